This design comes from an exercise in tuning for small area on the open sky130 flow, not from production work. The RTL was checked by simulation tests, not by an equivalence proof against the original design. Order is by start time. A run may have started before the one above it ended, and the first run may already hold edits. Not every run is shown, and edits may drop behaviour that the tests do not exercise.

==> flow/design.v <==
/*verilator lint_off UNOPTFLAT*/
module cic_rca #(parameter W = 8) (
    input  wire [W-1:0] a,
    input  wire [W-1:0] b,
    input  wire         ci,
    output wire [W-1:0] s,
    output wire         co
    );
    wire [W:0] c;
    assign c[0] = ci;
    genvar i;
    generate
        for (i = 0; i < W; i = i + 1) begin : bit_
            assign s[i]   = a[i] ^ b[i] ^ c[i];
            assign c[i+1] = (a[i] & b[i]) | (c[i] & (a[i] ^ b[i]));
        end
    endgenerate
    assign co = c[W];
endmodule
/*verilator lint_on UNOPTFLAT*/
module cic_count #(parameter R = 100) (
    input  wire       i_clk,
    input  wire       i_reset,
    input  wire       i_step,
    output wire       o_first,
    output wire       o_last
    );
    reg [6:0] cnt;
    assign o_first = (cnt == 7'd0);
    assign o_last  = (cnt == R - 1);
    always @(posedge i_clk) begin
        if (i_reset)
            cnt <= 7'd0;
        else if (i_step)
            cnt <= o_last ? 7'd0 : cnt + 7'd1;
    end
endmodule
module cic_comb_ring #(parameter D = 14, P = 5) (
    input  wire         i_clk,
    input  wire         i_proc,     
    input  wire         i_first,    
    input  wire [D-1:0] i_data,     
    output wire [D-1:0] o_data      
    );
    reg [D*P-1:0] ring;
    reg           cy;
    wire [D-1:0]  head = ring[D-1:0];
    wire          co;
    cic_rca #(.W(D)) sub (.a(i_data), .b(~head), .ci(cy | i_first), .s(o_data), .co(co));
    always @(posedge i_clk) begin
        ring <= {(i_proc ? i_data : head), ring[D*P-1:D]};
        cy   <= co;
    end
endmodule
module cic (
    i_clk,
    i_reset,
    i_data,
    i_ready,
    o_data,
    o_ready
    );
    parameter IW = 2, OW = 128, R = 100, M = 10;
    localparam W  = 69;             
    localparam L  = 36;             
    localparam H  = W - L;          
    localparam D  = 14, P = 5;      
    localparam WR = D * P;          
    input  wire i_clk, i_reset;
    input  wire signed [(IW-1):0] i_data;
    input  wire i_ready;
    output wire signed [(OW-1):0] o_data;
    output reg  o_ready;
    wire g = i_ready & ~i_reset;
    wire first, last;
    cic_count #(.R(R)) counter (.i_clk(i_clk), .i_reset(i_reset), .i_step(g),
                                .o_first(first), .o_last(last));
    reg gd, rd, fd, ld, xsd;
    always @(posedge i_clk) begin
        gd  <= g;
        rd  <= i_reset;
        fd  <= g & first;
        ld  <= g & last;
        xsd <= i_data[IW-1];
    end
    reg  [L-1:0] lo [1:M];
    reg  [H-1:0] hi [1:M];
    reg  [M:1]   cy;
    wire [L-1:0] nlo [0:M];
    wire [H-1:0] nhi [0:M];
    wire [M:1]   co;
    assign nlo[0] = {{(L-IW){i_data[IW-1]}}, i_data};
    assign nhi[0] = {H{xsd}};
    genvar k;
    generate
        for (k = 1; k <= M; k = k + 1) begin : integ
            wire clr_lo = (k == M) ? (g & first) : i_reset;
            wire clr_hi = (k == M) ? fd : rd;
            wire [L-1:0] a_lo = lo[k] & {L{~clr_lo}};
            wire [L-1:0] b_lo = nlo[k-1] & {L{g}};
            wire [H-1:0] a_hi = hi[k] & {H{~clr_hi}};
            wire [H-1:0] b_hi = nhi[k-1] & {H{gd}};
            cic_rca #(.W(L)) add_lo (.a(a_lo), .b(b_lo), .ci(1'b0),  .s(nlo[k]), .co(co[k]));
            cic_rca #(.W(H)) add_hi (.a(a_hi), .b(b_hi), .ci(cy[k]), .s(nhi[k]), .co());
            always @(posedge i_clk) begin
                lo[k] <= nlo[k];
                hi[k] <= nhi[k];
                cy[k] <= co[k];
            end
        end
    endgenerate
    reg  [2:0] ph;         
    reg        run;        
    reg        pp;         
    reg  [3:0] cp;         
    wire clr   = (cp != 4'd0);
    wire start = (pp | clr) & (ph == 3'd0);
    wire proc  = start | run;
    always @(posedge i_clk) begin
        if (i_reset) begin
            ph  <= 3'd0;
            run <= 1'b0;
            pp  <= 1'b0;
            cp  <= 4'd9;
        end else begin
            ph  <= (ph == P - 1) ? 3'd0 : ph + 3'd1;
            run <= proc & (ph != P - 1);
            if (ld)
                pp <= 1'b1;
            else if (start & ~clr)
                pp <= 1'b0;
            if (proc & (ph == P - 1) & clr)
                cp <= cp - 4'd1;
        end
    end
    reg  [WR-1:0] O;
    wire [D-1:0] cd [1:M];
    assign cd[1] = O[D-1:0] & {D{~clr}};
    generate
        for (k = 2; k <= M; k = k + 1) begin : comb_
            cic_comb_ring #(.D(D), .P(P)) stage (
                .i_clk(i_clk), .i_proc(proc), .i_first(ph == 3'd0),
                .i_data(cd[k-1]), .o_data(cd[k]));
        end
    endgenerate
    always @(posedge i_clk) begin
        if (g & last)
            O[L-1:0] <= nlo[M];
        else if (proc)
            O[L-1:0] <= {O[L+D-1:D]};
        if (ld)
            O[W-1:L] <= nhi[M];
        else if (proc)
            O[WR-1:L] <= {cd[M], O[WR-1:L+D]};
    end
    reg [3:0] tm;
    always @(posedge i_clk) begin
        if (i_reset) begin
            tm      <= 4'd0;
            o_ready <= 1'b0;
        end else begin
            o_ready <= (tm == 4'd10);
            if (g & last)
                tm <= 4'd1;
            else if (tm == 4'd10)
                tm <= 4'd0;
            else if (tm != 4'd0)
                tm <= tm + 4'd1;
        end
    end
    assign o_data = {{(OW-W){O[W-1]}}, O[W-1:0]};
endmodule
==> flow/run.sh <==
#!/bin/bash
# synth_recipe.tcl (not shown) runs the flow's synth.tcl, then flattens the netlist and writes it again
# the make line also repeats each setting of config.mk as NAME=value (left out here)
make -C /OpenROAD-flow-scripts/flow DESIGN_CONFIG=/design/flow/config.mk WORK_HOME=/design/flow/orfs CLKGATE_MAP_FILE= SYNTH_SCRIPT=/design/flow/synth_recipe.tcl finish
==> flow/config.mk <==
export PLATFORM = sky130hd
export DESIGN_NAME = cic
export DESIGN_NICKNAME = cic
export VERILOG_FILES = /design/flow/design.v
export SDC_FILE = /design/flow/constraint.sdc
export NUM_CORES = 4
export LEC_CHECK = 0
export CAP_MARGIN = 20
export CORE_MARGIN = 2
export CORE_UTILIZATION = 40
export SLEW_MARGIN = 20
==> flow/constraint.sdc <==
create_clock -name core_clock -period 36.0 [get_ports {i_clk}]
set_input_delay 7.2000 -clock core_clock [delete_from_list [all_inputs] [get_ports {i_clk}]]
set_output_delay 7.2000 -clock core_clock [all_outputs]
set_load 0.01 [all_outputs]
==> summary.md, run 1 <==
| Metric | Value |
|---|---|
| Mapped Area | approximately 59000 um2 |
| Hold Buf Count CTS | 0 |
| Detailed Place HPWL | 66800 um |
| Largest delay share family, worst path | adder cells |
| Sinks on Clock Net | between 1000 and 1500 |
| Top-area cell type share of the netlist area | 0.459 |
| Core ar. | 148000 um2 |
| Relative slew margins | 0.360 |
| Number of synthesized flops with an enable pin | 70 |
| PostCTS Resize Cnt | 0 |
| Synthesized area per cell | about 12 um2 |
| Max Clk Rate | between 30 and 40 MHz |
| Least-Margin Pin Slew | a little under 1 ns |
| Cell with the most instances after synthesis | dfxtp_1 |
| Initial Utilization | 0.403 |
| CP dominant cell by count | fa_1 |
| Warning count from the yosys run | 7 |
| Chip Width | 390 um |
| Max Cap Viol | 0 |
| Hold Fails Final Rpt | 0 |
| Die area | 152000 um2 |
| Avg WL per Cell | 13.4 um |
| Total track usage | 0.136 |
| Postcts setup bufs | 0 |
| Ys flop type | dfxtp_1 |
| CP required | 36.49 ns |
| CTS Buf Count | 149 |
| Critical-path top delay cell | buf_4 |
| TritonRoute pass-1 iters | 5 |
| Layout cells sized above 1 | 0.0607 |
| Maximum clock path buffer count | 3 |
| Worst hold-check path type | reg -> reg |
| Clk pin slew, worst setup/hold paths | about 0.06 ns |
| Iter 0 DRT Violations | between 1000 and 1500 |
| Io pins | 134 |
| Slowest stage delay, CP | 0.63 ns |
| I/O Buffers | 133 |
| #FFs+latches synth | ~1400 |
| Pins Over Slew Limit | 0 |
| Final worst slack | 5.36 ns |
| Netlist cell types | 37 |
| Routed vias | 30300 |
| Synth-to-Final Area Change | 12.6% |
| Buf/Inv on CP | 8 |
| Fin Setup TNS | 0 ns |
| WL final | ~96000 um |
| CTS tree | built |
| Remaining Overflow, GRT | 0 |
| Vias per std cell | roughly 4.2 |
| Placer congestion estimate | 0.775 |
| Pre-CTS setup slack | between 4 and 5 ns |
| Commonest cells in the netlist | 1365 x dfxtp_1, 796 x fa_1, 701 x inv_1 |
| First-pass GRT wire length | ~170000 um |
| H-Tree Depth | 4 |
| Root Driver | clkbuf_16 |
| Status | no timing/DRC/antenna violations |
| Crit path kind | in -> reg |
| Hold Crit Start | comb_[8].stage.ring[58]$_DFF_P_ |
| Initial antenna violation count | 7 |
| Synth area leaders | dfxtp_1 46%, fa_1 27%, nand2b_1 5.8%, inv_1 4.4%, nand2_1 4.3% |
| Antenna Cells | 0 |
| Critical Path Source | i_ready |
| Area leader, netlist | dfxtp_1 |
| Post-route cell area | approximately 67000 um2 |
| Data arrival, critical path | around 31 ns |
| CP Max Fanout | about 90 |
| Worst-skew pair later-pin latency | 0.78 ns |
| Final Skew | just over 0.06 ns |
| Vias in the first global route | 33000 |
| Drt drc | 0 |
| Post-synthesis cell count | 5121 |
| Nets | 5935 |
| RSZ-0062 raised after global routing | no |
| Pin count of the biggest net entering global routing | 122 |
| Crit end category | register |
| Num rows | 141 |
| Sequential share of the synthesized area | 0.495 |
| Die height | about 390 um |
| Final number of setup-violating endpoints | 0 |
| Async S/R FF share, synth | 0 |
| R2R Path Start | gd$_DFF_P_ |
| Crit path time final | 30.64 ns |
| Tcrit/Tclk final | 0.851 |
| DRT antenna net count | 0 |
| CP Launch Type | primary input |
| Placed instance area | approximately 62000 um2 |
==> path summary, 6_finish.rpt <==
kind         slack [ns]  cells past startpoint                              end
max                5.36                     64                  O[35]$_DFFE_PP_
max reg2reg       12.88                     63                  O[68]$_DFFE_PP_
min                0.30                      0  comb_[8].stage.ring[44]$_DFF_P_
min reg2reg        0.30                      0  comb_[8].stage.ring[44]$_DFF_P_
==> routing by layer <==
| layer | GRT usage | up-vias | part of all wire |
|---|---|---|---|
| met3 | 0.0276 | 163 | 0.044 |
| met2 | 0.213 | 387 | 0.45 |
| met4 | 0.0456 | 4 | 0.025 |
| met1 | 0.188 | 14900 | 0.48 |
| li1 | - | 14800 | - |
| met5 | 0 | - | 0.00018 |
==> per-stage QoR <==
step / utilization / cells / hold WS, ns
6_report: 0.454 / 7169 / 0.303
5_1_grt: 0.454 / 7169 / 0.315
4_1_cts: 0.454 / 7169 / 0.311
3_5_place_dp: 0.419 / 6894 / 0.312
3_3_place_gp: 0.419 / 6894 / 0.310
2_1_floorplan: - / 5121 / 0.310
==> area by class of cell <==
class	count	area, um2
multi-input cells	2666	25800
repair buffers	161	1560
flip-flops and latches	1435	29400
clock inverters	61	862
clock buffers	214	4330
well taps	1930	2410
fillers	13400	80600
inverters	702	2640
==> state kept, by name, indices dropped and copies added (netlist names), 3 cells and up <==
register	cells
cp	4
hi	330
lo	360
comb_.stage.cy	9
tm	4
comb_.stage.ring	630
ph	3
O	70
cy	10
counter.cnt	7
==> logic make-up after synthesis <==
group / after synthesis / synth area share
and+or+nand+nor: 1629 / 0.135
DFF: 1435 / 0.495
buffers and inverters: 1020 / 0.0726
adders and majority gates: 815 / 0.272
AOI/OAI and AO/OA: 143 / 0.0122
xor gates and xnor gates: 42 / 0.00696
muxes: 37 / 0.00696
==> cell usage in the layout (no fill, tap or decap), drive strengths merged, types with 78 or more instances in the layout <==
cell / n
a21oi: 93
and2: 78
clkbuf: 215
clkdlybuf4s50: 132
dfxtp: 1365
fa: 796
inv: 706
nand2: 687
nand2b: 556
nor2: 180
nor2b: 106
Power of run 1 is not shown: default switching activity piles up to over one toggle a cycle in this logic, so the estimate is an artifact.
==> run 2: changes to the inputs <==
--- a/flow/config.mk
+++ b/flow/config.mk
@@ -5,6 +5,7 @@
 export SDC_FILE = /design/flow/constraint.sdc
 export NUM_CORES = 4
 export LEC_CHECK = 0
+export ABC_AREA = 1
 export CAP_MARGIN = 20
 export CORE_MARGIN = 2
 export CORE_UTILIZATION = 40
==> summary.md, run 2 <==
| Metric | Value |
|---|---|
| Final Skew | 0.0304 ns (-0.0302 ns) |
| WL final | 96600 um (+0.60%) |
| Layout cells sized above 1 | 0.0518 (-0.00892) |
| I/O Buffers | 133 (unchanged) |
| Nets | 6222 (+4.8%) |
| RSZ-0062 raised after global routing | no |
| CP required | 36.51 ns (+0.02 ns) |
| Synthesized area per cell | 10.8 um2 (-7.2%) |
| Least-Margin Pin Slew | 0.941 ns (-0.0193 ns) |
| Critical-path top delay cell | fa_1 |
| Data arrival, critical path | 30.40 ns (-0.74 ns) |
| Compound-Gate Fraction of Synth Area | 0.0128 (+0.000519) |
| Drt drc | 0 (unchanged) |
| Ys flop type | dfxtp_1 |
| Commonest non-fill, non-tap cell in the layout | nand2_1 |
| Post-synthesis cell count | 5403 (+5.5%) |
| H-Tree Depth | 4 (unchanged) |
| CTS tree | built |
| Adder-Cell Fraction of Synth Area | 0.278 (+0.00580) |
| Die height | 386 um (-1.0%) |
| Fin Setup TNS | 0 ns (unchanged) |
| Crit path time final | 29.89 ns (-0.750 ns) |
| Pins Over Slew Limit | 0 (unchanged) |
| Initial Utilization | 0.402 (-0.00128) |
| Remaining Overflow, GRT | 0 (unchanged) |
| Vias per std cell | 4.07 (-3.7%) |
| XOR/XNOR Fraction of Synth Area | 0.00165 (-0.00531) |
| Simple-gate share of the synthesized area | 0.115 (-0.0201) |
| Clk pin slew, worst setup/hold paths | 0.07 ns (about the same) |
| Die area | 149000 um2 (-2.1%) |
| DRT antenna net count | 0 (unchanged) |
| Buf/Inv on CP | 11 (+3) |
| Crit path kind | in -> reg |
| Hold Fails Final Rpt | 0 (unchanged) |
| Initial antenna violation count | 2 (-5) |
| Fill cell count | 13300 (-0.37%) |
| Crit end category | register |
| Worst-skew pair later-pin latency | 0.77 ns (about the same) |
| Largest delay share family, worst path | adder cells |
| PostCTS Resize Cnt | 0 (unchanged) |
| Netlist cell types | 26 (-30%) |
| Mux share of post-synthesis cell area | 0 (-0.00696) |
| Status | no timing/DRC/antenna violations |
| Io pins | 134 (unchanged) |
| First-pass GRT wire length | 163000 um (-1.8%) |
| Max Clk Rate | 33.5 MHz (+2.5%) |
| Avg WL per Cell | 13.0 um (-3.1%) |
| Chip Width | 386 um (-1.0%) |
| Mapped Area | 58300 um2 (-2.1%) |
| Max Cap Viol | 0 (unchanged) |
| CP Max Fanout | 6 (-93%) |
| Postcts setup bufs | 0 (unchanged) |
| Synth-to-Final Area Change | 12.6% (about the same) |
| Synth area leaders | dfxtp_1 47%, fa_1 27%, nand2_1 9.4%, inv_1 5.9%, edfxtp_1 3.6% |
| Num rows | 140 (-0.71%) |
| Largest regs | comb_.stage.ring: 630 flops, lo: 360 flops, hi: 330 flops |
| Commonest cells in the netlist | 1452 x nand2_1, 1365 x dfxtp_1, 917 x inv_1 |
| Worst hold-check path type | reg -> reg |
| Detailed Place HPWL | 68400 um (+2.3%) |
| Largest Register | comb_.stage.ring |
| Relative slew margins | 0.371 (+0.0114) |
| Final number of setup-violating endpoints | 0 (unchanged) |
| Sinks on Clock Net | 1435 (unchanged) |
| Async S/R FF share, synth | 0 (unchanged) |
| Most frequent cells in the layout | 1452 x nand2_1, 1364 x dfxtp_1, 915 x inv_1 |
| Cell with the most instances after synthesis | nand2_1 |
| TritonRoute pass-1 iters | 5 (unchanged) |
| Warning count from the yosys run | 7 (unchanged) |
| Maximum clock path buffer count | 3 (unchanged) |
| Largest family of logic cells by synthesized area | adder cells |
| Slowest stage delay, CP | 0.61 ns (-0.02 ns) |
| Pin count of the biggest net entering global routing | 182 (+49%) |
| Hold Buf Count CTS | 0 (unchanged) |
| Core ar. | 145000 um2 (-1.8%) |
| Area leader, netlist | dfxtp_1 |
| Max reg flops | 630 (unchanged) |
| Routed vias | 30300 (-0.076%) |
| R2R Setup Slk | 13.08 ns (+0.20 ns) |
| Tcrit/Tclk final | 0.830 (-0.0208) |
| Number of synthesized flops with an enable pin | 70 (unchanged) |
| Iter 0 DRT Violations | 1473 (+31%) |
| CTS Buf Count | 146 (-2.0%) |
| Sequential share of the synthesized area | 0.505 (+0.0105) |
| Placer congestion estimate | 0.759 (-2.1%) |
| #FFs+latches synth | 1435 (unchanged) |
| Total track usage | 0.136 (+0.000484) |
| CP dominant cell by count | fa_1 |
| Root Driver | clkbuf_16 |
| Vias in the first global route | 32500 (-1.4%) |
| CP Launch Type | primary input |
| Top-area cell type share of the netlist area | 0.469 (+0.00980) |
[run 2: cell types whose count changed after synthesis, moves of 4 or more]
cell,previous run,this run
a21oi_1,93,8
and2_1,78,0
buf_1,7,11
clkbuf_1,181,176
inv_1,701,917
mux2_2,35,0
nand2_1,686,1452
nand2_2,0,10
nand2b_1,556,0
nand3_1,4,19
nor2_1,180,260
nor2b_1,106,0
o21ai_0,45,139
xnor2_1,28,2
[run 2: layout make-up]
type                       count  area, um2  share of cell area
sequential                  1435      29400               0.449
multi-input combinational   2731      23700               0.362
clock buffer                 225       4410              0.0672
inverter                     919       3460              0.0528
tap                         1917       2400              0.0366
timing repair buffer         169       1620              0.0247
clock inverter                44        557             0.00849
antenna                        1       2.50           0.0000381
[run 2: path summary, 6_finish.rpt]
kind	from	to	cells past startpoint
min	comb_[2].stage.ring[14]$_DFF_P_	comb_[2].stage.ring[0]$_DFF_P_	0
min reg2reg	comb_[2].stage.ring[14]$_DFF_P_	comb_[2].stage.ring[0]$_DFF_P_	0
max	i_ready	O[35]$_DFFE_PP_	68
max reg2reg	lo[1][0]$_DFF_P_	O[35]$_DFFE_PP_	65
[run 2: stage by stage]
stage | hold slack [ns] | util | cells | instance area [um2] | setup slack, ns
finish | 0.315 | 0.452 | 7441 | 65600 | 6.11
global route | 0.315 | 0.452 | 7440 | 65600 | 4.96
detailed placement | 0.312 | 0.418 | 7171 | 60600 | 5.11
CTS | 0.310 | 0.452 | 7440 | 65600 | 5.92
global placement | 0.310 | 0.418 | 7171 | 60600 | 5.21
floorplan | 0.310 | - | 5403 | 58300 | 5.40
[run 2: logic make-up after synthesis]
kind of cell / Yosys count
AOI/OAI and AO/OA: 148
xor gates and xnor gates: 11
adders and majority gates: 815
buffers and inverters: 1237
DFF: 1435
and+or+nand+nor: 1757
[run 2: metal layers]
| metal | GRT usage | routed length, um |
|---|---|---|
| met5 | 0 | 0 |
| met4 | 0.0456 | 2390 |
| met3 | 0.0234 | 2970 |
| met2 | 0.218 | 43600 |
| met1 | 0.188 | 47600 |
Power of run 2 is left out for the same reason.
==> run 3: changes to the inputs <==
==> flow/design.v (replaced) <==
module cic_fa (
    input  wire a,
    input  wire b,
    input  wire c,
    output wire s,
    output wire co
    );
    assign s  = a ^ b ^ c;
    assign co = (a & b) | (c & (a ^ b));
endmodule
/*verilator lint_off UNOPTFLAT*/
module cic_rca #(parameter W = 8) (
    input  wire [W-1:0] a,
    input  wire [W-1:0] b,
    input  wire         ci,
    output wire [W-1:0] s,
    output wire         co
    );
    wire [W:0] c;
    assign c[0] = ci;
    genvar i;
    generate
        for (i = 0; i < W; i = i + 1) begin : bit_
            cic_fa fa (.a(a[i]), .b(b[i]), .c(c[i]), .s(s[i]), .co(c[i+1]));
        end
    endgenerate
    assign co = c[W];
endmodule
/*verilator lint_on UNOPTFLAT*/
module cic (
    i_clk,
    i_reset,
    i_data,
    i_ready,
    o_data,
    o_ready
    );
    parameter IW = 2, OW = 128, R = 100, M = 10;
    localparam W  = 69;             
    localparam L  = 36;             
    localparam H  = W - L;          
    localparam D  = 14, P = 5;      
    localparam WR = D * P;          
    input  wire i_clk, i_reset;
    input  wire signed [(IW-1):0] i_data;
    input  wire i_ready;
    output wire signed [(OW-1):0] o_data;
    output reg  o_ready;
    wire g = i_ready & ~i_reset;
    reg  [6:0] cnt;
    wire first = (cnt == 7'd0);
    wire last  = (cnt == R - 1);
    always @(posedge i_clk) begin
        if (i_reset)
            cnt <= 7'd0;
        else if (g)
            cnt <= last ? 7'd0 : cnt + 7'd1;
    end
    reg gd, fd, ld, xgd;
    always @(posedge i_clk) begin
        gd  <= g;
        fd  <= g & first;
        ld  <= g & last;
        xgd <= g & i_data[IW-1];
    end
    reg  [L-1:0] lo [1:M];
    reg  [H-1:0] hi [1:M];
    reg  [M:1]   cy;
    wire [L-1:0] nlo [1:M];
    wire [H-1:0] nhi [1:M];
    wire [M:1]   co;
    genvar k;
    generate
        for (k = 1; k <= M; k = k + 1) begin : integ
            localparam NEG = (k % 2 == 0);
            wire [L-1:0] a_lo, b_lo;
            wire [H-1:0] a_hi, b_hi;
            if (k == M) begin : dump           
                assign a_lo = lo[k] | {L{g & first}};
                assign a_hi = hi[k] | {H{fd}};
            end else begin : keep
                assign a_lo = lo[k];
                assign a_hi = hi[k];
            end
            if (k == 1) begin : in_
                assign b_lo = {{(L-1){g & i_data[IW-1]}}, g & i_data[0]};
                assign b_hi = {H{xgd}};
            end else if (NEG) begin : neg_
                assign b_lo = ~(nlo[k-1] & {L{g}});
                assign b_hi = ~(nhi[k-1] & {H{gd}});
            end else begin : pos_
                assign b_lo = ~(nlo[k-1] | {L{~g}});
                assign b_hi = ~(nhi[k-1] | {H{~gd}});
            end
            cic_rca #(.W(L)) add_lo (.a(a_lo), .b(b_lo), .ci(NEG ? 1'b1 : 1'b0),
                                     .s(nlo[k]), .co(co[k]));
            cic_rca #(.W(H)) add_hi (.a(a_hi), .b(b_hi), .ci(cy[k]),
                                     .s(nhi[k]), .co());
            always @(posedge i_clk)
                cy[k] <= co[k];
            if (k == M) begin : noreset
                always @(posedge i_clk) begin
                    lo[k] <= nlo[k];
                    hi[k] <= nhi[k];
                end
            end else begin : areset
                always @(posedge i_clk or posedge i_reset) begin
                    if (i_reset) begin
                        lo[k] <= {L{NEG ? 1'b1 : 1'b0}};
                        hi[k] <= {H{NEG ? 1'b1 : 1'b0}};
                    end else begin
                        lo[k] <= nlo[k];
                        hi[k] <= nhi[k];
                    end
                end
            end
        end
    endgenerate
    reg  [2:0] ph;         
    reg        run;        
    reg        pp;         
    reg  [3:0] cp;         
    wire clr   = (cp != 4'd0);
    wire start = (pp | clr) & (ph == 3'd0);
    wire proc  = start | run;
    always @(posedge i_clk) begin
        if (i_reset) begin
            ph  <= 3'd0;
            run <= 1'b0;
            pp  <= 1'b0;
            cp  <= 4'd9;
        end else begin
            ph  <= (ph == P - 1) ? 3'd0 : ph + 3'd1;
            run <= proc & (ph != P - 1);
            if (ld)
                pp <= 1'b1;
            else if (start & ~clr)
                pp <= 1'b0;
            if (proc & (ph == P - 1) & clr)
                cp <= cp - 4'd1;
        end
    end
    reg  [WR-1:0] O;
    wire [D-1:0] cq [1:M];
    assign cq[1] = O[D-1:0] | {D{clr}};    
    wire dig0 = (ph == 3'd0);
    generate
        for (k = 2; k <= M; k = k + 1) begin : comb_
            reg  [WR-1:0] ring;
            reg           ccy;
            wire [D-1:0]  head = ring[D-1:0];
            wire          cco;
            cic_rca #(.W(D)) add (.a(cq[k-1]), .b(head), .ci(ccy & ~dig0),
                                  .s(cq[k]), .co(cco));
            always @(posedge i_clk) begin
                ring <= {(proc ? ~cq[k-1] : head), ring[WR-1:D]};
                ccy  <= cco;
            end
        end
    endgenerate
    always @(posedge i_clk) begin
        if (g & last)
            O[L-1:0] <= nlo[M];
        else if (proc)
            O[L-1:0] <= O[L+D-1:D];
        if (ld)
            O[W-1:L] <= nhi[M];
        else if (proc)
            O[WR-1:L] <= {~cq[M], O[WR-1:L+D]};
    end
    reg [3:0] tm;
    always @(posedge i_clk) begin
        if (i_reset) begin
            tm      <= 4'd0;
            o_ready <= 1'b0;
        end else begin
            o_ready <= (tm == 4'd10);
            if (g & last)
                tm <= 4'd1;
            else if (tm == 4'd10)
                tm <= 4'd0;
            else if (tm != 4'd0)
                tm <= tm + 4'd1;
        end
    end
    assign o_data = {{(OW-W){O[W-1]}}, O[W-1:0]};
endmodule
--- a/flow/config.mk
+++ b/flow/config.mk
@@ -8,5 +8,9 @@
 export ABC_AREA = 1
 export CAP_MARGIN = 20
 export CORE_MARGIN = 2
-export CORE_UTILIZATION = 40
+export CORE_UTILIZATION = 60
+export CTS_BUF_LIST = sky130_fd_sc_hd__clkbuf_16
+export CTS_CLUSTER_DIAMETER = 60
+export CTS_CLUSTER_SIZE = 30
 export SLEW_MARGIN = 20
+export SYNTH_HIERARCHICAL = 1
==> summary.md, run 3 <==
| Metric | Value |
|---|---|
| Fin Setup TNS | 0 ns (unchanged) |
| Met2 Usage GRT | 0.328 (+0.110) |
| Num rows | 112 (-20%) |
| Mapped Area | 56300 um2 (-3.3%) |
| Vias in the first global route | 29700 (-8.7%) |
| Largest family of logic cells by synthesized area | adder cells |
| Warning count from the yosys run | 11 (+4) |
| Compound-Gate Fraction of Synth Area | 0.0141 (+0.00132) |
| DRT antenna net count | 0 (unchanged) |
| Total track usage | 0.205 (+0.0694) |
| Clk pin slew, worst setup/hold paths | 0.10 ns (+0.03 ns) |
| Fill cell count | 6809 (-49%) |
| Relative slew margins | 0.355 (-0.0161) |
| R2R Path Start | lo[1][0]$_DFF_PP0_ |
| Crit end category | register |
| Die height | 310 um (-19%) |
| Sequential share of the synthesized area | 0.583 (+0.0781) |
| Nets | 4638 (-25%) |
| Top-area cell type share of the netlist area | 0.290 (-0.179) |
| Avg WL per Cell | 17.5 um (+35%) |
| CTS tree | built |
| CP Max Fanout | 183 (+177) |
| Number of synthesized flops with an enable pin | 70 (unchanged) |
| CTS Buf Count | 97 (-34%) |
| Least-Margin Pin Slew | 0.967 ns (+0.0253 ns) |
| RSZ-0062 raised after global routing | no |
| Drt drc | 0 (unchanged) |
| Final Skew | 0.0433 ns (+0.0129 ns) |
| Adder-Cell Fraction of Synth Area | 0.292 (+0.0143) |
| Hold Buf Count CTS | 0 (unchanged) |
| Initial antenna violation count | 1 (-1) |
| I/O Buffers | 133 (unchanged) |
| Crit path kind | in -> reg |
| CP dominant cell by count | fa_1 |
| Synthesized area per cell | 14.8 um2 (+38%) |
| Ys flop type | dfxtp_1 |
| Worst hold path depth | 0 (unchanged) |
| Detailed Place HPWL | 63000 um (-7.9%) |
| Initial Utilization | 0.605 (+0.203) |
| Simple-gate share of the synthesized area | 0.0774 (-0.0373) |
| Data arrival, critical path | 30.37 ns (-0.03 ns) |
| XOR/XNOR Fraction of Synth Area | 0.00109 (-0.000566) |
| Area leader, netlist | fa_1 |
| Commonest cells in the netlist | 816 x fa_1, 743 x dfxtp_1, 665 x nand2_1 |
| Post-synthesis cell count | 3795 (-30%) |
| Chip Width | 310 um (-19%) |
| #FFs+latches synth | 1434 (-0.070%) |
| CP Launch Type | primary input |
| Slowest stage delay, CP | 0.88 ns (+0.27 ns) |
| WL final | 90100 um (-6.7%) |
| TritonRoute pass-1 iters | 5 (unchanged) |
| Routed vias | 25900 (-15%) |
| Cell with the most instances after synthesis | fa_1 |
| Layout cells sized above 1 | 0.149 (+0.0975) |
| Core ar. | 93200 um2 (-36%) |
| Tcrit/Tclk final | 0.831 (+0.000887) |
| Crit path time final | 29.93 ns (+0.0319 ns) |
| Hold Crit Start | comb_[7].ring[46]$_DFF_P_ |
| Max reg flops | 630 (unchanged) |
| Hold Fails Final Rpt | 0 (unchanged) |
| First-pass GRT wire length | 156000 um (-4.3%) |
| RR Endpoint | O[35]$_DFFE_PP_ |
| Status | no timing/DRC/antenna violations |
| Grt met3 use | 0.0308 (+0.00735) |
| Met1 track demand over resource | 0.303 (+0.115) |
| Root Driver | clkbuf_16 |
| R2R Setup Slk | 14.76 ns (+1.68 ns) |
| Hold EP | comb_[7].ring[32]$_DFF_P_ |
| Remaining Overflow, GRT | 0 (unchanged) |
| R2R depth | 56 (-14%) |
| Placer congestion estimate | 0.831 (+9.5%) |
| Postcts setup bufs | 0 (unchanged) |
| Commonest non-fill, non-tap cell in the layout | fa_1 |
| Critical-path top delay cell | clkdlybuf4s50_1 |
| Io pins | 134 (unchanged) |
| Maximum clock path buffer count | 3 (unchanged) |
| Pin count of the biggest net entering global routing | 200 (+9.9%) |
| Pins Over Slew Limit | 0 (unchanged) |
| Netlist cell types | 34 (+31%) |
| H-Tree Depth | 3 (-1) |
| GRT busiest layer | met2 |
| Max Clk Rate | 33.4 MHz (-0.11%) |
| Worst hold-check path type | reg -> reg |
| PostCTS Resize Cnt | 0 (unchanged) |
| Die area | 96400 um2 (-35%) |
| CP required | 36.45 ns (-0.06 ns) |
| Async S/R FF share, synth | 0.433 (+0.433) |
| Final number of setup-violating endpoints | 0 (unchanged) |
| Largest regs | comb_.ring: 630 flops, lo: 360 flops, hi: 330 flops |
| Synth area leaders | fa_1 29%, dfxtp_1 26%, dfrtp_1 15%, dfstp_2 13%, nand2_1 4.4% |
| Most frequent cells in the layout | 816 x fa_1, 741 x dfxtp_1, 665 x nand2_1 |
| Worst-skew pair later-pin latency | 0.71 ns (-0.06 ns) |
| Mux share of post-synthesis cell area | 0 (unchanged) |
| Vias per std cell | 5.02 (+24%) |
| Synth-to-Final Area Change | 8.86% |
| Largest Register | comb_.ring |
| Max Cap Viol | 0 (unchanged) |
| Iter 0 DRT Violations | 1539 (+4.5%) |
| Sinks on Clock Net | 1434 (-0.070%) |
==> run 3: cell types whose count changed after synthesis, moves of 34 or more <==
| cell | before | now |
|---|---|---|
| inv_1 | 917 | 35 |
| nand2_1 | 1452 | 665 |
| dfxtp_1 | 1365 | 743 |
| dfrtp_1 | 0 | 345 |
| dfstp_2 | 0 | 276 |
| clkbuf_1 | 176 | 45 |
| o21ai_0 | 139 | 23 |
| o21ai_1 | 0 | 111 |
| or2_2 | 1 | 83 |
| nor2_1 | 260 | 312 |
| buf_2 | 1 | 35 |
==> run 3: layer usage <==
metal / vias to the layer above / wire, um
li1: 11500 / -
met1: 13900 / 39700
met2: 310 / 45100
met3: 132 / 3250
met4: 0 / 2030
met5: - / 0
==> run 3: how the worst max path moves through the flow <==
| stage | from | endpoint |
|---|---|---|
| floorplan | i_reset | O[35]$_DFFE_PP_ |
| global placement | i_reset | O[35]$_DFFE_PP_ |
| detailed placement | i_reset | O[35]$_DFFE_PP_ |
| CTS | i_reset | O[35]$_DFFE_PP_ |
| global route | i_reset | O[35]$_DFFE_PP_ |
| finish | i_reset | O[35]$_DFFE_PP_ |
==> run 3: through the flow <==
| step | instances | hold slack, ns | setup slack, ns | cell area (um2) | util |
|---|---|---|---|---|---|
| 6_report | 5148 | 0.315 | 6.07 | 61300 | 0.658 |
| 5_1_grt | 5147 | 0.318 | 5.09 | 61300 | 0.658 |
| 4_1_cts | 5146 | 0.318 | 5.85 | 61300 | 0.658 |
| 3_5_place_dp | 4962 | 0.312 | 5.10 | 57800 | 0.620 |
| 3_3_place_gp | 4962 | 0.310 | 5.44 | 57800 | 0.620 |
| 2_1_floorplan | 3803 | 0.310 | 2.45 | 56400 | - |
==> run 3: cell families after synthesis <==
family / count (synthesis)
AOI/OAI and AO/OA: 151
xor gates and xnor gates: 7
and+or+nand+nor: 1089
DFF: 1434
buffers and inverters: 287
adders and majority gates: 825
other: 2
==> run 3: layout make-up <==
| type | count | area, um2 | share of cell area |
|---|---|---|---|
| antenna | 1 | 2.50 | 0.0000408 |
| clock buffer | 98 | 2450 | 0.0400 |
| clock inverter | 86 | 1030 | 0.0167 |
| inverter | 39 | 178 | 0.00290 |
| multi-input combinational | 2082 | 21700 | 0.354 |
| sequential | 1434 | 32900 | 0.536 |
| tap | 1254 | 1570 | 0.0256 |
| timing repair buffer | 154 | 1530 | 0.0249 |
==> run 3: Yosys stat by module, one instance, submodules excluded, a selection <==
module | cells inside | flip-flops and latches
cic | 2979 | 1434
cic_fa | 1 | 0
==> run 3: critical path: cells and delay by family <==
family,cells,cell delay (ns)
and+or+nand+nor,13,1.28
adders and majority gates,45,19.63
buffers and inverters,4,2.17
Power of run 3 is left out for the same reason.
==> run 4: changes to the inputs <==
--- a/flow/config.mk
+++ b/flow/config.mk
@@ -9,8 +9,8 @@
 export CAP_MARGIN = 20
 export CORE_MARGIN = 2
 export CORE_UTILIZATION = 60
-export CTS_BUF_LIST = sky130_fd_sc_hd__clkbuf_16
-export CTS_CLUSTER_DIAMETER = 60
-export CTS_CLUSTER_SIZE = 30
+export CTS_BUF_LIST = sky130_fd_sc_hd__clkbuf_8
+export CTS_CLUSTER_DIAMETER = 50
+export CTS_CLUSTER_SIZE = 20
 export SLEW_MARGIN = 20
 export SYNTH_HIERARCHICAL = 1
==> summary.md, run 4 <==
| Metric | Value |
|---|---|
| PostCTS Resize Cnt | 0 (unchanged) |
| Die area | 96400 um2 (unchanged) |
| Total track usage | 0.207 (+0.00201) |
| Root Driver | clkbuf_8 |
| Routed vias | 26000 (+0.37%) |
| Worst hold-check path type | reg -> reg |
| Commonest cells in the netlist | 816 x fa_1, 743 x dfxtp_1, 665 x nand2_1 |
| Max Cap Viol | 0 (unchanged) |
| Placer congestion estimate | 0.831 (unchanged) |
| Sinks on Clock Net | 1434 (unchanged) |
| Final Skew | 0.0431 ns (-0.000207 ns) |
| Largest regs | comb_.ring: 630 flops, lo: 360 flops, hi: 330 flops |
| Io pins | 134 (unchanged) |
| WL final | 90500 um (+0.50%) |
| Clk pin slew, worst setup/hold paths | 0.11 ns (about the same) |
| Final number of setup-violating endpoints | 0 (unchanged) |
| Vias per std cell | 4.99 (-0.71%) |
| Data arrival, critical path | 30.38 ns (about the same) |
| First-pass GRT wire length | 157000 um (+0.41%) |
| Adder-Cell Fraction of Synth Area | 0.292 (unchanged) |
| Cell with the most instances after synthesis | fa_1 |
| Sequential share of the synthesized area | 0.583 (unchanged) |
| Remaining Overflow, GRT | 0 (unchanged) |
| Commonest non-fill, non-tap cell in the layout | fa_1 |
| Drt drc | 0 (unchanged) |
| Synth-to-Final Area Change | 8.02% |
| Placed instance count | 4962 (unchanged) |
| Worst-skew pair later-pin latency | 0.81 ns (+0.10 ns) |
| Warning count from the yosys run | 11 (unchanged) |
| Max reg flops | 630 (unchanged) |
| Crit path kind | in -> reg |
| Chip Width | 310 um (unchanged) |
| RSZ-0062 raised after global routing | no |
| CP Launch Type | primary input |
| Avg WL per Cell | 17.4 um (-0.58%) |
| Crit path depth | 62 (unchanged) |
| Hold Buf Count CTS | 0 (unchanged) |
| Maximum clock path buffer count | 3 (unchanged) |
| Pins Over Slew Limit | 0 (unchanged) |
| Max Clk Rate | 33.5 MHz (+0.38%) |
| Synth area leaders | fa_1 29%, dfxtp_1 26%, dfrtp_1 15%, dfstp_2 13%, nand2_1 4.4% |
| Layout cells sized above 1 | 0.161 (+0.0121) |
| Buf/Inv on CP | 4 (unchanged) |
| Largest delay share family, worst path | adder cells |
| Nets | 4675 (+0.80%) |
| Mapped Area | 56300 um2 (unchanged) |
| Num rows | 112 (unchanged) |
| R2R depth | 56 (unchanged) |
| XOR/XNOR Fraction of Synth Area | 0.00109 (unchanged) |
| Postcts setup bufs | 0 (unchanged) |
| DRT antenna net count | 0 (unchanged) |
| Final cell count without fillers | 5204 (+1.1%) |
| Top-area cell type share of the netlist area | 0.290 (unchanged) |
| Least-Margin Pin Slew | 0.966 ns (-0.000506 ns) |
| I/O Buffers | 133 (unchanged) |
| Area leader, netlist | fa_1 |
| Fin Setup TNS | 0 ns (unchanged) |
| Compound-Gate Fraction of Synth Area | 0.0141 (unchanged) |
| Post-synthesis cell count | 3795 (unchanged) |
| Iter 0 DRT Violations | 1337 (-13%) |
| R2R Setup Slk | 14.77 ns (about the same) |
| Number of synthesized flops with an enable pin | 70 (unchanged) |
| Tcrit/Tclk final | 0.828 (-0.00313) |
| Status | no timing/DRC/antenna violations |
| Detailed Place HPWL | 63000 um (unchanged) |
| Worst hold path depth | 0 (unchanged) |
| Crit end category | register |
| CP Max Fanout | 183 (unchanged) |
| Initial Utilization | 0.605 (unchanged) |
| #FFs+latches synth | 1434 (unchanged) |
| Vias in the first global route | 30000 (+1.1%) |
| Most frequent cells in the layout | 816 x fa_1, 741 x dfxtp_1, 665 x nand2_1 |
| Simple-gate share of the synthesized area | 0.0774 (unchanged) |
| Ys flop type | dfxtp_1 |
| CP dominant cell by count | fa_1 |
| Pin count of the biggest net entering global routing | 200 (unchanged) |
| Die height | 310 um (unchanged) |
| Largest Register | comb_.ring |
| H-Tree Depth | 4 (+1) |
| Mux share of post-synthesis cell area | 0 (unchanged) |
| Critical-path top delay cell | clkdlybuf4s50_1 |
| Core ar. | 93200 um2 (unchanged) |
| Async S/R FF share, synth | 0.433 (unchanged) |
| Largest family of logic cells by synthesized area | adder cells |
| TritonRoute pass-1 iters | 5 (unchanged) |
| Synthesized area per cell | 14.8 um2 (unchanged) |
| Netlist cell types | 34 (unchanged) |
| Slowest stage delay, CP | 0.88 ns (about the same) |
| CTS tree | built |
| Initial antenna violation count | 3 (+2) |
| Relative slew margins | 0.355 (about the same) |
| Hold Fails Final Rpt | 0 (unchanged) |
| Crit path time final | 29.81 ns (-0.113 ns) |
| CP required | 36.56 ns (+0.11 ns) |
| CTS Buf Count | 134 (+38%) |
-- run 4: cell counts after synthesis --
Identical to the previous run, type by type.
-- run 4: routing by layer --
metal	GRT usage	wire, um
met1	0.302	40200
met2	0.328	44900
met3	0.0357	3460
met4	0.0592	1980
met5	0	0
-- run 4: path summary, 6_finish.rpt --
kind                                                 from                        end
max in group asynchronous                         i_reset        lo[2][18]$_DFF_PP1_
worst max register to register         lo[1][0]$_DFF_PP0_            O[35]$_DFFE_PP_
min in group asynchronous                         i_reset         hi[9][1]$_DFF_PP0_
worst min-delay path            comb_[6].ring[41]$_DFF_P_  comb_[6].ring[27]$_DFF_P_
worst max-delay path                              i_reset            O[35]$_DFFE_PP_
worst min register to register  comb_[6].ring[41]$_DFF_P_  comb_[6].ring[27]$_DFF_P_
-- run 4: cell families after synthesis --
group	count (synthesis)
AND/OR/NAND/NOR	1089
other	2
XOR/XNOR	7
buffers and inverters	287
AO/OA/AOI/OAI	151
flip-flops	1434
adder cells (fa/ha/maj)	825
-- run 4: modules after synthesis (local to each module, per instance), excerpt --
| module | area (um2) | times used |
|---|---|---|
| cic_fa | 20.0 | 816 |
| cic | 40000 | 1 |
-- run 4: worst reg2reg max path, delay by kind of cell, from the launching register on --
family | cells | cell delay [ns]
AND/OR/NAND/NOR | 11 | 0.96
adder cells (fa/ha/maj) | 45 | 19.64
flip-flops | 1 | 0.39
-- run 4: cell type report --
cell class	count	area, um2
timing repair buffer	154	1530
clock buffer	151	2080
sequential	1434	32900
multi-input combinational	2082	21700
inverter	39	178
tap	1254	1570
antenna	2	5.00
clock inverter	88	925
fill	6923	32300
-- run 4: metrics by stage --
step	cell area [um2]	hold slack, ns	utilization	worst slack, ns
6_report	60900	0.324	0.653	6.19
5_1_grt	60900	0.326	0.653	5.22
4_1_cts	60800	0.326	0.653	5.99
3_5_place_dp	57800	0.312	0.620	5.10
3_3_place_gp	57800	0.310	0.620	5.44
2_1_floorplan	56400	0.310	-	2.45
Power of run 4 is left out for the same reason.
==> run 5: changes to the inputs <==
--- a/flow/config.mk
+++ b/flow/config.mk
@@ -8,9 +8,10 @@
 export ABC_AREA = 1
 export CAP_MARGIN = 20
 export CORE_MARGIN = 2
-export CORE_UTILIZATION = 60
+export CORE_UTILIZATION = 75
 export CTS_BUF_LIST = sky130_fd_sc_hd__clkbuf_8
-export CTS_CLUSTER_DIAMETER = 50
-export CTS_CLUSTER_SIZE = 20
+export CTS_CLUSTER_DIAMETER = 40
+export CTS_CLUSTER_SIZE = 25
+export PLACE_DENSITY = 0.8
 export SLEW_MARGIN = 20
 export SYNTH_HIERARCHICAL = 1
==> summary.md, run 5 <==
| Metric | Value |
|---|---|
| Total track usage | 0.271 (+0.0633) |
| Least-Margin Pin Slew | 1.01 ns (+0.0468 ns) |
| Synthesized area per cell | 14.8 um2 (unchanged) |
| Hold Fails Final Rpt | 0 (unchanged) |
| Status | no timing/DRC/antenna violations |
| R2R depth | 56 (unchanged) |
| Hold Buf Count CTS | 0 (unchanged) |
| Area leader, netlist | fa_1 |
| Relative slew margins | 0.325 (-0.0305) |
| Layout cells sized above 1 | 0.169 (+0.00733) |
| Post-synthesis cell count | 3795 (unchanged) |
| CP Launch Type | primary input |
| Number of synthesized flops with an enable pin | 70 (unchanged) |
| PostCTS Resize Cnt | 0 (unchanged) |
| Iter 0 DRT Violations | 1699 (+27%) |
| Drt drc | 0 (unchanged) |
| Crit path time final | 29.62 ns (-0.198 ns) |
| Mapped Area | 56300 um2 (unchanged) |
| Critical Path Source | i_reset |
| TritonRoute pass-1 iters | 5 (unchanged) |
| Detailed Place HPWL | 64300 um (+2.0%) |
| Maximum clock path buffer count | 3 (unchanged) |
| Remaining Overflow, GRT | 0 (unchanged) |
| Buf/Inv on CP | 3 (-1) |
| Largest regs | comb_.ring: 630 flops, lo: 360 flops, hi: 330 flops |
| R2R Path Start | lo[1][0]$_DFF_PP0_ |
| R2R Setup Slk | 14.82 ns (+0.05 ns) |
| WL final | 94500 um (+4.4%) |
| Worst hold path depth | 0 (unchanged) |
| Netlist cell types | 34 (unchanged) |
| H-Tree Depth | 4 (unchanged) |
| CP Max Fanout | 195 (+6.6%) |
| CTS Buf Count | 145 (+8.2%) |
| Most frequent cells in the layout | 816 x fa_1, 741 x dfxtp_1, 665 x nand2_1 |
| Sinks on Clock Net | 1434 (unchanged) |
| Placer congestion estimate | 0.892 (+7.3%) |
| #FFs+latches synth | 1434 (unchanged) |
| Root Driver | clkbuf_8 |
| Fin Setup TNS | 0 ns (unchanged) |
| CTS tree | built |
| Vias in the first global route | 31500 (+5.0%) |
| Hold Crit Start | comb_[10].ring[15]$_DFF_P_ |
| Worst hold-check path type | reg -> reg |
| Clk pin slew, worst setup/hold paths | 0.11 ns (about the same) |
| Sequential share of the synthesized area | 0.583 (unchanged) |
| Async S/R FF share, synth | 0.433 (unchanged) |
| Nets | 4685 (+0.21%) |
| Cell with the most instances after synthesis | fa_1 |
| Critical-path top delay cell | clkdlybuf4s50_1 |
| Synth area leaders | fa_1 29%, dfxtp_1 26%, dfrtp_1 15%, dfstp_2 13%, nand2_1 4.4% |
| Crit end category | register |
| Num rows | 100 (-11%) |
| Largest delay share family, worst path | adder cells |
| I/O Buffers | 133 (unchanged) |
| Pins Over Slew Limit | 0 (unchanged) |
| Largest Register | comb_.ring |
| Hold EP | comb_[10].ring[1]$_DFF_P_ |
| Max Cap Viol | 0 (unchanged) |
| Commonest cells in the netlist | 816 x fa_1, 743 x dfxtp_1, 665 x nand2_1 |
| Pin count of the biggest net entering global routing | 217 (+8.5%) |
| Max Clk Rate | 33.8 MHz (+0.67%) |
| RR Endpoint | O[35]$_DFFE_PP_ |
| Core ar. | 74400 um2 (-20%) |
| Vias per std cell | 5.40 (+8.2%) |
| Final number of setup-violating endpoints | 0 (unchanged) |
| DRT antenna net count | 0 (unchanged) |
| Warning count from the yosys run | 11 (unchanged) |
| Worst-skew pair later-pin latency | 0.84 ns (+0.03 ns) |
| Tcrit/Tclk final | 0.823 (-0.00550) |
| Ys flop type | dfxtp_1 |
| Routed vias | 26700 (+2.8%) |
| Commonest non-fill, non-tap cell in the layout | fa_1 |
| First-pass GRT wire length | 164000 um (+4.2%) |
| Avg WL per Cell | 19.1 um (+9.8%) |
| RSZ-0062 raised after global routing | no |
| Initial antenna violation count | 1 (-2) |
| Chip Width | 278 um (-10%) |
| Die area | 77300 um2 (-20%) |
| Final Skew | 0.0666 ns (+0.0235 ns) |
| Io pins | 134 (unchanged) |
| Slowest stage delay, CP | 0.89 ns (about the same) |
| Postcts setup bufs | 0 (unchanged) |
| Synth-to-Final Area Change | 8.09% (about the same) |
| Top-area cell type share of the netlist area | 0.290 (unchanged) |
| CP dominant cell by count | fa_1 |
| CP required | 36.56 ns (about the same) |
| Initial Utilization | 0.757 (+0.152) |
| Die height | 278 um (-10%) |
| Max reg flops | 630 (unchanged) |
| Data arrival, critical path | 30.17 ns (-0.21 ns) |
| Crit path kind | in -> reg |
## run 5: cell counts after synthesis
Identical to the previous run, type by type.
## run 5: modules after synthesis, one instance, submodules excluded, excerpt
module / cells / flops+latches
cic: 2979 / 1434
cic_fa: 1 / 0
## run 5: worst max path at each step
stage	slack (ns)	cells past startpoint	end
after CTS	6.34	61	O[35]$_DFFE_PP_
after global routing	5.37	60	O[35]$_DFFE_PP_
after global placement	6.26	61	O[35]$_DFFE_PP_
final	6.38	61	O[35]$_DFFE_PP_
after floorplan	2.45	60	O[35]$_DFFE_PP_
after detailed placement	5.51	61	O[35]$_DFFE_PP_
## run 5: cell type report
type                       count  area (um2)
antenna                        1        2.50
clock buffer                 156        2150
clock inverter               114        1240
fill                        3866       13500
inverter                      39         173
multi-input combinational   2082       21700
sequential                  1434       32900
tap                          969        1210
timing repair buffer         153        1540
## run 5: per-layer routing
metal | routed length (um) | up-vias | global-route usage
li1 | - | 11700 | -
met1 | 38700 | 14300 | 0.384
met2 | 49400 | 528 | 0.445
met3 | 3860 | 185 | 0.0423
met4 | 2600 | 0 | 0.0872
met5 | 0 | - | 0
## run 5: cells by family (layout without fill, tap and decap cells)
kind of cell               Yosys count  after routing  synth area share
DFF                               1434           1434             0.583
and+or+nand+nor                   1089           1089            0.0774
adders and majority gates          825            825             0.292
buffers and inverters              287            462            0.0321
AOI/OAI and AO/OA                  151            151            0.0141
xor gates and xnor gates             7              7           0.00109
other                                2             11          0.000133
## run 5: worst reg2reg max path: cells and delay by family, from the launching register on
kind                       cells  cell delay [ns]
adders and majority gates     45            19.63
and+or+nand+nor               11             0.91
DFF                            1             0.40
## run 5: stage by stage
step / area [um2] / hold slack, ns / std cells / util / worst slack (ns)
global route: 60900 / 0.286 / 4948 / 0.818 / 5.37
finish: 60900 / 0.282 / 4948 / 0.818 / 6.38
global placement: 57500 / 0.310 / 4676 / 0.772 / 6.26
floorplan: 56400 / 0.310 / 3803 / - / 2.45
detailed placement: 57500 / 0.312 / 4676 / 0.772 / 5.51
CTS: 60900 / 0.280 / 4946 / 0.818 / 6.34
Power of run 5 is left out for the same reason.
==> run 6: changes to the inputs <==
==> flow/flow/run.sh (new file) <==
#!/bin/bash
# The standard layout (standard.sh: the ORFS flow with the standard
# synthesis), with two changes made through ORFS's own variables:
#  - clock tree synthesis without dummy loads, with clkbuf_8 buffers;
#  - port buffers use buf_1 (every input and output still gets a buffer).
# The full make output goes to standard.log in the work folder; each
# tool's own log is under orfs/logs/.
set -euo pipefail
export CTS_ARGS="-sink_clustering_enable -repair_clock_nets -dont_use_dummy_load -sink_clustering_size 10 -sink_clustering_max_diameter 30 -buf_list sky130_fd_sc_hd__clkbuf_4"
export BUFFER_PORTS_ARGS="-buffer_cell sky130_fd_sc_hd__buf_1"
bash standard.sh > standard.log 2>&1
==> flow/standard.sh (new file) <==
#!/bin/bash
# synth_recipe.tcl (not shown) runs the flow's synth.tcl, then flattens the netlist and writes it again
# the make line also repeats each setting of config.mk as NAME=value (left out here)
make -C /OpenROAD-flow-scripts/flow DESIGN_CONFIG=/design/flow/config.mk WORK_HOME=/design/flow/orfs CLKGATE_MAP_FILE= SYNTH_SCRIPT=/design/flow/synth_recipe.tcl "${@:-finish}"
--- a/flow/config.mk
+++ b/flow/config.mk
@@ -8,10 +8,9 @@
 export ABC_AREA = 1
 export CAP_MARGIN = 20
 export CORE_MARGIN = 2
-export CORE_UTILIZATION = 75
+export CORE_UTILIZATION = 60
 export CTS_BUF_LIST = sky130_fd_sc_hd__clkbuf_8
-export CTS_CLUSTER_DIAMETER = 40
-export CTS_CLUSTER_SIZE = 25
-export PLACE_DENSITY = 0.8
+export CTS_CLUSTER_DIAMETER = 50
+export CTS_CLUSTER_SIZE = 20
 export SLEW_MARGIN = 20
 export SYNTH_HIERARCHICAL = 1
removed: flow/run.sh
==> summary.md, run 6 <==
| Metric | Value |
|---|---|
| Placed instance area | 57000 um2 (-0.83%) |
| Cell with the most instances after synthesis | fa_1 |
| CTS Buf Count | 284 (+96%) |
| Chip Width | 310 um (+12%) |
| Clk pin slew, worst setup/hold paths | 0.08 ns (-0.03 ns) |
| Postcts setup bufs | 0 (unchanged) |
| Tcrit/Tclk final | 0.818 (-0.00452) |
| Maximum clock path buffer count | 4 (+1) |
| Detailed Place HPWL | 63100 um (-1.8%) |
| CTS tree | built |
| Multi-input logic area | 21700 um2 (unchanged) |
| First-pass GRT wire length | 159000 um (-2.6%) |
| Final number of setup-violating endpoints | 0 (unchanged) |
| I/O Buffers | 133 (unchanged) |
| Synthesized area per cell | 14.8 um2 (unchanged) |
| Io pins | 134 (unchanged) |
| Least-Margin Pin Slew | 0.944 ns (-0.0692 ns) |
| Pin count of the biggest net entering global routing | 218 (+0.46%) |
| DRT antenna net count | 0 (unchanged) |
| Hold Fails Final Rpt | 0 (unchanged) |
| Iter 0 DRT Violations | 1147 (-32%) |
| Ys flop type | dfxtp_1 |
| Avg WL per Cell | 17.4 um (-8.9%) |
| PostCTS Resize Cnt | 0 (unchanged) |
| CP required | 36.90 ns (+0.34 ns) |
| Placer congestion estimate | 0.832 (-6.8%) |
| Netlist cell types | 34 (unchanged) |
| #FFs+latches synth | 1434 (unchanged) |
| Layout cells sized above 1 | 0.174 (+0.00521) |
| Area leader, netlist | fa_1 |
| Die height | 310 um (+12%) |
| Final cell count without fillers | 5252 (+6.1%) |
| Largest delay share family, worst path | adder cells |
| Initial Utilization | 0.605 (-0.152) |
| CP dominant cell by count | fa_1 |
| Core ar. | 93200 um2 (+25%) |
| Critical-path top delay cell | inv_6 |
| Final Skew | 0.0985 ns (+0.0319 ns) |
| Routed vias | 26400 (-1.0%) |
| Max Cap Viol | 0 (unchanged) |
| Max reg flops | 630 (unchanged) |
| WL final | 91400 um (-3.3%) |
| RSZ-0062 raised after global routing | no |
| Fin util | 0.635 (-0.183) |
| Crit end category | register |
| Crit path kind | in -> reg |
| Async S/R FF share, synth | 0.433 (unchanged) |
| Post-route cell area | 59200 um2 (-2.8%) |
| Largest regs | comb_.ring: 630 flops, lo: 360 flops, hi: 330 flops |
| TritonRoute pass-1 iters | 5 (unchanged) |
| Initial antenna violation count | 3 (+2) |
| Vias per std cell | 5.03 (-6.7%) |
| Sequential share of the synthesized area | 0.583 (unchanged) |
| Vias in the first global route | 31100 (-1.2%) |
| Worst-skew pair later-pin latency | 1.16 ns (+0.32 ns) |
| Fill cell count | 7162 (+85%) |
| Post-synthesis cell count | 3795 (unchanged) |
| Commonest cells in the netlist | 816 x fa_1, 743 x dfxtp_1, 665 x nand2_1 |
| Commonest non-fill, non-tap cell in the layout | fa_1 |
| Drt drc | 0 (unchanged) |
| CP Max Fanout | 187 (-4.1%) |
| Fin Setup TNS | 0 ns (unchanged) |
| Worst hold-check path type | reg -> reg |
| Remaining Overflow, GRT | 0 (unchanged) |
| Most frequent cells in the layout | 816 x fa_1, 741 x dfxtp_1, 665 x nand2_1 |
| Root Driver | clkbuf_4 |
| CP Launch Type | primary input |
| Nets | 4823 (+2.9%) |
| Largest Register | comb_.ring |
| Total track usage | 0.211 (-0.0593) |
| Synth area leaders | fa_1 29%, dfxtp_1 26%, dfrtp_1 15%, dfstp_2 13%, nand2_1 4.4% |
| Placed instance count | 4960 (+6.1%) |
| Top-area cell type share of the netlist area | 0.290 (unchanged) |
| Hold Buf Count CTS | 0 (unchanged) |
| Die area | 96400 um2 (+25%) |
| Data arrival, critical path | 30.35 ns (+0.18 ns) |
| Mapped Area | 56300 um2 (unchanged) |
| H-Tree Depth | 5 (+1) |
| Warning count from the yosys run | 11 (unchanged) |
| Relative slew margins | 0.371 (+0.0461) |
| Status | no timing/DRC/antenna violations |
| Max Clk Rate | 34.0 MHz (+0.55%) |
| Number of synthesized flops with an enable pin | 70 (unchanged) |
| Buf/Inv on CP | 4 (+1) |
| Pins Over Slew Limit | 0 (unchanged) |
| Num rows | 112 (+12%) |
| Sinks on Clock Net | 1434 (unchanged) |
| Slowest stage delay, CP | 0.72 ns (-0.17 ns) |
| Synth-to-Final Area Change | 5.03% |
| Crit path time final | 29.45 ns (-0.163 ns) |
| Reg area | 32900 um2 (about the same) |
run 6: cell counts after synthesis:
No cell type changed its count.
run 6: modules after synthesis, one instance, submodules excluded, excerpt:
module	flops+latches	cell area [um2]
cic_fa	0	20.0
cic	1434	40000
run 6: final timing paths:
path | from | endpoint | slack [ns] | depth (start not counted)
max | i_reset | O[35]$_DFFE_PP_ | 6.55 | 60
min in group asynchronous | i_reset | lo[9][35]$_DFF_PP0_ | 6.53 | 2
min reg2reg | comb_[7].ring[18]$_DFF_P_ | comb_[7].ring[4]$_DFF_P_ | 0.27 | 0
min | comb_[7].ring[18]$_DFF_P_ | comb_[7].ring[4]$_DFF_P_ | 0.27 | 0
max reg2reg | lo[1][0]$_DFF_PP0_ | O[35]$_DFFE_PP_ | 14.89 | 56
max in group asynchronous | i_reset | lo[3][8]$_DFF_PP0_ | 27.63 | 4
run 6: cell type report:
type / count / area share
timing repair buffer: 152 / 0.0119
inverter: 39 / 0.00300
tap: 1254 / 0.0265
antenna: 7 / 0.000296
clock buffer: 284 / 0.0360
sequential: 1434 / 0.555
multi-input combinational: 2082 / 0.367
run 6: cells by family (layout without fill, tap and decap cells):
kind of cell,count (synthesis),in the layout,synth area share
other,2,17,0.000133
AO/OA/AOI/OAI,151,151,0.0141
flip-flops,1434,1434,0.583
buffers and inverters,287,475,0.0321
adder cells (fa/ha/maj),825,825,0.292
AND/OR/NAND/NOR,1089,1089,0.0774
XOR/XNOR,7,7,0.00109
run 6: through the flow:
step	setup slack (ns)	hold WS, ns
global route	5.42	0.270
floorplan	2.45	0.310
detailed placement	5.22	0.312
CTS	6.48	0.277
global placement	5.56	0.310
finish	6.55	0.270
run 6: layer usage:
layer	wire length [um]	part of all wire	GRT usage
met1	39900	0.44	0.301
met4	2690	0.029	0.0820
met2	44900	0.49	0.327
met3	3880	0.042	0.0429
met5	0	0	0
Power of run 6 is left out for the same reason.
==> run 7: changes to the inputs <==
--- a/flow/flow/run.sh
+++ b/flow/flow/run.sh
@@ -6,6 +6,6 @@
 # The full make output goes to standard.log in the work folder; each
 # tool's own log is under orfs/logs/.
 set -euo pipefail
-export CTS_ARGS="-sink_clustering_enable -repair_clock_nets -dont_use_dummy_load -sink_clustering_size 10 -sink_clustering_max_diameter 30 -buf_list sky130_fd_sc_hd__clkbuf_4"
+export CTS_ARGS="-sink_clustering_enable -repair_clock_nets -dont_use_dummy_load -sink_clustering_size 20 -sink_clustering_max_diameter 50 -buf_list sky130_fd_sc_hd__clkbuf_8"
 export BUFFER_PORTS_ARGS="-buffer_cell sky130_fd_sc_hd__buf_1"
 bash standard.sh > standard.log 2>&1
==> summary.md, run 7 <==
| Metric | Value |
|---|---|
| Area leader, netlist | fa_1 |
| Chip Width | 310 um (unchanged) |
| R2R depth | 56 (unchanged) |
| R2R Path Start | lo[1][0]$_DFF_PP0_ |
| Final number of setup-violating endpoints | 0 (unchanged) |
| Status | no timing/DRC/antenna violations |
| Final cell count without fillers | 5106 (-2.8%) |
| Pin count of the biggest net entering global routing | 218 (unchanged) |
| Max Cap Viol | 0 (unchanged) |
| Commonest non-fill, non-tap cell in the layout | fa_1 |
| XOR/XNOR Fraction of Synth Area | 0.00109 (unchanged) |
| First-pass GRT wire length | 156000 um (-1.7%) |
| Placed instance count | 4960 (unchanged) |
| Relative slew margins | 0.373 (+0.00169) |
| Synth area leaders | fa_1 29%, dfxtp_1 26%, dfrtp_1 15%, dfstp_2 13%, nand2_1 4.4% |
| Routed vias | 25800 (-2.5%) |
| Pins Over Slew Limit | 0 (unchanged) |
| Fin Setup TNS | 0 ns (unchanged) |
| Largest regs | comb_.ring: 630 flops, lo: 360 flops, hi: 330 flops |
| Crit path kind | in -> reg |
| WL final | 89900 um (-1.6%) |
| Worst hold-check path type | reg -> reg |
| Initial antenna violation count | 3 (unchanged) |
| Synth-to-Final Area Change | 4.63% |
| Post-synthesis cell count | 3795 (unchanged) |
| CTS Buf Count | 139 (-51%) |
| Buf/Inv on CP | 4 (unchanged) |
| Netlist cell types | 34 (unchanged) |
| Avg WL per Cell | 17.6 um (+1.2%) |
| Least-Margin Pin Slew | 0.941 ns (-0.00253 ns) |
| Adder-Cell Fraction of Synth Area | 0.292 (unchanged) |
| Drt drc | 0 (unchanged) |
| Cell with the most instances after synthesis | fa_1 |
| Largest delay share family, worst path | adder cells |
| Mapped Area | 56300 um2 (unchanged) |
| Critical-path top delay cell | inv_6 |
| Number of synthesized flops with an enable pin | 70 (unchanged) |
| H-Tree Depth | 4 (-1) |
| Iter 0 DRT Violations | 1280 (+12%) |
| Detailed Place HPWL | 63100 um (unchanged) |
| Final Skew | 0.0764 ns (-0.0222 ns) |
| Maximum clock path buffer count | 3 (-1) |
| Sequential share of the synthesized area | 0.583 (unchanged) |
| Sinks on Clock Net | 1434 (unchanged) |
| Placer congestion estimate | 0.832 (unchanged) |
| CP dominant cell by count | fa_1 |
| Io pins | 134 (unchanged) |
| Tcrit/Tclk final | 0.824 (+0.00619) |
| Max Clk Rate | 33.7 MHz (-0.75%) |
| RSZ-0062 raised after global routing | no |
| Num rows | 112 (unchanged) |
| DRT antenna net count | 0 (unchanged) |
| Crit path time final | 29.68 ns (+0.223 ns) |
| PostCTS Resize Cnt | 0 (unchanged) |
| Hold Crit Start | comb_[8].ring[48]$_DFF_P_ |
| Hold EP | comb_[8].ring[34]$_DFF_P_ |
| CP required | 36.57 ns (-0.33 ns) |
| Postcts setup bufs | 0 (unchanged) |
| TritonRoute pass-1 iters | 5 (unchanged) |
| Synthesized area per cell | 14.8 um2 (unchanged) |
| Remaining Overflow, GRT | 0 (unchanged) |
| Slowest stage delay, CP | 0.71 ns (about the same) |
| #FFs+latches synth | 1434 (unchanged) |
| Worst-skew pair later-pin latency | 0.82 ns (-0.34 ns) |
| Top-area cell type share of the netlist area | 0.290 (unchanged) |
| Most frequent cells in the layout | 816 x fa_1, 741 x dfxtp_1, 665 x nand2_1 |
| Max reg flops | 630 (unchanged) |
| Warning count from the yosys run | 11 (unchanged) |
| Initial Utilization | 0.605 (unchanged) |
| Nets | 4678 (-3.0%) |
| Ys flop type | dfxtp_1 |
| Die height | 310 um (unchanged) |
| Commonest cells in the netlist | 816 x fa_1, 743 x dfxtp_1, 665 x nand2_1 |
| Mux share of post-synthesis cell area | 0 (unchanged) |
| Worst hold path depth | 0 (unchanged) |
| Largest Register | comb_.ring |
| CTS tree | built |
| Data arrival, critical path | 30.24 ns (-0.11 ns) |
| Total track usage | 0.208 (-0.00359) |
| I/O Buffers | 133 (unchanged) |
| RR Endpoint | O[35]$_DFFE_PP_ |
| Die area | 96400 um2 (unchanged) |
| Compound-Gate Fraction of Synth Area | 0.0141 (unchanged) |
| R2R Setup Slk | 14.92 ns (+0.03 ns) |
| Core ar. | 93200 um2 (unchanged) |
| Vias per std cell | 5.04 (+0.26%) |
| Simple-gate share of the synthesized area | 0.0774 (unchanged) |
| Crit end category | register |
| Vias in the first global route | 29900 (-3.9%) |
| CP Max Fanout | 187 (unchanged) |
| Root Driver | clkbuf_8 |
| Layout cells sized above 1 | 0.143 (-0.0311) |
| Async S/R FF share, synth | 0.433 (unchanged) |
| Largest family of logic cells by synthesized area | adder cells |
| CP Launch Type | primary input |
| Fill cell count | 7103 (-0.82%) |
| Clk pin slew, worst setup/hold paths | 0.10 ns (+0.02 ns) |
| Hold Fails Final Rpt | 0 (unchanged) |
| Hold Buf Count CTS | 0 (unchanged) |
## run 7: cell counts after synthesis
No cell type changed its count.
## run 7: per-layer routing
metal  track usage  part of all wire  vias to the layer above
met5             0                 0                        -
met4        0.0615             0.024                        0
met3        0.0362             0.042                      157
met2         0.327              0.49                      358
met1         0.303              0.44                    13700
li1              -                 -                    11500
## run 7: per-module statistics from Yosys, one instance, submodules excluded, excerpt
module | flops+latches | area [um2]
cic | 1434 | 40000
cic_fa | 0 | 20.0
## run 7: stage by stage
| stage | area, um2 | hold slack (ns) | setup slack [ns] | utilization |
|---|---|---|---|---|
| 6_report | 59000 | 0.262 | 6.32 | 0.633 |
| 5_1_grt | 59000 | 0.253 | 5.04 | 0.633 |
| 4_1_cts | 58900 | 0.259 | 6.13 | 0.632 |
| 3_5_place_dp | 57000 | 0.312 | 5.22 | 0.612 |
| 3_3_place_gp | 57000 | 0.310 | 5.56 | 0.612 |
| 2_1_floorplan | 56400 | 0.310 | 2.45 | - |
## run 7: cell type report
class                           count  area [um2]  share of cell area
Tap cell                         1254        1570              0.0266
Antenna cell                        6        15.0            0.000255
Timing Repair Buffer              152         703              0.0119
Sequential cell                  1434       32900               0.558
Multi-Input combinational cell   2082       21700               0.368
Clock buffer                      139        1910              0.0325
Inverter                           39         178             0.00301
## run 7: logic make-up (layout without fill, tap and decap cells)
logic type | Yosys count | count (layout)
compound gates | 151 | 151
buf+inv | 287 | 330
flops | 1434 | 1434
xor+xnor | 7 | 7
other cells | 2 | 16
simple gates | 1089 | 1089
fa+ha+maj | 825 | 825
## run 7: worst max path at each step
| stage | cells past startpoint | slack (ns) | startpoint | to |
|---|---|---|---|---|
| floorplan | 60 | 2.45 | i_reset | O[35]$_DFFE_PP_ |
| global placement | 60 | 5.56 | i_reset | O[35]$_DFFE_PP_ |
| detailed placement | 60 | 5.22 | i_reset | O[35]$_DFFE_PP_ |
| CTS | 60 | 6.13 | i_reset | O[35]$_DFFE_PP_ |
| global route | 60 | 5.04 | i_reset | O[35]$_DFFE_PP_ |
| finish | 60 | 6.32 | i_reset | O[35]$_DFFE_PP_ |
Power of run 7 is left out for the same reason.
==> run 8: changes to the inputs <==
--- a/flow/flow/run.sh
+++ b/flow/flow/run.sh
@@ -6,6 +6,6 @@
 # The full make output goes to standard.log in the work folder; each
 # tool's own log is under orfs/logs/.
 set -euo pipefail
-export CTS_ARGS="-sink_clustering_enable -repair_clock_nets -dont_use_dummy_load -sink_clustering_size 20 -sink_clustering_max_diameter 50 -buf_list sky130_fd_sc_hd__clkbuf_8"
+export CTS_ARGS="-sink_clustering_enable -repair_clock_nets -dont_use_dummy_load -sink_clustering_size 16 -sink_clustering_max_diameter 100 -buf_list sky130_fd_sc_hd__clkbuf_8"
 export BUFFER_PORTS_ARGS="-buffer_cell sky130_fd_sc_hd__buf_1"
 bash standard.sh > standard.log 2>&1
==> summary.md, run 8 <==
| Metric | Value |
|---|---|
| Avg WL per Cell | 17.6 um (+0.22%) |
| Total track usage | 0.205 (-0.00301) |
| Drt drc | 0 (unchanged) |
| Status | no timing/DRC/antenna violations |
| CTS tree | built |
| Largest delay share family, worst path | adder cells |
| Die height | 310 um (unchanged) |
| Data arrival, critical path | 30.33 ns (+0.09 ns) |
| Crit path time final | 29.82 ns (+0.147 ns) |
| Most frequent cells in the layout | 816 x fa_1, 741 x dfxtp_1, 665 x nand2_1 |
| Fin Setup TNS | 0 ns (unchanged) |
| Core ar. | 93200 um2 (unchanged) |
| Pins Over Slew Limit | 0 (unchanged) |
| Num rows | 112 (unchanged) |
| Hold Buf Count CTS | 0 (unchanged) |
| Crit end category | register |
| Postcts setup bufs | 0 (unchanged) |
| Area leader, netlist | fa_1 |
| Synthesized area per cell | 14.8 um2 (unchanged) |
| Routed vias | 25500 (-0.92%) |
| DRT antenna net count | 0 (unchanged) |
| Die area | 96400 um2 (unchanged) |
| Fin util | 0.627 (-0.00601) |
| Hold Fails Final Rpt | 0 (unchanged) |
| First-pass GRT wire length | 155000 um (-0.80%) |
| CTS Buf Count | 99 (-29%) |
| Number of synthesized flops with an enable pin | 70 (unchanged) |
| Netlist cell types | 34 (unchanged) |
| CP Max Fanout | 187 (unchanged) |
| Ys flop type | dfxtp_1 |
| Clk pin slew, worst setup/hold paths | 0.10 ns (about the same) |
| Layout cells sized above 1 | 0.134 (-0.00901) |
| Final Skew | 0.0638 ns (-0.0126 ns) |
| Post-synthesis cell count | 3795 (unchanged) |
| Sequential share of the synthesized area | 0.583 (unchanged) |
| CP dominant cell by count | fa_1 |
| Critical-path top delay cell | inv_6 |
| Worst hold-check path type | reg -> reg |
| WL final | 89300 um (-0.65%) |
| Async S/R FF share, synth | 0.433 (unchanged) |
| Crit path kind | in -> reg |
| CP required | 36.50 ns (-0.07 ns) |
| Worst-skew pair later-pin latency | 0.78 ns (-0.04 ns) |
| Initial antenna violation count | 2 (-1) |
| Cell with the most instances after synthesis | fa_1 |
| H-Tree Depth | 3 (-1) |
| Iter 0 DRT Violations | 1189 (-7.1%) |
| Commonest non-fill, non-tap cell in the layout | fa_1 |
| Tcrit/Tclk final | 0.828 (+0.00409) |
| Warning count from the yosys run | 11 (unchanged) |
| #FFs+latches synth | 1434 (unchanged) |
| Max reg flops | 630 (unchanged) |
| Final number of setup-violating endpoints | 0 (unchanged) |
| Vias per std cell | 5.04 (about the same) |
| Relative slew margins | 0.372 (-0.000978) |
| Buf/Inv on CP | 4 (unchanged) |
| Initial Utilization | 0.605 (unchanged) |
| Chip Width | 310 um (unchanged) |
| Largest Register | comb_.ring |
| Max Cap Viol | 0 (unchanged) |
| Mapped Area | 56300 um2 (unchanged) |
| Placer congestion estimate | 0.832 (unchanged) |
| Reg area | 32900 um2 (unchanged) |
| RSZ-0062 raised after global routing | no |
| Maximum clock path buffer count | 3 (unchanged) |
| Root Driver | clkbuf_8 |
| Multi-input logic area | 21700 um2 (unchanged) |
| Detailed Place HPWL | 63100 um (unchanged) |
| I/O Buffers | 133 (unchanged) |
| Commonest cells in the netlist | 816 x fa_1, 743 x dfxtp_1, 665 x nand2_1 |
| Pin count of the biggest net entering global routing | 218 (unchanged) |
| Remaining Overflow, GRT | 0 (unchanged) |
| Synth-to-Final Area Change | 3.64% |
| PostCTS Resize Cnt | 0 (unchanged) |
| Final worst slack | 6.18 ns (-0.147 ns) |
| Sinks on Clock Net | 1434 (unchanged) |
| Vias in the first global route | 29400 (-1.6%) |
| Io pins | 134 (unchanged) |
| TritonRoute pass-1 iters | 5 (unchanged) |
| Hold_ws | 0.307 ns (+0.0442 ns) |
| Largest regs | comb_.ring: 630 flops, lo: 360 flops, hi: 330 flops |
| Slowest stage delay, CP | 0.72 ns (about the same) |
| Least-Margin Pin Slew | 0.943 ns (+0.00147 ns) |
| CP Launch Type | primary input |
| Synth area leaders | fa_1 29%, dfxtp_1 26%, dfrtp_1 15%, dfstp_2 13%, nand2_1 4.4% |
| Pre-CTS setup slack | 5.22 ns (unchanged) |
| Fill cell count | 7138 (+0.49%) |
| Nets | 4638 (-0.86%) |
| Top-area cell type share of the netlist area | 0.290 (unchanged) |
| Max Clk Rate | 33.5 MHz (-0.49%) |
==> run 8: cell counts after synthesis <==
No cell type changed its count.
==> run 8: area by class of cell <==
cell class / instances / area share
tap: 1254 / 0.0269
antenna: 2 / 0.0000857
sequential: 1434 / 0.563
inverter: 39 / 0.00304
timing repair buffer: 152 / 0.0120
multi-input combinational: 2082 / 0.372
clock buffer: 99 / 0.0233
==> run 8: stage by stage <==
step           instance area (um2)  cells
5_1_grt                      58400   5061
3_3_place_gp                 57000   4960
2_1_floorplan                56400   3803
3_5_place_dp                 57000   4960
6_report                     58400   5062
4_1_cts                      58400   5059
==> run 8: Yosys stat by module (local to each module, per instance), excerpt <==
module  flops+latches  cell area [um2]
cic              1434            40000
cic_fa              0             20.0
==> run 8: final timing paths <==
kind / startpoint / endpoint / slack [ns] / depth (start not counted)
setup / recovery: i_reset / O[35]$_DFFE_PP_ / 6.18 / 60
hold / removal: comb_[8].ring[38]$_DFF_P_ / comb_[8].ring[24]$_DFF_P_ / 0.31 / 0
setup reg to reg: lo[1][0]$_DFF_PP0_ / O[35]$_DFFE_PP_ / 14.89 / 56
hold reg to reg: comb_[8].ring[38]$_DFF_P_ / comb_[8].ring[24]$_DFF_P_ / 0.31 / 0
max in group asynchronous: i_reset / lo[3][9]$_DFF_PP0_ / 27.33 / 4
min in group asynchronous: i_reset / lo[9][35]$_DFF_PP0_ / 6.91 / 2
==> run 8: kinds of logic after synthesis <==
logic type | count (synthesis) | share of synthesized area
other | 2 | 0.000133
xor gates and xnor gates | 7 | 0.00109
buffers and inverters | 287 | 0.0321
and+or+nand+nor | 1089 | 0.0774
adders and majority gates | 825 | 0.292
AOI/OAI and AO/OA | 151 | 0.0141
DFF | 1434 | 0.583
==> run 8: metal layers <==
layer	vias to the layer above	part of all wire	global-route usage
met2	328	0.50	0.326
met4	0	0.026	0.0526
met5	-	0	0
li1	11400	-	-
met1	13600	0.44	0.301
met3	129	0.039	0.0315
Power of run 8 is left out for the same reason.
==> run 9: changes to the inputs <==
--- a/flow/config.mk
+++ b/flow/config.mk
@@ -8,7 +8,7 @@
 export ABC_AREA = 1
 export CAP_MARGIN = 20
 export CORE_MARGIN = 2
-export CORE_UTILIZATION = 60
+export CORE_UTILIZATION = 50
 export CTS_BUF_LIST = sky130_fd_sc_hd__clkbuf_8
 export CTS_CLUSTER_DIAMETER = 50
 export CTS_CLUSTER_SIZE = 20
==> summary.md, run 9 <==
| Metric | Value |
|---|---|
| Nets | 4644 (+0.13%) |
| CTS Buf Count | 100 (+1.0%) |
| Hold Fails Final Rpt | 0 (unchanged) |
| Worst hold path depth | 0 (unchanged) |
| Sequential share of the synthesized area | 0.583 (unchanged) |
| Area leader, netlist | fa_1 |
| Final Skew | 0.119 ns (+0.0548 ns) |
| CP Max Fanout | 139 (-26%) |
| Avg WL per Cell | 16.2 um (-8.2%) |
| Drt drc | 0 (unchanged) |
| Cell with the most instances after synthesis | fa_1 |
| Number of synthesized flops with an enable pin | 70 (unchanged) |
| Post-synthesis cell count | 3795 (unchanged) |
| XOR/XNOR Fraction of Synth Area | 0.00109 (unchanged) |
| Placer congestion estimate | 0.797 (-4.2%) |
| Post-route cell area | 58700 um2 (+0.59%) |
| CTS tree | built |
| Reg area | 32900 um2 (unchanged) |
| Synth-to-Final Area Change | 4.25% |
| Worst hold-check path type | reg -> reg |
| Top-area cell type share of the netlist area | 0.290 (unchanged) |
| Warning count from the yosys run | 11 (unchanged) |
| Pin count of the biggest net entering global routing | 205 (-6.0%) |
| R2R depth | 56 (unchanged) |
| Fill cell count | 9435 (+32%) |
| First-pass GRT wire length | 151000 um (-2.4%) |
| Crit path kind | in -> reg |
| I/O Buffers | 133 (unchanged) |
| Iter 0 DRT Violations | 1336 (+12%) |
| Postcts setup bufs | 0 (unchanged) |
| Fin util | 0.524 (-0.103) |
| Synthesized area per cell | 14.8 um2 (unchanged) |
| Max Clk Rate | 34.4 MHz (+2.5%) |
| Initial Utilization | 0.502 (-0.102) |
| Slowest stage delay, CP | 0.65 ns (-0.07 ns) |
| Simple-gate share of the synthesized area | 0.0774 (unchanged) |
| Status | no timing/DRC/antenna violations |
| Chip Width | 340 um (+9.4%) |
| Vias per std cell | 4.75 (-5.8%) |
| Ys flop type | dfxtp_1 |
| Adder-Cell Fraction of Synth Area | 0.292 (unchanged) |
| Final number of setup-violating endpoints | 0 (unchanged) |
| #FFs+latches synth | 1434 (unchanged) |
| Vias in the first global route | 28700 (-2.3%) |
| Layout cells sized above 1 | 0.135 (+0.00136) |
| Maximum clock path buffer count | 3 (unchanged) |
| RSZ-0062 raised after global routing | no |
| DRT antenna net count | 0 (unchanged) |
| Mux share of post-synthesis cell area | 0 (unchanged) |
| Initial antenna violation count | 3 (+1) |
| Max Cap Viol | 0 (unchanged) |
| Detailed Place HPWL | 59400 um (-5.8%) |
| Total track usage | 0.163 (-0.0414) |
| WL final | 86100 um (-3.6%) |
| TritonRoute pass-1 iters | 5 (unchanged) |
| Largest family of logic cells by synthesized area | adder cells |
| Placed instance area | 57300 um2 (+0.57%) |
| Worst-skew pair later-pin latency | 0.76 ns (-0.02 ns) |
| Die area | 115000 um2 (+20%) |
| Commonest non-fill, non-tap cell in the layout | fa_1 |
| Crit path time final | 29.10 ns (-0.725 ns) |
| Compound-Gate Fraction of Synth Area | 0.0141 (unchanged) |
| Netlist cell types | 34 (unchanged) |
| Relative slew margins | 0.330 (-0.0419) |
| Largest regs | comb_.ring: 630 flops, lo: 360 flops, hi: 330 flops |
| Largest Register | comb_.ring |
| Final cell count without fillers | 5313 (+5.0%) |
| Io pins | 134 (unchanged) |
| CP dominant cell by count | fa_1 |
| Mapped Area | 56300 um2 (unchanged) |
| Placed instance count | 5211 (+5.1%) |
| Root Driver | clkbuf_8 |
| Num rows | 123 (+9.8%) |
| PostCTS Resize Cnt | 0 (unchanged) |
| Routed vias | 25200 (-1.1%) |
| Critical-path top delay cell | buf_1 |
| Multi-input logic area | 21700 um2 (about the same) |
| Pins Over Slew Limit | 0 (unchanged) |
| Least-Margin Pin Slew | 1.01 ns (+0.0629 ns) |
| Tcrit/Tclk final | 0.808 (-0.0201) |
| Fin Setup TNS | 0 ns (unchanged) |
| Synth area leaders | fa_1 29%, dfxtp_1 26%, dfrtp_1 15%, dfstp_2 13%, nand2_1 4.4% |
| Remaining Overflow, GRT | 0 (unchanged) |
| Crit end category | register |
| Max reg flops | 630 (unchanged) |
| Async S/R FF share, synth | 0.433 (unchanged) |
| Most frequent cells in the layout | 816 x fa_1, 741 x dfxtp_1, 665 x nand2_1 |
| Data arrival, critical path | 29.65 ns (-0.68 ns) |
| H-Tree Depth | 3 (unchanged) |
| Commonest cells in the netlist | 816 x fa_1, 743 x dfxtp_1, 665 x nand2_1 |
| Clk pin slew, worst setup/hold paths | 0.10 ns (about the same) |
| Sinks on Clock Net | 1434 (unchanged) |
| Core ar. | 112000 um2 (+20%) |
| CP required | 36.55 ns (+0.05 ns) |
| CP Launch Type | primary input |
| Die height | 340 um (+9.4%) |
| Hold Buf Count CTS | 0 (unchanged) |
## run 9: path summary, 6_finish.rpt
check	to	from	slack [ns]
max	O[35]$_DFFE_PP_	i_reset	6.90
min	comb_[7].ring[12]$_DFF_P_	comb_[7].ring[26]$_DFF_P_	0.30
max reg2reg	O[35]$_DFFE_PP_	lo[1][0]$_DFF_PP0_	15.09
min reg2reg	comb_[7].ring[12]$_DFF_P_	comb_[7].ring[26]$_DFF_P_	0.30
max in group asynchronous	hi[1][8]$_DFF_PP0_	i_reset	27.49
min in group asynchronous	lo[9][35]$_DFF_PP0_	i_reset	6.90
## run 9: modules after synthesis (local to each module, per instance), excerpt
module  flops+latches  cells  area [um2]
cic_fa              0      1        20.0
cic              1434   2979       40000
## run 9: cell type report
type	count	area share
well taps	1500	0.0320
inverters	39	0.00302
clock buffers	100	0.0234
flip-flops and latches	1434	0.560
multi-input cells	2082	0.370
repair buffers	157	0.0122
diodes	1	0.0000426
## run 9: worst max-delay path, delay by kind of cell
kind | cells | cell delay, ns
buffers and inverters | 3 | 1.39
and+or+nand+nor | 13 | 1.50
adders and majority gates | 45 | 19.35
## run 9: cell families after synthesis
kind of cell	after synthesis
adder cells (fa/ha/maj)	825
other	2
flip-flops	1434
buffers and inverters	287
AO/OA/AOI/OAI	151
XOR/XNOR	7
AND/OR/NAND/NOR	1089
## run 9: per-layer routing
metal,global-route usage,routed length (um),up-vias
met1,0.249,40800,13400
met2,0.248,40000,301
met3,0.0262,3780,100
li1,-,-,11400
met5,0,0,-
met4,0.0399,1540,0
## run 9: per-stage QoR
stage,setup WS (ns),hold slack (ns)
after floorplan,2.45,0.310
after global placement,6.00,0.310
after detailed placement,5.67,0.312
after CTS,6.58,0.302
after global routing,5.61,0.306
final,6.90,0.298
Power of run 9 is left out for the same reason.
==> run 10: changes to the inputs <==
--- a/flow/flow/run.sh
+++ b/flow/flow/run.sh
@@ -6,6 +6,6 @@
 # The full make output goes to standard.log in the work folder; each
 # tool's own log is under orfs/logs/.
 set -euo pipefail
-export CTS_ARGS="-sink_clustering_enable -repair_clock_nets -dont_use_dummy_load -sink_clustering_size 16 -sink_clustering_max_diameter 100 -buf_list sky130_fd_sc_hd__clkbuf_8"
+export CTS_ARGS="-sink_clustering_enable -repair_clock_nets -dont_use_dummy_load -sink_clustering_size 18 -sink_clustering_max_diameter 100 -buf_list sky130_fd_sc_hd__clkbuf_8"
 export BUFFER_PORTS_ARGS="-buffer_cell sky130_fd_sc_hd__buf_1"
 bash standard.sh > standard.log 2>&1
--- a/flow/config.mk
+++ b/flow/config.mk
@@ -8,7 +8,7 @@
 export ABC_AREA = 1
 export CAP_MARGIN = 20
 export CORE_MARGIN = 2
-export CORE_UTILIZATION = 50
+export CORE_UTILIZATION = 60
 export CTS_BUF_LIST = sky130_fd_sc_hd__clkbuf_8
 export CTS_CLUSTER_DIAMETER = 50
 export CTS_CLUSTER_SIZE = 20
==> summary.md, run 10 <==
| Metric | Value |
|---|---|
| R2R Path Start | lo[1][0]$_DFF_PP0_ |
| Postcts setup bufs | 0 (unchanged) |
| Initial Utilization | 0.605 (+0.102) |
| Async S/R FF share, synth | 0.433 (unchanged) |
| Num rows | 112 (-8.9%) |
| Worst-skew pair later-pin latency | 0.77 ns (about the same) |
| Tcrit/Tclk final | 0.829 (+0.0204) |
| Slowest stage delay, CP | 0.71 ns (+0.06 ns) |
| Final Skew | 0.0665 ns (-0.0521 ns) |
| Sinks on Clock Net | 1434 (unchanged) |
| Max Clk Rate | 33.5 MHz (-2.5%) |
| First-pass GRT wire length | 155000 um (+2.2%) |
| Nets | 4628 (-0.34%) |
| Fin Setup TNS | 0 ns (unchanged) |
| H-Tree Depth | 3 (unchanged) |
| CTS tree | built |
| #FFs+latches synth | 1434 (unchanged) |
| Crit path kind | in -> reg |
| Total track usage | 0.204 (+0.0410) |
| Max Cap Viol | 0 (unchanged) |
| Status | no timing/DRC/antenna violations |
| Ys flop type | dfxtp_1 |
| Clk pin slew, worst setup/hold paths | 0.11 ns (about the same) |
| Worst hold-check path type | reg -> reg |
| CP required | 36.49 ns (-0.06 ns) |
| Chip Width | 310 um (-8.6%) |
| Hold EP | comb_[4].ring[45]$_DFF_P_ |
| Die area | 96400 um2 (-16%) |
| Area leader, netlist | fa_1 |
| TritonRoute pass-1 iters | 5 (unchanged) |
| I/O Buffers | 133 (unchanged) |
| PostCTS Resize Cnt | 0 (unchanged) |
| Top-area cell type share of the netlist area | 0.290 (unchanged) |
| Core ar. | 93200 um2 (-17%) |
| Number of synthesized flops with an enable pin | 70 (unchanged) |
| Commonest cells in the netlist | 816 x fa_1, 743 x dfxtp_1, 665 x nand2_1 |
| Initial antenna violation count | 2 (-1) |
| Io pins | 134 (unchanged) |
| Vias in the first global route | 29400 (+2.2%) |
| WL final | 89000 um (+3.3%) |
| Max reg flops | 630 (unchanged) |
| Cell with the most instances after synthesis | fa_1 |
| Warning count from the yosys run | 11 (unchanged) |
| Avg WL per Cell | 17.6 um (+8.7%) |
| Final number of setup-violating endpoints | 0 (unchanged) |
| Netlist cell types | 34 (unchanged) |
| CP Launch Type | primary input |
| CTS Buf Count | 89 (-11%) |
| R2R Setup Slk | 14.88 ns (-0.21 ns) |
| Pins Over Slew Limit | 0 (unchanged) |
| Die height | 310 um (-8.6%) |
| Maximum clock path buffer count | 3 (unchanged) |
| RR Endpoint | O[35]$_DFFE_PP_ |
| Synth area leaders | fa_1 29%, dfxtp_1 26%, dfrtp_1 15%, dfstp_2 13%, nand2_1 4.4% |
| Synthesized area per cell | 14.8 um2 (unchanged) |
| Fin util | 0.625 (+0.102) |
| Largest Register | comb_.ring |
| Fill cell count | 7160 (-24%) |
| Remaining Overflow, GRT | 0 (unchanged) |
| R2R depth | 56 (unchanged) |
| Layout cells sized above 1 | 0.131 (-0.00365) |
| Drt drc | 0 (unchanged) |
| Detailed Place HPWL | 63100 um (+6.2%) |
| Root Driver | clkbuf_8 |
| RSZ-0062 raised after global routing | no |
| Worst hold path depth | 0 (unchanged) |
| Placer congestion estimate | 0.832 (+4.4%) |
| Crit end category | register |
| Hold Crit Start | comb_[4].ring[59]$_DFF_P_ |
| Synth-to-Final Area Change | 3.40% |
| Hold Buf Count CTS | 0 (unchanged) |
| Post-synthesis cell count | 3795 (unchanged) |
| Final cell count without fillers | 5053 (-4.9%) |
| Least-Margin Pin Slew | 0.943 ns (-0.0623 ns) |
| Crit path time final | 29.83 ns (+0.734 ns) |
| Largest regs | comb_.ring: 630 flops, lo: 360 flops, hi: 330 flops |
| Relative slew margins | 0.371 (+0.0415) |
| Data arrival, critical path | 30.32 ns (+0.67 ns) |
| Iter 0 DRT Violations | 1224 (-8.4%) |
| Reg area | 32900 um2 (unchanged) |
| CP dominant cell by count | fa_1 |
| Routed vias | 25400 (+0.55%) |
| Pin count of the biggest net entering global routing | 218 (+6.3%) |
| Mapped Area | 56300 um2 (unchanged) |
| DRT antenna net count | 0 (unchanged) |
| Placed instance count | 4960 (-4.8%) |
| Multi-input logic area | 21700 um2 (about the same) |
| Critical-path top delay cell | inv_6 |
| Commonest non-fill, non-tap cell in the layout | fa_1 |
| Hold Fails Final Rpt | 0 (unchanged) |
| Sequential share of the synthesized area | 0.583 (unchanged) |
| Vias per std cell | 5.02 (+5.7%) |
| Most frequent cells in the layout | 816 x fa_1, 741 x dfxtp_1, 665 x nand2_1 |
| CP Max Fanout | 187 (+35%) |
[run 10: layout make-up]
class | count | area share
Timing Repair Buffer | 152 | 0.0121
Inverter | 39 | 0.00305
Clock buffer | 89 | 0.0210
Multi-Input combinational cell | 2082 | 0.373
Sequential cell | 1434 | 0.564
Antenna cell | 3 | 0.000129
Tap cell | 1254 | 0.0269
[run 10: critical path: cells and delay by family]
kind,cells,cell delay (ns)
buffers and inverters,4,2.34
adder cells (fa/ha/maj),44,18.98
AND/OR/NAND/NOR,12,1.49
[run 10: cells by family after synthesis]
kind of cell	share of synthesized area
buf+inv	0.0321
compound gates	0.0141
flops	0.583
other cells	0.000133
xor+xnor	0.00109
simple gates	0.0774
fa+ha+maj	0.292
[run 10: metrics by stage]
step	instance area, um2	hold WS [ns]	setup slack, ns
after CTS	58200	0.284	6.05
after detailed placement	57000	0.312	5.22
final	58300	0.294	6.17
after global routing	58300	0.285	4.93
after global placement	57000	0.310	5.56
after floorplan	56400	0.310	2.45
[run 10: worst max path at each step]
stage / startpoint / to / slack (ns) / depth (start not counted)
2_1_floorplan: i_reset / O[35]$_DFFE_PP_ / 2.45 / 60
3_3_place_gp: i_reset / O[35]$_DFFE_PP_ / 5.56 / 60
3_5_place_dp: i_reset / O[35]$_DFFE_PP_ / 5.22 / 60
4_1_cts: i_reset / O[35]$_DFFE_PP_ / 6.05 / 60
5_1_grt: i_reset / O[35]$_DFFE_PP_ / 4.93 / 60
6_report: i_reset / O[35]$_DFFE_PP_ / 6.17 / 60
[run 10: per-module statistics from Yosys (local to each module, per instance), excerpt]
module | times used | flops+latches | area, um2
cic | 1 | 1434 | 40000
cic_fa | 816 | 0 | 20.0
[run 10: per-layer routing]
layer,track usage,part of all wire,vias to the layer above
li1,-,-,11400
met1,0.302,0.44,13600
met2,0.325,0.50,296
met3,0.0293,0.039,108
met4,0.0536,0.022,0
met5,0,0,-
Power of run 10 is left out for the same reason.
==> run 11: changes to the inputs <==
--- a/flow/flow/run.sh
+++ b/flow/flow/run.sh
@@ -6,6 +6,6 @@
 # The full make output goes to standard.log in the work folder; each
 # tool's own log is under orfs/logs/.
 set -euo pipefail
-export CTS_ARGS="-sink_clustering_enable -repair_clock_nets -dont_use_dummy_load -sink_clustering_size 18 -sink_clustering_max_diameter 100 -buf_list sky130_fd_sc_hd__clkbuf_8"
+export CTS_ARGS="-sink_clustering_enable -repair_clock_nets -dont_use_dummy_load -sink_clustering_size 17 -sink_clustering_max_diameter 150 -buf_list sky130_fd_sc_hd__clkbuf_8"
 export BUFFER_PORTS_ARGS="-buffer_cell sky130_fd_sc_hd__buf_1"
 bash standard.sh > standard.log 2>&1
==> summary.md, run 11 <==
| Metric | Value |
|---|---|
| Commonest cells in the netlist | 816 x fa_1, 743 x dfxtp_1, 665 x nand2_1 |
| Tcrit/Tclk final | 0.829 (about the same) |
| Maximum clock path buffer count | 3 (unchanged) |
| Vias in the first global route | 29400 (+0.22%) |
| Post-synthesis cell count | 3795 (unchanged) |
| Relative slew margins | 0.372 (+0.000708) |
| CTS Buf Count | 94 (+5.6%) |
| Fill cell count | 7165 (+0.070%) |
| Sequential share of the synthesized area | 0.583 (unchanged) |
| CP Launch Type | primary input |
| Remaining Overflow, GRT | 0 (unchanged) |
| Netlist cell types | 34 (unchanged) |
| Warning count from the yosys run | 11 (unchanged) |
| Clk pin slew, worst setup/hold paths | 0.10 ns (about the same) |
| Placer congestion estimate | 0.832 (unchanged) |
| Status | no timing/DRC/antenna violations |
| Top-area cell type share of the netlist area | 0.290 (unchanged) |
| Drt drc | 0 (unchanged) |
| Number of synthesized flops with an enable pin | 70 (unchanged) |
| CP Max Fanout | 187 (unchanged) |
| Hold Fails Final Rpt | 0 (unchanged) |
| Avg WL per Cell | 17.7 um (+0.51%) |
| Least-Margin Pin Slew | 0.942 ns (-0.00106 ns) |
| RSZ-0062 raised after global routing | no |
| Root Driver | clkbuf_8 |
| Max reg flops | 630 (unchanged) |
| Worst-skew pair later-pin latency | 0.78 ns (about the same) |
| TritonRoute pass-1 iters | 5 (unchanged) |
| CP dominant cell by count | fa_1 |
| Die area | 96400 um2 (unchanged) |
| Fin Setup TNS | 0 ns (unchanged) |
| Critical-path top delay cell | inv_6 |
| Largest Register | comb_.ring |
| #FFs+latches synth | 1434 (unchanged) |
| Initial Utilization | 0.605 (unchanged) |
| Slowest stage delay, CP | 0.72 ns (about the same) |
| Ys flop type | dfxtp_1 |
| Num rows | 112 (unchanged) |
| CP required | 36.50 ns (about the same) |
| Cell with the most instances after synthesis | fa_1 |
| Pin count of the biggest net entering global routing | 218 (unchanged) |
| Data arrival, critical path | 30.36 ns (+0.04 ns) |
| H-Tree Depth | 3 (unchanged) |
| DRT antenna net count | 0 (unchanged) |
| Sinks on Clock Net | 1434 (unchanged) |
| Critical Path Source | i_reset |
| Post-route cell area | 58300 um2 (+0.11%) |
| First-pass GRT wire length | 155000 um (+0.28%) |
| Synth-to-Final Area Change | 3.51% |
| Final number of setup-violating endpoints | 0 (unchanged) |
| Final cell count without fillers | 5056 (+0.059%) |
| WL final | 89500 um (+0.57%) |
| Core ar. | 93200 um2 (unchanged) |
| PostCTS Resize Cnt | 0 (unchanged) |
| R2R Path Start | lo[1][0]$_DFF_PP0_ |
| Postcts setup bufs | 0 (unchanged) |
| Placed instance area | 57000 um2 (unchanged) |
| Initial antenna violation count | 2 (unchanged) |
| Die height | 310 um (unchanged) |
| Pins Over Slew Limit | 0 (unchanged) |
| Routed vias | 25400 (+0.29%) |
| Max Cap Viol | 0 (unchanged) |
| Crit end category | register |
| Nets | 4633 (+0.11%) |
| Largest regs | comb_.ring: 630 flops, lo: 360 flops, hi: 330 flops |
| Final Skew | 0.0822 ns (+0.0157 ns) |
| Most frequent cells in the layout | 816 x fa_1, 741 x dfxtp_1, 665 x nand2_1 |
| Placed instance count | 4960 (unchanged) |
| Hold Crit Start | comb_[8].ring[23]$_DFF_P_ |
| Hold Buf Count CTS | 0 (unchanged) |
| Crit path kind | in -> reg |
| CTS tree | built |
| Commonest non-fill, non-tap cell in the layout | fa_1 |
| Crit path time final | 29.86 ns (+0.0256 ns) |
| Mapped Area | 56300 um2 (unchanged) |
| Layout cells sized above 1 | 0.133 (+0.00114) |
| Area leader, netlist | fa_1 |
| Synthesized area per cell | 14.8 um2 (unchanged) |
| Max Clk Rate | 33.5 MHz (about the same) |
| Worst hold-check path type | reg -> reg |
| Synth area leaders | fa_1 29%, dfxtp_1 26%, dfrtp_1 15%, dfstp_2 13%, nand2_1 4.4% |
| Fin util | 0.626 (+0.000684) |
| Total track usage | 0.205 (about the same) |
| Iter 0 DRT Violations | 1292 (+5.6%) |
| I/O Buffers | 133 (unchanged) |
| Vias per std cell | 5.03 (+0.23%) |
| Async S/R FF share, synth | 0.433 (unchanged) |
| Chip Width | 310 um (unchanged) |
| Detailed Place HPWL | 63100 um (unchanged) |
| Io pins | 134 (unchanged) |
-- run 11: cell types whose count changed in the layout (fill, tap and decap cells not counted) --
cell | previous run | this run
clkbuf_8 | 89 | 94
diode_2 | 3 | 1
-- run 11: critical path: cells and delay by family --
kind,cells,cell delay [ns]
and+or+nand+nor,12,1.50
adders and majority gates,44,18.99
buffers and inverters,4,2.33
-- run 11: cell type report --
type / instances / area [um2] / share of cell area
tap: 1254 / 1570 / 0.0269
inverter: 39 / 178 / 0.00305
antenna: 1 / 2.50 / 0.0000429
multi-input combinational: 2082 / 21700 / 0.372
timing repair buffer: 152 / 703 / 0.0121
clock buffer: 94 / 1290 / 0.0222
sequential: 1434 / 32900 / 0.564
-- run 11: modules after synthesis (local to each module, per instance), a selection --
| module | copies in the design | flip-flops and latches |
|---|---|---|
| cic | 1 | 1434 |
| cic_fa | 816 | 0 |
-- run 11: metrics by stage --
| stage | hold WS (ns) | setup slack, ns |
|---|---|---|
| after CTS | 0.276 | 6.06 |
| after floorplan | 0.310 | 2.45 |
| after global placement | 0.310 | 5.56 |
| after detailed placement | 0.312 | 5.22 |
| after global routing | 0.276 | 4.96 |
| final | 0.278 | 6.14 |
-- run 11: logic make-up (layout without fill, tap and decap cells) --
kind of cell	after synthesis	in the layout	synth area share
DFF	1434	1434	0.583
and+or+nand+nor	1089	1089	0.0774
adders and majority gates	825	825	0.292
buffers and inverters	287	285	0.0321
AOI/OAI and AO/OA	151	151	0.0141
xor gates and xnor gates	7	7	0.00109
other	2	11	0.000133
-- run 11: final timing paths --
path                                       endpoint  slack, ns  cells past startpoint
hold reg to reg            comb_[8].ring[9]$_DFF_P_       0.28                      0
min in group asynchronous       lo[9][35]$_DFF_PP0_       6.95                      2
setup reg to reg                    O[35]$_DFFE_PP_      14.87                     56
max in group asynchronous        lo[3][3]$_DFF_PP0_      27.33                      4
setup / recovery                    O[35]$_DFFE_PP_       6.14                     60
hold / removal             comb_[8].ring[9]$_DFF_P_       0.28                      0
-- run 11: layer usage --
| layer | global-route usage | part of all wire | up-vias |
|---|---|---|---|
| li1 | - | - | 11400 |
| met1 | 0.302 | 0.45 | 13600 |
| met2 | 0.325 | 0.49 | 304 |
| met3 | 0.0317 | 0.036 | 126 |
| met4 | 0.0524 | 0.026 | 0 |
| met5 | 0 | 0 | - |
Power of run 11 is left out for the same reason.

-- separate check: timing with driven ports --
How much do the figures lean on ideal ports? The routed layouts below were timed once more, with nothing changed but the port constraints. Step 1 sets driving cells, clkbuf_16 on the clock port and buf_2 on the other inputs (assumed; they add their load-dependent delay and slew). Step 2 adds t to the input delays and takes it off the output delays; t is the mean of the earliest and latest rising clock arrival at the registers after step 1. Input paths then give back, and output paths get back, about the clock's delay inside the block. a / b / c = ideal / step 1 / step 2; a / b = the first two.
| run | shift t [ns] | setup slack, ns | worst hold slack (ns) | worst register clock-pin slew, ns | worst slew at a driven data input, ns |
|---|---|---|---|---|---|
| run 1 | 0.817 | 5.356 / 5.316 / 4.499 | 0.303 / 0.303 / 0.303 | 0.06 / 0.06 | 0.11 |
| run 2 | 0.836 | 6.106 / 6.160 / 5.324 | 0.315 / 0.315 / 0.315 | 0.07 / 0.07 | 0.08 |
| run 3 | 0.756 | 6.074 / 6.053 / 5.297 | 0.315 / 0.315 / 0.315 | 0.10 / 0.10 | 0.12 |
| run 4 | 0.849 | 6.187 / 6.163 / 5.314 | 0.324 / 0.324 / 0.324 | 0.11 / 0.11 | 0.11 |
| run 5 | 0.877 | 6.385 / 6.370 / 5.494 | 0.282 / 0.282 / 0.282 | 0.13 / 0.13 | 0.08 |
| run 6 | 1.166 | 6.548 / 6.587 / 5.421 | 0.270 / 0.270 / 0.270 | 0.10 / 0.10 | 0.14 |
| run 7 | 0.849 | 6.325 / 6.362 / 5.513 | 0.262 / 0.262 / 0.262 | 0.11 / 0.11 | 0.13 |
| run 8 | 0.807 | 6.177 / 6.216 / 5.409 | 0.307 / 0.307 / 0.307 | 0.11 / 0.11 | 0.13 |
| run 9 | 0.777 | 6.903 / 6.938 / 6.161 | 0.298 / 0.298 / 0.298 | 0.10 / 0.10 | 0.12 |
| run 10 | 0.796 | 6.168 / 6.205 / 5.409 | 0.294 / 0.294 / 0.294 | 0.12 / 0.12 | 0.15 |
| run 11 | 0.800 | 6.143 / 6.182 / 5.382 | 0.278 / 0.278 / 0.278 | 0.11 / 0.11 | 0.14 |
After both steps every run listed still meets setup and hold. For run 6, which loses most, drivers alone change the setup slack by +0.039 ns; drivers and shift together by -1.127 ns.
